What follows belongs to an exercise in optimizing a design on an open flow for small area; a production flow would make more cautious choices.
At most, simulation tests tie the RTL to the original design; equivalence was not proved.
The runs stand in the order in which they began. Some may have run side by side, so a run need not build on the results above it, and the first need not be the original design.
Not every run is shown, and edits may drop behaviour that the tests do not exercise.
No functional check of the RTL was part of runs 3 and 4.
The clock cells of runs 7 to 11 come from the design's own scripts or RTL, not from TritonCTS.
No driver is modelled on the clock port, so clock power and skew are understated where the tree is cut down; a real chip needs a root buffer or a tree.

## flow/design.v

```verilog
module contador_ms (
    input logic clk, rst, pulse_in,
    input logic read_time,  
    output logic ready, done_tick,
    output logic [19:0] count,  
    output logic [5:0] time_ms,  
    output logic [5:0] last_time_ms  
);
typedef enum {idle, counting, done} state_type;
state_type state_reg, state_next;
logic [31:0] count_reg, count_next;
logic [31:0] time_ms_reg, time_ms_next;
logic [31:0] last_time_ms_reg, last_time_ms_next;  
  parameter logic [31:0] MS_PER_CLOCK = 50000;  
logic pulse_in_prev;  
logic edge_detected;
always_ff @(posedge clk, posedge rst) begin
    if (rst) begin
        state_reg <= idle;
        count_reg <= 0;
        time_ms_reg <= 0;
        last_time_ms_reg <= 0;
        pulse_in_prev <= 0;
    end else begin
        state_reg <= state_next;
        count_reg <= count_next;
        time_ms_reg <= time_ms_next;
        last_time_ms_reg <= last_time_ms_next;
        pulse_in_prev <= pulse_in;  
    end
end
assign edge_detected = (pulse_in && !pulse_in_prev);  
always_comb begin
    state_next = state_reg;
    ready = 1'b0;
    done_tick = 1'b0;
    count_next = count_reg;
    time_ms_next = time_ms_reg;
    last_time_ms_next = last_time_ms_reg;  
    case (state_reg)
        idle: begin
            ready = 1'b1;
            if (edge_detected) begin  
                count_next = 0;  
                state_next = counting;
            end
        end
        counting: begin
            if (!pulse_in) begin  
                state_next = done;
            end else begin
                count_next = count_reg + 1;  
            end
        end
        done: begin
            done_tick = 1'b1;
            time_ms_next = count_reg / MS_PER_CLOCK;  
            if (read_time) begin
                last_time_ms_next = time_ms_next;  
            end
            state_next = idle;  
        end
        default: state_next = idle;
    endcase
end
assign time_ms = time_ms_reg[5:0];  
assign count = count_reg;  
assign last_time_ms = last_time_ms_reg[5:0];  
endmodule
```

## flow/config.mk

```make
export PLATFORM = sky130hd
export DESIGN_NAME = contador_ms
export DESIGN_NICKNAME = contador_ms
export VERILOG_FILES = /design/flow/design.v
export SDC_FILE = /design/flow/constraint.sdc
export NUM_CORES = 4
export LEC_CHECK = 0
export CAP_MARGIN = 20
export CORE_MARGIN = 2
export CORE_UTILIZATION = 40
export SLEW_MARGIN = 20
```

## flow/run.sh

```bash
#!/bin/bash
# synth_recipe.tcl (not shown) runs the flow's synth.tcl, then flattens the netlist and writes it again
# the make line also repeats each setting of config.mk as NAME=value (left out here)
make -C /OpenROAD-flow-scripts/flow DESIGN_CONFIG=/design/flow/config.mk WORK_HOME=/design/flow/orfs CLKGATE_MAP_FILE= SYNTH_SCRIPT=/design/flow/synth_recipe.tcl finish
```

## flow/constraint.sdc

```tcl
create_clock -name core_clock -period 25.0 [get_ports {clk}]
set_input_delay 5.0000 -clock core_clock [delete_from_list [all_inputs] [get_ports {clk}]]
set_output_delay 5.0000 -clock core_clock [all_outputs]
set_load 0.01 [all_outputs]
```

==> results of run 1 <==
[final cells by class]
type / count / area [um2] / area share
flip-flops and latches: 47 / 1180 / 0.0952
well taps: 384 / 480 / 0.0389
multi-input cells: 1460 / 10000 / 0.810
clock inverters: 3 / 27.5 / 0.00223
inverters: 31 / 118 / 0.00952
repair buffers: 43 / 415 / 0.0336
clock buffers: 5 / 125 / 0.0101
[cells in the mapped netlist (10+ instances only)]
| master | instances |
|---|---|
| or2_2 | 13 |
| or3_1 | 23 |
| o21ai_1 | 21 |
| o31ai_1 | 18 |
| xor2_1 | 33 |
| o21a_1 | 13 |
| mux2i_1 | 29 |
| and2_1 | 15 |
| a21o_1 | 22 |
| o221ai_1 | 12 |
| a211o_1 | 15 |
| nand3_1 | 70 |
| o21ai_0 | 95 |
| o22ai_1 | 18 |
| nand2b_1 | 13 |
| a21oi_1 | 99 |
| nor3_1 | 50 |
| xnor2_1 | 85 |
| dfrtp_1 | 47 |
| inv_1 | 24 |
| nor3_2 | 10 |
| nand2_1 | 161 |
| o211ai_1 | 36 |
| and3_1 | 17 |
| buf_4 | 26 |
| a211oi_1 | 24 |
| nor2_1 | 173 |
| clkbuf_1 | 43 |
| nand4_1 | 24 |
| o2111ai_1 | 11 |
| nor4_1 | 16 |
| buf_2 | 27 |
| a31oi_1 | 39 |
| mux2_2 | 18 |
[cells by family after synthesis]
kind of cell | Yosys count | share of synthesized area
and+or+nand+nor | 651 | 0.284
AOI/OAI and AO/OA | 614 | 0.396
buffers and inverters | 132 | 0.0531
xor gates and xnor gates | 126 | 0.0995
muxes | 62 | 0.0610
DFF | 47 | 0.0996
adders and majority gates | 7 | 0.00636
[path summary, 6_finish.rpt]
check	startpoint	to	slack, ps	cells past startpoint
hold / removal	last_time_ms_reg[1]	last_time_ms_reg[1]	490	2
setup reg to reg	count_reg[21]	last_time_ms_reg[0]	6670	54
min in group asynchronous	rst	pulse_in_prev	5150	2
hold reg to reg	last_time_ms_reg[1]	last_time_ms_reg[1]	490	2
setup / recovery	count_reg[21]	last_time_ms_reg[0]	6670	54
max in group asynchronous	rst	count_reg[18]	19350	2
[worst max-delay path: cells and delay by family (launching register included)]
kind | cells | cell delay [ps]
xor+xnor | 2 | 390
flops | 1 | 570
mux | 4 | 1910
simple gates | 15 | 5330
compound gates | 33 | 9980
[metal layers]
| metal | vias up | track usage | routed length, um |
|---|---|---|---|
| li1 | 6218 | - | - |
| met1 | 6209 | 0.337 | 17800 |
| met2 | 387 | 0.378 | 17000 |
| met3 | 44 | 0.0145 | 1630 |
| met4 | 0 | 0.0448 | 628 |
| met5 | - | 0 | 0 |
[placed cells by master (no fill, tap or decap), types with 10 or more instances in the layout]
cell	Yosys	layout
a211o_1	15	15
a211oi_1	24	24
a21o_1	22	22
a21oi_1	99	99
a31oi_1	39	39
and2_1	15	15
and3_1	17	17
clkdlybuf4s50_1	0	37
dfrtp_1	47	47
inv_1	24	23
mux2_2	18	18
mux2i_1	29	29
nand2_1	161	161
nand2b_1	13	13
nand3_1	70	70
nand4_1	24	24
nor2_1	173	173
nor3_1	50	50
nor3_2	10	10
nor4_1	16	16
o2111ai_1	11	11
o211ai_1	36	36
o21a_1	13	13
o21ai_0	95	95
o21ai_1	21	21
o221ai_1	12	12
o22ai_1	18	18
o31ai_1	18	18
or2_2	13	13
or3_1	23	23
xnor2_1	85	85
xor2_1	33	33
[per-stage QoR]
stage                     setup slack (ps)   util
after global placement                7250  0.423
final                                 6670  0.428
after detailed placement              7030  0.423
after floorplan                      10350      -
after CTS                             6960  0.428
after global routing                  5110  0.428
==> impl_metrics.py, run 1 <==
metrics = {
    "layout": {
        "largest_register_ffs": 32,
        "layout.cells.non_filler": 1973,
        "final_nets": 1594,
        "n_antenna_cell": 0,
        "drive_gt1_frac": 0.110,
        "fill_cells": 3081,
        "fin_area_mm2": 0.0124,
        "area_growth_pct": 4.62,
    },
    "status": {
        "outcome": "complete, no violations",
    },
    "sta": {
        "skew_ps": 8.78,
        "period_needed_ps": 18330,
        "grt_setup_unrepaired": "no",
        "max_slew.worst_pin.slew_ps": 977,
        "holdWs_ps": 492,
        "fmax_mhz": 54.6,
        "setup_tns_ps": 0,
        "hold_viol": 0,
        "drv_slew": 0,
        "setup_viol": 0,
        "relSlewSlack": 0.346,
        "period_share": 0.733,
    },
    "clock_network": {
        "cts-root-buf": "clkbuf_16",
        "cts_htree_levels": 2,
        "cts_buffer_depth": 2,
        "cts_made_buffers": 5,
        "cts_resized": 0,
        "cts_tree": "built",
        "clkTransAtPathRegs_ps": 80,
        "post_cts_buffers": 0,
        "cts_hold_buf": 0,
        "worstSkewPairLatency_ps": 300,
        "clkSinkCount": 47,
    },
    "min_path": {
        "worst_hold_path_type": "reg2reg",
    },
    "placement": {
        "gp_congestion": 0.895,
        "portBuffers": 37,
        "placement.cell_area_mm2": 0.0122,
        "dp_hpwl_um": 28600,
        "dp.cells": 1965,
    },
    "route": {
        "final_antenna_net_count": 0,
        "post-route-drc-count": 0,
        "num_vias": 12900,
        "drt_pre_antenna_iters": 5,
        "avgRoutedWirePerCell_um": 18.8,
        "wirelength_um": 37000,
        "drt_iter0_markers": 1176,
        "vias_per_cell": 6.52,
    },
    "yosys": {
        "synthArstFlopShare": 1.00,
        "syn-instance-count": 1639,
        "ys_ff_latch": 47,
        "synth_area_leaders": "dfrtp_1 10%, xnor2_1 6.3%, nor2_1 5.5%",
        "synth_top_area_share": 0.0996,
        "syn_avg_cell_area_um2": 7.20,
        "synth_edf_count": 0,
        "synth_area_mm2": 0.0118,
        "synth-seq-area-share": 0.0996,
        "ys_warn_count": 1,
        "synth-main-ff-cell": "dfrtp_1",
        "synth.largest_area_cell": "dfrtp_1",
        "synth.distinct_cells": 141,
        "synth_nets": 1645,
    },
    "setup_path": {
        "crit_fanout": 18,
        "startpoint_type": "flop",
        "cp-end-kind": "flop",
        "crit_type": "reg2reg",
        "required_ps": 25170,
        "arrival_ps": 18500,
        "max_stage_delay_ps": 680,
        "slowest_stage": "nor3_1",
        "path_common_cell": "nor2_1",
    },
    "floorplanning": {
        "die_area_mm2": 0.0309,
        "dieWidth_um": 176,
        "start_util": 0.409,
        "ios": 38,
        "core_region_area_mm2": 0.0289,
        "core.rowCount": 62,
        "chipHeight_um": 176,
    },
    "global_route": {
        "grt_antenna_before_repair": 0,
        "first_global_vias": 11300,
        "grt_overflow": 0,
        "grt_max_degree": 48,
        "grt_pass1_wl_um": 60500,
        "grt_usage": 0.232,
    },
    "flow_run": {
        "maxCapViolations": 0,
    },
}
Power of run 1 is not shown: the default activity estimate is doubtful for this run.
==> run 2, diff against run 1 <==
==> flow/design.v (replaced) <==
module contador_ms (
    input logic clk, rst, pulse_in,
    input logic read_time,
    output logic ready, done_tick,
    output logic [19:0] count,
    output logic [5:0] time_ms,
    output logic [5:0] last_time_ms
);
logic rdy, dn, p;
logic [19:0] c;
logic [5:0] q, tm, lt;
logic [11:0] r;
wire cnt = !rdy && !dn;
wire start = rdy && pulse_in && !p;
wire inc = cnt && pulse_in;
wire tick = inc && (c[3:0] == 4'hf);
always_ff @(posedge clk, posedge rst) begin
    if (rst) begin
        rdy <= 1'b1; dn <= 1'b0; p <= 1'b0; c <= '0; tm <= '0; lt <= '0;
    end else begin
        p <= pulse_in;
        if (start) begin rdy <= 1'b0; c <= '0; end
        if (cnt) begin
            if (pulse_in) c <= c + 20'd1;
            else dn <= 1'b1;
        end
        if (dn) begin
            dn <= 1'b0; rdy <= 1'b1; tm <= q;
            if (read_time) lt <= q;
        end
    end
end
always_ff @(posedge clk) begin
    if (rdy) begin q <= '0; r <= '0; end
    else if (tick) begin
        if (r == 12'd3124) begin r <= '0; q <= q + 6'd1; end
        else r <= r + 12'd1;
    end
end
assign ready = rdy;
assign done_tick = dn;
assign count = c;
assign time_ms = tm;
assign last_time_ms = lt;
endmodule
==> run 2 against run 1 <==
Still clean. Global-route usage fell by 7.5 points. Clock skew fell by 1.7 ps. Maximum frequency rose to 2.6 times the previous value. Via count fell by 85%. First-iteration DRC count fell by 90%. Critical path depth fell by 49. Final area fell by 75%. Synthesized cell count fell by 85%. Area after synthesis fell by 79%. Routed wire length fell by 86%. Core utilization rose by 7.7 points. Die area fell by 78%. Largest cell class is now sequential cells.
==> impl_metrics.py, run 2 <==
metrics = {
    "route": {
        "final_antenna_net_count": 0,
        "drt_iter0_markers": 121,
        "num_vias": 1870,
        "vias_per_cell": 5.19,
        "wirelength_um": 5100,
        "post-route-drc-count": 0,
        "drt_pre_antenna_iters": 4,
        "avgRoutedWirePerCell_um": 14.2,
    },
    "floorplanning": {
        "ios": 38,
        "core_region_area_mm2": 0.00599,
        "dieWidth_um": 83.4,
        "chipHeight_um": 83.4,
        "start_util": 0.421,
        "core.rowCount": 28,
        "die_area_mm2": 0.00695,
    },
    "layout": {
        "final_common_cell": "clkdlybuf4s50_1",
        "largest_register_ffs": 20,
        "area_growth_pct": 20.1,
        "mostFrequentLayoutCells": "37 x clkdlybuf4s50_1, 34 x nand2_1, 34 x dfrtp_1",
        "n_antenna_cell": 0,
        "final_nets": 292,
        "fin_area_mm2": 0.00303,
        "drive_gt1_frac": 0.0877,
    },
    "placement": {
        "placement.cell_area_mm2": 0.00294,
        "dp_hpwl_um": 3500,
        "portBuffers": 37,
        "gp_congestion": 0.780,
        "preCtsSetupSlack_ps": 17580,
    },
    "yosys": {
        "syn-instance-count": 249,
        "ys_ff_latch": 53,
        "synth_commonest_cells": "34 x dfrtp_1, 34 x nand2_1, 18 x dfxtp_1, 15 x nor2_1, 13 x mux2i_1",
        "synthArstFlopShare": 0.660,
        "syn_avg_cell_area_um2": 10.1,
        "synth.distinct_cells": 44,
        "synth_area_mm2": 0.00252,
        "synth_top_area_share": 0.338,
        "ys_warn_count": 1,
        "synth_area_leaders": "dfrtp_1 34%, dfxtp_1 14%, mux2i_1 5.2%",
        "synth.largest_area_cell": "dfrtp_1",
        "synth-seq-area-share": 0.491,
        "synth_nets": 257,
        "synth_edf_count": 0,
        "synth-main-ff-cell": "dfrtp_1",
    },
    "sta": {
        "skew_ps": 7.06,
        "max_slew.worst_pin.slew_ps": 856,
        "relSlewSlack": 0.428,
        "worst_slack_ps": 17950,
        "fmax_mhz": 142,
        "holdWs_ps": 479,
        "period_share": 0.282,
        "period_needed_ps": 7050,
        "setup_viol": 0,
        "setup_tns_ps": 0,
        "grt_setup_unrepaired": "no",
        "hold_viol": 0,
        "drv_slew": 0,
    },
    "global_route": {
        "grt_antenna_before_repair": 0,
        "grt_usage": 0.157,
        "grt_pass1_wl_um": 8940,
        "grt_max_degree": 36,
        "first_global_vias": 1786,
        "grt_overflow": 0,
    },
    "clock_network": {
        "cts_hold_buf": 0,
        "cts-root-buf": "clkbuf_8",
        "clkSinkCount": 53,
        "cts_made_buffers": 5,
        "worstSkewPairLatency_ps": 310,
        "cts_tree": "built",
        "cts_htree_levels": 2,
        "cts_resized": 0,
        "post_cts_buffers": 0,
        "cts_buffer_depth": 2,
        "clkTransAtPathRegs_ps": 100,
    },
    "min_path": {
        "worst_hold_path_type": "reg2reg",
    },
    "setup_path": {
        "startpoint_type": "input port",
        "crit_fanout": 12,
        "arrival_ps": 7220,
        "required_ps": 25170,
        "crit_type": "in2reg",
        "cp-end-kind": "flop",
    },
    "flow_run": {
        "maxCapViolations": 0,
    },
    "status": {
        "outcome": "complete, no violations",
    },
}
## run 2: changes by cell type in the layout (fill, tap and decap cells not counted), sizes merged, moves of 32 or more
cell	change
nor2	-162
a21oi	-101
xnor2	-85
nand2	-127
o211ai	-39
o21ai	-116
xor2	-32
nand3	-60
a31oi	-42
nor3	-56
## run 2: cell families (layout without fill, tap and decap cells)
kind of cell / count (synthesis) / in the layout / share of synthesized area
buffers and inverters: 17 / 53 / 0.0328
and+or+nand+nor: 111 / 111 / 0.243
adders and majority gates: 4 / 4 / 0.0199
DFF: 53 / 53 / 0.491
muxes: 27 / 27 / 0.114
xor gates and xnor gates: 9 / 9 / 0.0313
AOI/OAI and AO/OA: 28 / 28 / 0.0675
## run 2: final cells by class
cell class	count	area [um2]
Multi-Input combinational cell	179	1200
Sequential cell	53	1240
Tap cell	75	93.8
Inverter	7	26.3
Timing Repair Buffer	38	378
Fill cell	536	2960
Clock inverter	3	22.5
Clock buffer	5	68.8
## run 2: path summary, 6_finish.rpt
kind / start / endpoint / depth (start not counted) / slack, ps
worst min-delay path: c[19] / c[19] / 1 / 480
worst max-delay path: pulse_in / r[7] / 5 / 17950
worst max register to register: dn / r[7] / 4 / 22500
worst min register to register: c[19] / c[19] / 1 / 480
min in group asynchronous: rst / c[17] / 3 / 5090
max in group asynchronous: rst / rdy / 3 / 19570
## run 2: worst max-delay path, stage by stage
cell             delay, ps
clkdlybuf4s50_1        640
and4bb_1               440
nand4_1                270
o21bai_1               750
nor2_1                 110
## run 2: through the flow
step,cells,util
finish,360,0.505
floorplan,249,-
global route,360,0.505
CTS,360,0.505
detailed placement,352,0.490
global placement,352,0.490
## run 2: layer usage
layer  vias up  routed length, um  track usage
li1        957                  -            -
met3        10                198       0.0417
met5         -                  0            0
met4         0                 90       0.0492
met2        33               2180        0.232
met1       870               2630        0.223
Power of run 2 is not shown: the default activity estimate is doubtful for this run.
==> run 3, diff against run 2 <==
==> flow/design.v (replaced) <==
module contador_ms (
    input logic clk, rst, pulse_in,
    input logic read_time,
    output logic ready, done_tick,
    output logic [19:0] count,
    output logic [5:0] time_ms,
    output logic [5:0] last_time_ms
);
logic x, y;
logic [19:0] c;
logic [5:0] q, tm, lt;
wire dn = !x && !y;
wire start = x && !y && pulse_in;
wire inc = !x && y && pulse_in;
always_ff @(posedge clk, posedge rst) begin
    if (rst) begin
        x <= 1'b1; y <= 1'b0; c <= '0; tm <= '0; lt <= '0;
    end else begin
        y <= pulse_in;
        if (!y) x <= !(x && pulse_in);
        if (start) c <= '0;
        else if (inc) c <= c + 20'd1;
        if (dn) begin
            tm <= q;
            if (read_time) lt <= q;
        end
    end
end
assign ready = x;
assign done_tick = dn;
assign count = c;
assign time_ms = tm;
assign last_time_ms = lt;
logic [15:0] r;
wire wrap = (r == 16'd33928);
always_ff @(posedge clk) begin
    if (x || wrap) r <= '0;
    else r <= {r[14:0], ~(r[15] ^ r[2])};
    if (x) q <= '0;
    else if (inc && wrap) q <= q + 6'd1;
end
endmodule
==> run 3 against run 2 <==
Final area shrank 7.5%. Still clean on timing, DRC and antenna. Sequential cell count increased by 3. Synthesized cell count shrank 17%. Die area fell by 9.2%. Critical endpoint is now done_tick. Non-clock buffer count unchanged. Via count down 11%. Routed wire length shrank 12%. Hold slack gained 20 ps. Maximum frequency rose by 0.79%.
==> impl_metrics.py, run 3 <==
metrics = {
    "layout": {
        "area_growth_pct": 23.0,
        "fill_cells": 506,
        "drive_gt1_frac": 0.103,
        "final_nets": 248,
        "largest_register_ffs": 20,
        "mostFrequentLayoutCells": "37 x clkdlybuf4s50_1, 33 x dfrtp_1, 22 x dfxtp_1",
        "final_common_cell": "clkdlybuf4s50_1",
        "n_antenna_cell": 0,
    },
    "yosys": {
        "synth_most_common_cell": "dfrtp_1",
        "synth_commonest_cells": "33 x dfrtp_1, 22 x dfxtp_1, 18 x and3_1, 16 x nand2_1, 12 x mux2_2",
        "ys_ff_latch": 56,
        "syn-instance-count": 206,
        "synth_nets": 212,
        "synth.largest_area_cell": "dfrtp_1",
        "syn_avg_cell_area_um2": 11.0,
        "synthArstFlopShare": 0.607,
        "synth-main-ff-cell": "dfrtp_1",
        "synth_edf_count": 0,
        "synth.distinct_cells": 36,
        "ys_warn_count": 1,
        "synth_area_mm2": 0.00228,
        "synth-seq-area-share": 0.568,
        "synth_area_leaders": "dfrtp_1 36%, dfxtp_1 19%, mux2_2 5.9%",
        "synth_top_area_share": 0.363,
    },
    "global_route": {
        "first_global_vias": 1598,
        "grt_usage": 0.155,
        "grt_overflow": 0,
        "grt_antenna_before_repair": 0,
        "grt_max_degree": 35,
        "grt_pass1_wl_um": 7710,
    },
    "setup_path": {
        "r2r-start": "r[9]",
        "crit_start": "x",
        "arrival_ps": 2000,
        "cp-end-kind": "output pin",
        "cp_top_family": "buffers and inverters",
        "startpoint_type": "flop",
        "reg2regPathDepth": 4,
        "max_stage_delay_ps": 660,
        "crit_chain": "nor2_1 > clkdlybuf4s50_1",
        "crit_fanout": 12,
        "crit_type": "reg2out",
        "path_buf_inv": 1,
        "cp.depth": 2,
        "slowest_stage": "clkdlybuf4s50_1",
        "required_ps": 20000,
    },
    "sta": {
        "period_share": 0.280,
        "fmax_mhz": 143,
        "drv_slew": 0,
        "hold_viol": 0,
        "period_needed_ps": 7000,
        "setup_tns_ps": 0,
        "max_slew.worst_pin.slew_ps": 833,
        "grt_setup_unrepaired": "no",
        "skew_ps": 6.04,
        "relSlewSlack": 0.443,
        "setup_viol": 0,
    },
    "clock_network": {
        "cts_htree_levels": 2,
        "post_cts_buffers": 0,
        "clkTransAtPathRegs_ps": 100,
        "cts_buffer_depth": 2,
        "cts-root-buf": "clkbuf_8",
        "cts_made_buffers": 5,
        "cts_hold_buf": 0,
        "cts_tree": "built",
        "cts_resized": 0,
        "worstSkewPairLatency_ps": 310,
        "clkSinkCount": 56,
    },
    "placement": {
        "dp_hpwl_um": 3010,
        "portBuffers": 37,
        "gp_congestion": 0.731,
    },
    "flow_run": {
        "maxCapViolations": 0,
    },
    "route": {
        "vias_per_cell": 5.27,
        "wirelength_um": 4510,
        "drt_pre_antenna_iters": 4,
        "final_antenna_net_count": 0,
        "avgRoutedWirePerCell_um": 14.3,
        "post-route-drc-count": 0,
        "drt_iter0_markers": 123,
        "num_vias": 1660,
    },
    "min_path": {
        "hold_path_depth": 1,
        "worst_hold_path_type": "reg2reg",
        "worstHoldStart": "r[14]",
    },
    "floorplanning": {
        "die_area_mm2": 0.00631,
        "core.rowCount": 27,
        "chipHeight_um": 79.4,
        "dieWidth_um": 79.4,
        "ios": 38,
        "core_region_area_mm2": 0.00551,
        "start_util": 0.413,
    },
    "status": {
        "outcome": "complete, no violations",
    },
}
==> run 3: metrics by stage <==
stage	util	hold slack, ps	setup slack (ps)	cell area [um2]	instances
after global routing	0.509	527	17850	2800	315
final	0.509	499	18000	2800	315
after floorplan	-	451	18630	2280	206
after detailed placement	0.492	474	17720	2710	307
after CTS	0.509	500	17950	2800	315
after global placement	0.492	467	17780	2710	307
==> run 3: path summary, 6_finish.rpt <==
check                           slack [ps]   endpoint
worst max-delay path                 18000  done_tick
worst min-delay path                   500      r[15]
worst max register to register       22670       q[5]
worst min register to register         500      r[15]
max in group asynchronous            19590          x
min in group asynchronous             5070      tm[1]
==> run 3: cell type report <==
class	count	area [um2]	share of cell area
Sequential cell	56	1290	0.462
Multi-Input combinational cell	135	926	0.331
Timing Repair Buffer	38	378	0.135
Tap cell	72	90.1	0.0322
Clock buffer	5	68.8	0.0246
Clock inverter	3	22.5	0.00804
Inverter	6	22.5	0.00804
==> run 3: logic make-up after synthesis <==
logic type / synth area share
AOI/OAI and AO/OA: 0.114
xor gates and xnor gates: 0.00770
adders and majority gates: 0.0110
buffers and inverters: 0.0253
DFF: 0.568
muxes: 0.0814
and+or+nand+nor: 0.192
==> run 3: worst register-to-register path, stage by stage, from the launching register on <==
cell	delay (ps)
dfxtp_1	330
nor4b_1	310
nand4_1	720
or4_1	750
a21oi_1	160
==> run 3: routing by layer <==
| metal | share of wire | global-route usage | wire length (um) |
|---|---|---|---|
| met1 | 0.51 | 0.225 | 2310 |
| met2 | 0.45 | 0.230 | 2020 |
| met3 | 0.031 | 0.0317 | 140 |
| met4 | 0.010 | 0.0534 | 46 |
| met5 | 0 | 0 | 0 |
Power of run 3 is not shown: the default activity estimate is doubtful for this run.
==> run 4, diff against run 3 <==
==> flow/flow/run.sh (new file) <==
#!/bin/bash
# Standard ORFS layout with two changes: port buffers use the smallest
# buffer (buf_1) instead of the default pick, and CTS uses no dummy loads.
set -euo pipefail
export BUFFER_PORTS_ARGS="-buffer_cell sky130_fd_sc_hd__buf_1"
export CTS_ARGS="-sink_clustering_enable -repair_clock_nets -dont_use_dummy_load"
bash standard.sh finish > standard_flow.log 2>&1
==> flow/standard.sh (new file) <==
#!/bin/bash
# synth_recipe.tcl (not shown) runs the flow's synth.tcl, then flattens the netlist and writes it again
# the make line also repeats each setting of config.mk as NAME=value (left out here)
make -C /OpenROAD-flow-scripts/flow DESIGN_CONFIG=/design/flow/config.mk WORK_HOME=/design/flow/orfs CLKGATE_MAP_FILE= SYNTH_SCRIPT=/design/flow/synth_recipe.tcl "${@:-finish}"
removed: flow/run.sh
==> run 4 against run 3 <==
Still clean. Critical path depth increased by 3. Maximum frequency rose by 6.2%. Area after synthesis is the same. First-iteration DRC count shrank 31%. Clock skew is 15 ps higher. Die area did not move. Routed wire length shrank 3.2%. Global-route usage fell by 0.76 points. Synthesized cell count did not move. Setup slack gained 410 ps. Final cell count decreased by 0.95%. Hold slack got worse by 4.1 ps. Critical path type is now in2reg.
==> impl_metrics.py, run 4 <==
metrics = {
    "status": {
        "outcome": "complete, no violations",
    },
    "clock_network": {
        "cts_made_buffers": 5,
        "post_cts_buffers": 0,
        "cts_htree_levels": 2,
        "worstSkewPairLatency_ps": 310,
        "cts_tree": "built",
        "cts_hold_buf": 0,
        "clkTransAtPathRegs_ps": 100,
        "cts-root-buf": "clkbuf_8",
        "clkSinkCount": 56,
        "cts_buffer_depth": 2,
        "cts_resized": 0,
    },
    "floorplanning": {
        "chipHeight_um": 79.4,
        "core_region_area_mm2": 0.00551,
        "core.rowCount": 27,
        "die_area_mm2": 0.00631,
        "ios": 38,
        "dieWidth_um": 79.4,
        "start_util": 0.413,
    },
    "setup_path": {
        "crit_fanout": 17,
        "max_stage_delay_ps": 740,
        "r2r-start": "r[5]",
        "cp.depth": 5,
        "cp_top_family": "simple AND/OR/NAND/NOR gates",
        "crit_chain": "buf_1 > nand3b_2 > or4_1 > or4_1 > nand2_1",
        "path_common_cell": "or4_1",
        "path_buf_inv": 1,
        "crit_start": "pulse_in",
        "cp-end-kind": "flop",
        "reg2regPathDepth": 4,
        "required_ps": 25230,
        "startpoint_type": "input port",
        "slowest_stage": "or4_1",
        "arrival_ps": 6820,
        "crit_type": "in2reg",
    },
    "yosys": {
        "synth_area_mm2": 0.00228,
        "synth_top_family_by_area": "simple AND/OR/NAND/NOR gates",
        "ys_ff_latch": 56,
        "yosys.area_share.simple": 0.192,
        "synthArstFlopShare": 0.607,
        "synth_area_leaders": "dfrtp_1 36%, dfxtp_1 19%, mux2_2 5.9%",
        "synth_edf_count": 0,
        "synth.largest_area_cell": "dfrtp_1",
        "synth_compound_area_frac": 0.114,
        "synth_xor_area_frac": 0.00770,
        "synth_nets": 212,
        "syn_avg_cell_area_um2": 11.0,
        "synth_commonest_cells": "33 x dfrtp_1, 22 x dfxtp_1, 18 x and3_1, 16 x nand2_1, 12 x mux2_2",
        "synth-seq-area-share": 0.568,
        "synth_top_area_share": 0.363,
        "synth_most_common_cell": "dfrtp_1",
        "synth-main-ff-cell": "dfrtp_1",
        "ys_warn_count": 1,
        "syn-instance-count": 206,
        "synth.distinct_cells": 36,
        "synth_fa_ha_area_frac": 0.0110,
        "synthMuxAreaShare": 0.0814,
    },
    "sta": {
        "hold_viol": 0,
        "setup_viol": 0,
        "period_share": 0.264,
        "relSlewSlack": 0.436,
        "period_needed_ps": 6590,
        "grt_setup_unrepaired": "no",
        "drv_slew": 0,
        "max_slew.worst_pin.slew_ps": 843,
        "skew_ps": 20.8,
        "fmax_mhz": 152,
        "setup_tns_ps": 0,
    },
    "layout": {
        "n_antenna_cell": 0,
        "drive_gt1_frac": 0.0917,
        "final_nets": 248,
        "fin_util": 0.462,
        "mostFrequentLayoutCells": "37 x buf_1, 33 x dfrtp_1, 22 x dfxtp_1",
        "final_common_cell": "buf_1",
        "area_growth_pct": 11.9,
        "largest_register_ffs": 20,
        "fin_area_mm2": 0.00255,
    },
    "min_path": {
        "worst_hold_path_type": "reg2reg",
        "worstHoldStart": "r[10]",
        "hold_path_depth": 1,
    },
    "route": {
        "final_antenna_net_count": 0,
        "vias_per_cell": 5.31,
        "num_vias": 1658,
        "drt_pre_antenna_iters": 4,
        "post-route-drc-count": 0,
        "drt_iter0_markers": 85,
        "avgRoutedWirePerCell_um": 14.0,
        "wirelength_um": 4360,
    },
    "flow_run": {
        "maxCapViolations": 0,
    },
    "global_route": {
        "grt_overflow": 0,
        "grt_pass1_wl_um": 7200,
        "first_global_vias": 1460,
        "grt_usage": 0.147,
        "grt_max_degree": 35,
        "grt_antenna_before_repair": 0,
    },
    "placement": {
        "dp_hpwl_um": 2920,
        "portBuffers": 37,
        "gp_congestion": 0.687,
        "placement.cell_area_mm2": 0.00248,
    },
}
run 4: cell count changes in the layout (fill, tap and decap cells not counted), sizes merged:
cell	previous run	this run
buf	1	38
clkdlybuf4s50	37	0
inv	7	6
clkinv	2	0
run 4: cell families (layout without fill, tap and decap cells):
| group | count (synthesis) | count (layout) |
|---|---|---|
| AO/OA/AOI/OAI | 39 | 39 |
| adder cells (fa/ha/maj) | 2 | 2 |
| XOR/XNOR | 2 | 2 |
| buffers and inverters | 15 | 49 |
| flip-flops | 56 | 56 |
| multiplexers | 17 | 17 |
| AND/OR/NAND/NOR | 75 | 75 |
run 4: path summary, 6_finish.rpt:
| path | to | slack [ps] |
|---|---|---|
| worst max-delay path | c[19] | 18410 |
| worst min-delay path | r[11] | 490 |
| worst max register to register | q[5] | 22650 |
| worst min register to register | r[11] | 490 |
| max in group asynchronous | x | 19910 |
| min in group asynchronous | tm[1] | 4750 |
run 4: layer usage:
metal,vias to the layer above,wire length [um],global-route usage
met1,788,2250,0.221
met2,20,1920,0.202
met3,5,131,0.0373
met5,-,0,0
met4,0,60,0.0569
li1,845,-,-
run 4: layout make-up:
cell class                 instances  area [um2]
sequential                        56        1290
inverter                           6        22.5
tap                               72        90.1
fill                             546        2960
multi-input combinational        135         926
timing repair buffer              38         146
clock buffer                       5        68.8
run 4: metrics by stage:
step	instances	hold WS (ps)	setup WS, ps
CTS	312	502	18400
finish	312	495	18410
global route	312	514	18290
detailed placement	307	474	18120
floorplan	206	451	18630
global placement	307	469	18150
Power of run 4 is not shown: the default activity estimate is doubtful for this run.
==> run 5, diff against run 4 <==
--- a/flow/design.v
+++ b/flow/design.v
@@ -32,11 +32,14 @@
 assign time_ms = tm;
 assign last_time_ms = lt;
-logic [15:0] r;
-wire wrap = (r == 16'd33928);
+localparam logic [11:0] TERM = 12'd1702;
+localparam logic [11:0] MASK = 12'd3839;
+logic [11:0] r;
+wire rterm = (r & MASK) == (TERM & MASK);
+wire reload = x || rterm;
 always_ff @(posedge clk) begin
-    if (x || wrap) r <= '0;
-    else r <= {r[14:0], ~(r[15] ^ r[2])};
+    if (reload) r <= '0;
+    else r <= {~r[10:0], ~(r[0] ^ r[11])};
     if (x) q <= '0;
-    else if (inc && wrap) q <= q + 6'd1;
+    else if (inc && (c[3:0] == 4'hf) && rterm) q <= q + 6'd1;
 end
 endmodule
==> flow/flow/run.sh (replaced) <==
#!/bin/bash
# The standard ORFS layout (standard.sh) with three changes:
# - synthesis maps the logic with an area-oriented ABC script (flow/abc_area.script);
#   everything else in synthesis is the standard script (see flow/my_synth.tcl);
# - port buffers are the smallest buffer, buf_1;
# - clock tree synthesis settings below.
set -euo pipefail
here=$(pwd)
export MY_ABC_SCRIPT=$here/flow/abc_area.script
export BUFFER_PORTS_ARGS="-buffer_cell sky130_fd_sc_hd__buf_1"
export CTS_ARGS="-sink_clustering_enable -repair_clock_nets -dont_use_dummy_load -sink_clustering_size 64 -sink_clustering_max_diameter 300 -buf_list sky130_fd_sc_hd__clkbuf_8"
sed "s#SYNTH_SCRIPT=[^ ]*#SYNTH_SCRIPT=$here/flow/my_synth.tcl#" standard.sh > my_standard.sh
bash my_standard.sh finish > flow_make.log 2>&1
==> flow/flow/abc_area.script (new file) <==
strash
&get -n
&deepsyn -T 20
&put
&get -n
&nf -a -R 1000
&put
dnsize -c
==> flow/flow/my_synth.tcl (new file) <==
proc synth {args} { yosys synth -nofsm -noshare {*}$args }
# Map with our own ABC script (area oriented); everything else is the standard synthesis.
proc abc {args} {
  set i [lsearch -exact $args -script]
  if {$i >= 0} { lset args [expr {$i + 1}] $::env(MY_ABC_SCRIPT) }
  yosys abc {*}$args
}
source $::env(SCRIPTS_DIR)/synth.tcl
# left out here: clear keep_hierarchy, flatten, clean up, hide names made inside functions, write 1_2_yosys.v
==> run 5 against run 4 <==
Still clean on timing, DRC and antenna. First-iteration DRC count fell by 31%. Area after synthesis fell by 14%. Non-clock buffer count did not move. Count of clock-buffer cells in the layout did not move. Routed wire length fell by 21%. Via count fell by 15%. Final cell count fell by 9.3%. Global-route usage fell by 0.41 points. Critical endpoint unchanged. Largest cell class unchanged.
==> impl_metrics.py, run 5 <==
metrics = {
    "sta": {
        "drv_slew": 0,
        "fmax_mhz": 127,
        "skew_ps": 8.01,
        "hold_viol": 0,
        "relSlewSlack": 0.493,
        "max_slew.worst_pin.slew_ps": 759,
        "setup_tns_ps": 0,
        "grt_setup_unrepaired": "no",
        "setup_viol": 0,
        "period_needed_ps": 7850,
        "period_share": 0.314,
    },
    "global_route": {
        "grt_usage": 0.143,
        "grt_overflow": 0,
        "grt_pass1_wl_um": 5980,
        "grt_antenna_before_repair": 0,
        "first_global_vias": 1304,
        "grt_max_degree": 35,
    },
    "layout": {
        "multiInputGateArea_um2": 721,
        "fill_cells": 464,
        "final_nets": 224,
        "seqCellArea_mm2": 0.00121,
        "largest_register_ffs": 20,
        "area_growth_pct": 15.3,
        "final_common_cell": "buf_1",
        "mostFrequentLayoutCells": "37 x buf_1, 33 x dfrtp_1, 26 x nor2_1",
        "drive_gt1_frac": 0.0324,
        "n_antenna_cell": 0,
    },
    "yosys": {
        "syn-instance-count": 173,
        "synth-main-ff-cell": "dfrtp_1",
        "synth_compound_area_frac": 0.106,
        "synth_fa_ha_area_frac": 0.0128,
        "synth-seq-area-share": 0.620,
        "synth_edf_count": 0,
        "synth_most_common_cell": "dfrtp_1",
        "synth_top_family_by_area": "simple AND/OR/NAND/NOR gates",
        "synthMuxAreaShare": 0.0742,
        "ys_warn_count": 1,
        "synthArstFlopShare": 0.654,
        "synth_commonest_cells": "33 x dfrtp_1, 26 x nor2_1, 18 x dfxtp_1, 13 x and3_1",
        "synth_area_mm2": 0.00196,
        "synth_xor_area_frac": 0.00448,
        "yosys.area_share.simple": 0.171,
        "ys_ff_latch": 52,
        "synth.distinct_cells": 26,
        "syn_avg_cell_area_um2": 11.3,
        "synth.largest_area_cell": "dfrtp_1",
        "synth_top_area_share": 0.422,
        "synth_area_leaders": "dfrtp_1 42%, dfxtp_1 18%, mux2_1 6.9%",
        "synth_nets": 179,
    },
    "floorplanning": {
        "dieWidth_um": 73.9,
        "ios": 38,
        "core.rowCount": 25,
        "start_util": 0.414,
        "core_region_area_mm2": 0.00472,
        "chipHeight_um": 73.9,
        "die_area_mm2": 0.00546,
    },
    "route": {
        "final_antenna_net_count": 0,
        "num_vias": 1411,
        "avgRoutedWirePerCell_um": 12.2,
        "drt_pre_antenna_iters": 4,
        "drt_iter0_markers": 59,
        "post-route-drc-count": 0,
        "wirelength_um": 3460,
        "vias_per_cell": 4.99,
    },
    "clock_network": {
        "clkSinkCount": 52,
        "cts_htree_levels": 2,
        "worstSkewPairLatency_ps": 290,
        "cts-root-buf": "clkbuf_8",
        "cts_made_buffers": 5,
        "post_cts_buffers": 0,
        "cts_resized": 0,
        "cts_buffer_depth": 2,
        "cts_hold_buf": 0,
        "cts_tree": "built",
        "clkTransAtPathRegs_ps": 80,
    },
    "setup_path": {
        "cp-end-kind": "flop",
        "arrival_ps": 8030,
        "path_common_cell": "and3_1",
        "max_stage_delay_ps": 660,
        "crit_chain": "buf_1 > nor3b_1 > o21ai_0 > nor3_1 > and3_1 > and4_1 > and2_0 > and3_1 > and3_1 > and3_1 > nand4_1 > a21oi_1 > a21oi_1",
        "slowest_stage": "nor3b_1",
        "startpoint_type": "input port",
        "required_ps": 25180,
        "crit_type": "in2reg",
        "crit_fanout": 7,
    },
    "placement": {
        "portBuffers": 37,
        "dp_hpwl_um": 2470,
        "gp_congestion": 0.732,
    },
    "status": {
        "outcome": "complete, no violations",
    },
    "min_path": {
        "worst_hold_path_type": "reg2reg",
    },
    "flow_run": {
        "maxCapViolations": 0,
    },
}
## run 5: final cells by class
class	instances	area share
Clock buffer	5	0.0305
Inverter	6	0.00999
Multi-Input combinational cell	115	0.320
Sequential cell	52	0.538
Tap cell	67	0.0372
Timing Repair Buffer	38	0.0649
## run 5: per-layer routing
layer,global-route usage,routed length (um),vias to the layer above
met1,0.197,1700,660
li1,-,-,715
met4,0.0687,81,0
met2,0.208,1530,27
met5,0,0,-
met3,0.0412,147,9
## run 5: critical path: cells and delay by family
family	cells	cell delay [ps]
buf+inv	1	150
compound gates	3	470
simple gates	9	2410
## run 5: final timing paths
check	to	from	depth (start not counted)	slack (ps)
worst max-delay path	c[19]	pulse_in	13	17150
worst min-delay path	r[9]	r[8]	1	380
worst max register to register	c[19]	x	13	21080
worst min register to register	r[9]	r[8]	1	380
max in group asynchronous	x	rst	3	19910
min in group asynchronous	lt[0]	rst	3	4760
## run 5: stage by stage
step / hold slack [ps] / worst slack, ps / utilization / instance area (um2) / std cells
6_report: 385 / 17150 / 0.477 / 2250 / 283
5_1_grt: 413 / 16660 / 0.477 / 2250 / 283
4_1_cts: 390 / 17140 / 0.477 / 2250 / 283
3_5_place_dp: 379 / 16830 / 0.463 / 2190 / 278
3_3_place_gp: 370 / 16890 / 0.463 / 2190 / 278
2_1_floorplan: 368 / 17430 / - / 1960 / 173
## run 5: logic make-up after synthesis
kind of cell,after synthesis
AOI/OAI and AO/OA,33
xor gates and xnor gates,1
adders and majority gates,2
buffers and inverters,6
DFF,52
muxes,13
and+or+nand+nor,66
Power of run 5 is not shown: the default activity estimate is doubtful for this run.
==> run 6, diff against run 5 <==
--- a/flow/flow/run.sh
+++ b/flow/flow/run.sh
@@ -9,5 +9,5 @@
 export MY_ABC_SCRIPT=$here/flow/abc_area.script
 export BUFFER_PORTS_ARGS="-buffer_cell sky130_fd_sc_hd__buf_1"
-export CTS_ARGS="-sink_clustering_enable -repair_clock_nets -dont_use_dummy_load -sink_clustering_size 64 -sink_clustering_max_diameter 300 -buf_list sky130_fd_sc_hd__clkbuf_8"
+export CTS_ARGS="-sink_clustering_enable -repair_clock_nets -dont_use_dummy_load"
 sed "s#SYNTH_SCRIPT=[^ ]*#SYNTH_SCRIPT=$here/flow/my_synth.tcl#" standard.sh > my_standard.sh
 bash my_standard.sh finish > flow_make.log 2>&1
==> run 6 against run 5 <==
Hold slack did not move. Setup slack stayed put. Critical path depth unchanged. Non-clock buffer count stayed put. Area after synthesis stayed put. Largest cell class unchanged. Core utilization unchanged. First-iteration DRC count unchanged. Synthesized cell count is the same. Via count unchanged. Count of clock-buffer cells in the layout is the same. Maximum frequency did not move.
==> impl_metrics.py, run 6 <==
metrics = {
    "status": {
        "outcome": "complete, no violations",
    },
    "flow_run": {
        "maxCapViolations": 0,
    },
    "global_route": {
        "grt_overflow": 0,
        "grt_pass1_wl_um": 5980,
        "first_global_vias": 1304,
        "grt_antenna_before_repair": 0,
        "grt_max_degree": 35,
        "grt_usage": 0.143,
    },
    "yosys": {
        "syn-instance-count": 173,
        "ys_ff_latch": 52,
        "synth_most_common_cell": "dfrtp_1",
        "synth_edf_count": 0,
        "synth_top_area_share": 0.422,
        "ys_warn_count": 1,
        "synth-main-ff-cell": "dfrtp_1",
        "synthArstFlopShare": 0.654,
        "synth-seq-area-share": 0.620,
        "synth_area_mm2": 0.00196,
        "synth.distinct_cells": 26,
        "syn_avg_cell_area_um2": 11.3,
        "synth_commonest_cells": "33 x dfrtp_1, 26 x nor2_1, 18 x dfxtp_1, 13 x and3_1",
        "synth_area_leaders": "dfrtp_1 42%, dfxtp_1 18%, mux2_1 6.9%",
        "synth.largest_area_cell": "dfrtp_1",
        "synth_nets": 179,
    },
    "placement": {
        "portBuffers": 37,
        "dp_hpwl_um": 2470,
        "gp_congestion": 0.732,
    },
    "layout": {
        "final_common_cell": "buf_1",
        "mostFrequentLayoutCells": "37 x buf_1, 33 x dfrtp_1, 26 x nor2_1",
        "area_growth_pct": 15.3,
        "drive_gt1_frac": 0.0324,
        "n_antenna_cell": 0,
        "largest_register_ffs": 20,
        "final_nets": 224,
    },
    "clock_network": {
        "cts-root-buf": "clkbuf_8",
        "cts_resized": 0,
        "cts_buffer_depth": 2,
        "clkTransAtPathRegs_ps": 80,
        "worstSkewPairLatency_ps": 290,
        "cts_made_buffers": 5,
        "cts_tree": "built",
        "post_cts_buffers": 0,
        "clkSinkCount": 52,
        "cts_htree_levels": 2,
        "cts_hold_buf": 0,
    },
    "floorplanning": {
        "dieWidth_um": 73.9,
        "core.rowCount": 25,
        "chipHeight_um": 73.9,
        "core_region_area_mm2": 0.00472,
        "start_util": 0.414,
        "die_area_mm2": 0.00546,
        "ios": 38,
    },
    "sta": {
        "drv_slew": 0,
        "holdWs_ps": 385,
        "setup_viol": 0,
        "hold_viol": 0,
        "period_share": 0.314,
        "skew_ps": 8.01,
        "relSlewSlack": 0.493,
        "max_slew.worst_pin.slew_ps": 759,
        "setup_tns_ps": 0,
        "grt_setup_unrepaired": "no",
        "fmax_mhz": 127,
        "period_needed_ps": 7850,
    },
    "route": {
        "drt_iter0_markers": 59,
        "wirelength_um": 3460,
        "num_vias": 1411,
        "avgRoutedWirePerCell_um": 12.2,
        "vias_per_cell": 4.99,
        "drt_pre_antenna_iters": 4,
        "final_antenna_net_count": 0,
        "post-route-drc-count": 0,
    },
    "setup_path": {
        "startpoint_type": "input port",
        "crit_fanout": 7,
        "cp-end-kind": "flop",
        "arrival_ps": 8030,
        "crit_type": "in2reg",
        "required_ps": 25180,
    },
    "min_path": {
        "worst_hold_path_type": "reg2reg",
    },
}
run 6: cell counts in the layout (fill, tap and decap cells not counted):
No cell type changed its count.
run 6: layout make-up:
cell class / instances / area (um2)
fill: 464 / 2470
tap: 67 / 83.8
sequential: 52 / 1210
multi-input combinational: 115 / 721
timing repair buffer: 38 / 146
clock buffer: 5 / 68.8
inverter: 6 / 22.5
run 6: cells by family (layout without fill, tap and decap cells):
logic type,Yosys count,in the layout,share of synthesized area
compound gates,33,33,0.106
simple gates,66,66,0.171
mux,13,13,0.0742
buf+inv,6,49,0.0115
fa+ha+maj,2,2,0.0128
flops,52,52,0.620
xor+xnor,1,1,0.00448
run 6: worst paths after layout:
path,start,endpoint,slack [ps],depth (start not counted)
min in group asynchronous,rst,lt[0],4760,3
setup / recovery,pulse_in,c[19],17150,13
hold / removal,r[8],r[9],380,1
max in group asynchronous,rst,x,19910,3
hold reg to reg,r[8],r[9],380,1
setup reg to reg,x,c[19],21080,13
run 6: through the flow:
stage	instance area (um2)	worst slack [ps]	instances	utilization
after floorplan	1960	17430	173	-
after global placement	2190	16890	278	0.463
after detailed placement	2190	16830	278	0.463
after CTS	2250	17140	283	0.477
after global routing	2250	16660	283	0.477
final	2250	17150	283	0.477
run 6: critical path, cell delays in order:
cell     delay, ps
buf_1          150
nor3b_1        660
o21ai_0        250
nor3_1         320
and3_1         260
and4_1         220
and2_0         180
and3_1         210
and3_1         200
and3_1         230
nand4_1        130
a21oi_1        170
a21oi_1         50
run 6: routing by layer:
metal  global-route usage  wire, um  vias up
li1                     -         -      715
met1                0.197      1700      660
met2                0.208      1530       27
met3               0.0412       147        9
met4               0.0687        81        0
met5                    0         0        -
Power of run 6 is not shown: the default activity estimate is doubtful for this run.
==> run 7, diff against run 6 <==
==> flow/flow/run.sh (replaced) <==
#!/bin/bash
# The standard ORFS layout (standard.sh) with these changes:
# - synthesis maps the logic with an area-oriented ABC script (flow/abc_area.script);
#   everything else in synthesis is the standard script (see flow/my_synth.tcl);
# - port buffers are the smallest buffer, buf_1;
# - the clock tree is a flat tree of a few buffers fed by the clock port
#   (flow/pre_cts.tcl, flow/manual_cts.tcl).
# Each make step's log is in orfs/logs/; make's own output goes to flow_make.log.
set -euo pipefail
here=$(pwd)
export MY_FLOW_DIR=$here/flow
export MY_ABC_SCRIPT=$here/flow/abc_area.script
export BUFFER_PORTS_ARGS="-buffer_cell sky130_fd_sc_hd__buf_1"
export PRE_CTS_TCL=$here/flow/pre_cts.tcl
sed "s#SYNTH_SCRIPT=[^ ]*#SYNTH_SCRIPT=$here/flow/my_synth.tcl#" standard.sh > my_standard.sh
bash my_standard.sh finish > flow_make.log 2>&1
==> flow/flow/abc_area.script (replaced) <==
strash
&get -n
&deepsyn -T 20
&put
&get -n
&dch -f
&nf -a -R 1000
&put
dnsize -c
==> flow/flow/manual_cts.tcl (new file) <==
# Clock tree of k buffers, each driving one group of clock sinks, all fed
# from the clock port. Groups come from a few rounds of k-means on the
# sink locations; each buffer starts at its group's centre.
proc manual_cts { master_name k } {
  set block [ord::get_db_block]
  set master [[ord::get_db] findMaster $master_name]
  set port_net [[$block findBTerm clk] getNet]
  $port_net setSigType CLOCK
  set sinks {}
  foreach it [$port_net getITerms] {
    set loc [[$it getInst] getLocation]
    lappend sinks [list $it [lindex $loc 0] [lindex $loc 1]]
  }
  set sinks [lsort -real -index 1 $sinks]
  set n [llength $sinks]
  # initial centres: spread along x
  set cx {}; set cy {}
  for {set g 0} {$g < $k} {incr g} {
    set s [lindex $sinks [expr {int(($g + 0.5) * $n / $k)}]]
    lappend cx [lindex $s 1]; lappend cy [lindex $s 2]
  }
  for {set iter 0} {$iter < 20} {incr iter} {
    set assign {}
    foreach s $sinks {
      set best 0; set bd 1e18
      for {set g 0} {$g < $k} {incr g} {
        set d [expr {abs([lindex $s 1] - [lindex $cx $g]) + abs([lindex $s 2] - [lindex $cy $g])}]
        if {$d < $bd} { set bd $d; set best $g }
      }
      lappend assign $best
    }
    set nx {}; set ny {}
    for {set g 0} {$g < $k} {incr g} {
      set sx 0; set sy 0; set m 0
      foreach s $sinks a $assign {
        if {$a == $g} { set sx [expr {$sx + [lindex $s 1]}]; set sy [expr {$sy + [lindex $s 2]}]; incr m }
      }
      if {$m > 0} { lappend nx [expr {$sx / $m}]; lappend ny [expr {$sy / $m}] } else { lappend nx [lindex $cx $g]; lappend ny [lindex $cy $g] }
    }
    set cx $nx; set cy $ny
  }
  for {set g 0} {$g < $k} {incr g} {
    set inst [odb::dbInst_create $block $master clkbuf_$g]
    set net [odb::dbNet_create $block clknet_$g]
    $net setSigType CLOCK
    set m 0
    foreach s $sinks a $assign {
      if {$a == $g} { set it [lindex $s 0]; $it disconnect; $it connect $net; incr m }
    }
    [$inst findITerm A] connect $port_net
    [$inst findITerm X] connect $net
    $inst setLocation [expr {int([lindex $cx $g])}] [expr {int([lindex $cy $g])}]
    $inst setPlacementStatus PLACED
    puts "manual_cts: clkbuf_$g ($master_name) drives $m sinks"
  }
}
==> flow/flow/pre_cts.tcl (new file) <==
# Sourced by ORFS's cts.tcl (PRE_CTS_TCL) just before clock_tree_synthesis.
# Replace clock tree synthesis with a flat tree: the clock port drives
# 3 sky130_fd_sc_hd__clkbuf_8 buffers, each driving one cluster of registers.
source $::env(MY_FLOW_DIR)/manual_cts.tcl
proc clock_tree_synthesis {args} { manual_cts sky130_fd_sc_hd__clkbuf_8 3 }
==> run 7 against run 6 <==
Hold slack improved by 8.8 ps. Core utilization decreased by 1.0 points. Routed wire length about the same. Die area decreased by 0.90%. Critical endpoint unchanged.
==> impl_metrics.py, run 7 <==
metrics = {
    "setup_path": {
        "startpoint_type": "input port",
        "crit_chain": "buf_1 > nand2_1 > or2_0 > nand3_1 > nor3_1 > and3_1 > and4_1 > and2_0 > and3_1 > and3_1 > and3_1 > nand4_1 > nand3_1 > o21ai_0",
        "path_common_cell": "and3_1",
        "arrival_ps": 7930,
        "path_buf_inv": 1,
        "required_ps": 25030,
        "cp_top_family": "simple AND/OR/NAND/NOR gates",
        "cp-end-kind": "flop",
        "max_stage_delay_ps": 670,
        "crit_fanout": 17,
        "slowest_stage": "or2_0",
        "crit_type": "in2reg",
    },
    "sta": {
        "skew_ps": 29.9,
        "relSlewSlack": 0.418,
        "holdWs_ps": 393,
        "fmax_mhz": 126,
        "max_slew.worst_pin.slew_ps": 872,
        "period_needed_ps": 7910,
        "setup_viol": 0,
        "period_share": 0.316,
        "hold_viol": 0,
        "drv_slew": 0,
        "grt_setup_unrepaired": "no",
        "setup_tns_ps": 0,
    },
    "yosys": {
        "ys_warn_count": 1,
        "syn-instance-count": 171,
        "syn_avg_cell_area_um2": 11.3,
        "synth-seq-area-share": 0.626,
        "synth.distinct_cells": 25,
        "ys_ff_latch": 52,
        "synth_area_mm2": 0.00194,
        "synth_commonest_cells": "33 x dfrtp_1, 25 x nor2_1, 18 x dfxtp_1, 12 x mux2_1, 10 x a21oi_1",
        "synth_most_common_cell": "dfrtp_1",
        "synth-main-ff-cell": "dfrtp_1",
        "synthArstFlopShare": 0.654,
        "synth_top_area_share": 0.426,
        "synth_nets": 177,
        "synth_area_leaders": "dfrtp_1 43%, dfxtp_1 19%, mux2_1 7.0%",
        "synth_edf_count": 0,
        "synth.largest_area_cell": "dfrtp_1",
    },
    "placement": {
        "portBuffers": 37,
        "dp_hpwl_um": 2470,
        "gp_congestion": 0.775,
    },
    "layout": {
        "final_common_cell": "buf_1",
        "final_nets": 220,
        "fill_cells": 473,
        "n_antenna_cell": 0,
        "seqCellArea_mm2": 0.00121,
        "area_growth_pct": 13.2,
        "mostFrequentLayoutCells": "37 x buf_1, 33 x dfrtp_1, 25 x nor2_1",
        "multiInputGateArea_um2": 706,
        "largest_register_ffs": 20,
        "drive_gt1_frac": 0.0236,
    },
    "floorplanning": {
        "core_region_area_mm2": 0.00469,
        "die_area_mm2": 0.00541,
        "core.rowCount": 25,
        "start_util": 0.413,
        "dieWidth_um": 73.6,
        "chipHeight_um": 73.6,
        "ios": 38,
    },
    "route": {
        "wirelength_met1_um": 1710,
        "wirelength_um": 3460,
        "met2_length_um": 1570,
        "num_vias": 1391,
        "drt_pre_antenna_iters": 4,
        "wl_met3_um": 113,
        "vias_per_cell": 5.23,
        "post-route-drc-count": 0,
        "final_antenna_net_count": 0,
        "routed.top_layer": "met4",
        "avgRoutedWirePerCell_um": 13.0,
        "drt_iter0_markers": 63,
    },
    "global_route": {
        "grt_usage": 0.133,
        "grt_max_degree": 35,
        "grt_overflow": 0,
        "grt_antenna_before_repair": 0,
        "first_global_vias": 1292,
        "grt_pass1_wl_um": 6000,
    },
    "clock_network": {
        "worstSkewPairLatency_ps": 170,
        "post_cts_buffers": 0,
        "cts_resized": 0,
        "cts_hold_buf": 0,
        "clkTransAtPathRegs_ps": 120,
    },
    "min_path": {
        "worst_hold_path_type": "reg2reg",
    },
    "status": {
        "outcome": "complete, no violations",
    },
    "flow_run": {
        "maxCapViolations": 0,
    },
}
==> run 7: worst paths after layout <==
check	start	endpoint	slack, ps	cells after the start
worst max-delay path	pulse_in	c[19]	17090	14
worst min-delay path	r[8]	r[9]	390	1
worst max register to register	x	c[19]	21570	13
worst min register to register	r[8]	r[9]	390	1
max in group asynchronous	rst	x	19780	3
min in group asynchronous	rst	tm[2]	4870	3
==> run 7: logic make-up after synthesis <==
group	Yosys count	share of synthesized area
buffers and inverters	5	0.00969
adder cells (fa/ha/maj)	2	0.0129
flip-flops	52	0.626
AND/OR/NAND/NOR	62	0.160
multiplexers	12	0.0698
AO/OA/AOI/OAI	37	0.117
XOR/XNOR	1	0.00452
==> run 7: metal layers <==
| layer | GRT usage | up-vias |
|---|---|---|
| li1 | - | 710 |
| met1 | 0.201 | 656 |
| met2 | 0.212 | 19 |
| met3 | 0.0110 | 6 |
| met4 | 0.0222 | 0 |
| met5 | 0 | - |
==> run 7: layout make-up <==
cell class,count,share of cell area
Sequential cell,52,0.553
Tap cell,54,0.0308
Multi-Input combinational cell,114,0.322
Timing Repair Buffer,38,0.0668
Buffer,3,0.0188
Inverter,5,0.00856
==> run 7: metrics by stage <==
stage / util / instance area [um2] / cells / setup slack, ps
after global placement: 0.458 / 2150 / 263 / 17040
after detailed placement: 0.458 / 2150 / 263 / 16900
after floorplan: - / 1940 / 171 / 17480
after CTS: 0.467 / 2190 / 266 / 16880
final: 0.467 / 2190 / 266 / 17090
after global routing: 0.467 / 2190 / 266 / 16660
Power of run 7 is not shown: the default activity estimate is doubtful for this run.
==> run 8, diff against run 7 <==
--- a/flow/flow/run.sh
+++ b/flow/flow/run.sh
@@ -3,4 +3,5 @@
 # - synthesis maps the logic with an area-oriented ABC script (flow/abc_area.script);
 #   everything else in synthesis is the standard script (see flow/my_synth.tcl);
+# - after floorplan, muxes that share a select become a22o cells (flow/swap_mux.tcl);
 # - port buffers are the smallest buffer, buf_1;
 # - the clock tree is a flat tree of a few buffers fed by the clock port
@@ -11,4 +12,5 @@
 export MY_FLOW_DIR=$here/flow
 export MY_ABC_SCRIPT=$here/flow/abc_area.script
+export POST_FLOORPLAN_TCL=$here/flow/post_floorplan.tcl
 export BUFFER_PORTS_ARGS="-buffer_cell sky130_fd_sc_hd__buf_1"
 export PRE_CTS_TCL=$here/flow/pre_cts.tcl
==> flow/flow/post_floorplan.tcl (new file) <==
# Sourced by ORFS's floorplan.tcl (POST_FLOORPLAN_TCL), before tap cells and
# the power grid: mux2_1 groups sharing a select become a22o_1 + one inverter.
source $::env(MY_FLOW_DIR)/swap_mux.tcl
swap_mux_to_a22o
==> flow/flow/swap_mux.tcl (new file) <==
# Replace each group of mux2_1 cells that share a select net by a22o_1 cells
# plus one inverter for the group: X = S&A1 | ~S&A0. Same function, less area
# once two or more muxes share the select.
proc swap_mux_to_a22o {} {
  set block [ord::get_db_block]
  set db [ord::get_db]
  set a22o [$db findMaster sky130_fd_sc_hd__a22o_1]
  set invm [$db findMaster sky130_fd_sc_hd__inv_1]
  set groups [dict create]
  foreach inst [$block getInsts] {
    if {[[$inst getMaster] getName] eq "sky130_fd_sc_hd__mux2_1"} {
      dict lappend groups [[[$inst findITerm S] getNet] getName] $inst
    }
  }
  set k 0
  dict for {sname insts} $groups {
    if {[llength $insts] < 2} { continue }
    set snet [$block findNet $sname]
    set inv [odb::dbInst_create $block $invm "muxsel_inv_$k"]
    set snn [odb::dbNet_create $block "muxsel_n_$k"]
    [$inv findITerm A] connect $snet
    [$inv findITerm Y] connect $snn
    foreach m $insts {
      set a0 [[$m findITerm A0] getNet]
      set a1 [[$m findITerm A1] getNet]
      set x [[$m findITerm X] getNet]
      set name [$m getName]
      odb::dbInst_destroy $m
      set n [odb::dbInst_create $block $a22o $name]
      [$n findITerm A1] connect $snet
      [$n findITerm A2] connect $a1
      [$n findITerm B1] connect $snn
      [$n findITerm B2] connect $a0
      [$n findITerm X] connect $x
    }
    puts "swap_mux_to_a22o: [llength $insts] muxes on select $sname"
    incr k
  }
}
--- a/flow/config.mk
+++ b/flow/config.mk
@@ -9,3 +9,4 @@
 export CORE_MARGIN = 2
 export CORE_UTILIZATION = 40
+export PLACE_DENSITY = 0.75
 export SLEW_MARGIN = 20
==> run 8 against run 7 <==
Still clean on timing, DRC and antenna. Maximum frequency increased by 1.1%. Core utilization down 0.48 points. Setup slack improved by 85 ps. Sequential cell count unchanged. First-iteration DRC count increased by 30%. Area after synthesis unchanged. Final area fell by 1.0%. Hold slack worse by 3.4 ps. Clock skew down 6.4 ps. Critical path depth did not move. Via count increased by 2.8%. Register-to-register slack improved by 70 ps. Critical endpoint unchanged. Highest routed layer unchanged.
==> impl_metrics.py, run 8 <==
metrics = {
    "yosys": {
        "synthArstFlopShare": 0.654,
        "ys_ff_latch": 52,
        "syn_avg_cell_area_um2": 11.3,
        "synth_top_area_share": 0.426,
        "synth_top_family_by_area": "simple AND/OR/NAND/NOR gates",
        "synth.distinct_cells": 25,
        "synth_compound_area_frac": 0.117,
        "synth_fa_ha_area_frac": 0.0129,
        "synth_commonest_cells": "33 x dfrtp_1, 25 x nor2_1, 18 x dfxtp_1, 12 x mux2_1, 10 x a21oi_1",
        "synth-seq-area-share": 0.626,
        "syn-instance-count": 171,
        "ys_warn_count": 1,
        "synth_xor_area_frac": 0.00452,
        "synth-main-ff-cell": "dfrtp_1",
        "synth.largest_area_cell": "dfrtp_1",
        "synth_area_mm2": 0.00194,
        "synth_most_common_cell": "dfrtp_1",
        "synth_edf_count": 0,
        "synthMuxAreaShare": 0.0698,
        "synth_area_leaders": "dfrtp_1 43%, dfxtp_1 19%, mux2_1 7.0%",
        "yosys.area_share.simple": 0.160,
        "synth_nets": 177,
    },
    "setup_path": {
        "crit_type": "in2reg",
        "slowest_stage": "or2_0",
        "startpoint_type": "input port",
        "required_ps": 25060,
        "crit_fanout": 17,
        "path_buf_inv": 1,
        "max_stage_delay_ps": 640,
        "arrival_ps": 7880,
        "crit_chain": "buf_1 > nand2_1 > or2_0 > nand3_1 > nor3_1 > and3_1 > and4_1 > and2_0 > and3_1 > and3_1 > and3_1 > nand4_1 > nand3_1 > o21ai_0",
        "path_common_cell": "and3_1",
        "cp_top_family": "simple AND/OR/NAND/NOR gates",
        "cp-end-kind": "flop",
    },
    "global_route": {
        "top_usage_layer": "met2",
        "grt_antenna_before_repair": 0,
        "grt_pass1_wl_um": 6030,
        "met2_usage": 0.219,
        "first_global_vias": 1293,
        "grt_overflow": 0,
        "use_met3": 0.00960,
        "grt_usage": 0.135,
        "grt_use_met1": 0.206,
        "grt_max_degree": 35,
    },
    "clock_network": {
        "cts_hold_buf": 0,
        "post_cts_buffers": 0,
        "worstSkewPairLatency_ps": 170,
        "cts_resized": 0,
        "clkTransAtPathRegs_ps": 110,
    },
    "layout": {
        "final_common_cell": "buf_1",
        "n_antenna_cell": 0,
        "mostFrequentLayoutCells": "37 x buf_1, 33 x dfrtp_1, 25 x nor2_1",
        "drive_gt1_frac": 0.0234,
        "final_nets": 222,
        "fin_util": 0.462,
        "area_growth_pct": 12.0,
        "largest_register_ffs": 20,
    },
    "route": {
        "vias_per_cell": 5.34,
        "num_vias": 1430,
        "post-route-drc-count": 0,
        "avgRoutedWirePerCell_um": 13.1,
        "drt_iter0_markers": 82,
        "drt_pre_antenna_iters": 4,
        "final_antenna_net_count": 0,
        "wirelength_um": 3510,
    },
    "sta": {
        "relSlewSlack": 0.454,
        "drv_slew": 0,
        "setup_tns_ps": 0,
        "fmax_mhz": 128,
        "grt_setup_unrepaired": "no",
        "period_share": 0.313,
        "hold_viol": 0,
        "setup_viol": 0,
        "skew_ps": 23.5,
        "max_slew.worst_pin.slew_ps": 819,
        "period_needed_ps": 7820,
        "holdWs_ps": 390,
    },
    "placement": {
        "dp_hpwl_um": 2590,
        "portBuffers": 37,
        "gp_congestion": 0.753,
    },
    "flow_run": {
        "maxCapViolations": 0,
    },
    "floorplanning": {
        "core_region_area_mm2": 0.00469,
        "die_area_mm2": 0.00541,
        "ios": 38,
        "chipHeight_um": 73.6,
        "dieWidth_um": 73.6,
        "start_util": 0.413,
        "core.rowCount": 25,
    },
    "min_path": {
        "worst_hold_path_type": "reg2reg",
    },
    "status": {
        "outcome": "complete, no violations",
    },
}
-- run 8: changes by cell type in the layout (fill, tap and decap cells not counted) --
cell	delta
inv_1	+2
a22o_1	+12
mux2_1	-12
-- run 8: cell families after synthesis --
| group | count (synthesis) |
|---|---|
| flip-flops | 52 |
| adder cells (fa/ha/maj) | 2 |
| XOR/XNOR | 1 |
| buffers and inverters | 5 |
| AO/OA/AOI/OAI | 37 |
| multiplexers | 12 |
| AND/OR/NAND/NOR | 62 |
-- run 8: final cells by class --
| type | count | area (um2) |
|---|---|---|
| Fill cell | 454 | 2520 |
| Sequential cell | 52 | 1210 |
| Multi-Input combinational cell | 114 | 676 |
| Timing Repair Buffer | 38 | 146 |
| Tap cell | 54 | 67.6 |
| Buffer | 3 | 41.3 |
| Inverter | 7 | 26.3 |
-- run 8: stage by stage --
stage / area [um2] / std cells / worst slack [ps]
finish: 2170 / 268 / 17180
global route: 2170 / 268 / 16770
CTS: 2170 / 268 / 17010
detailed placement: 2130 / 265 / 17010
global placement: 2130 / 265 / 17090
floorplan: 1940 / 171 / 17480
-- run 8: worst reg2reg max path, delay by kind of cell, from the launching register on --
kind	cells	cell delay, ps
simple gates	12	2730
flops	1	450
compound gates	1	90
-- run 8: per-layer routing --
metal | share of wire | vias to the layer above
met4 | 0.011 | 0
met3 | 0.045 | 5
met2 | 0.45 | 31
met1 | 0.49 | 663
met5 | 0 | -
li1 | - | 731
-- run 8: final timing paths --
check,start,to,slack [ps],depth (start not counted)
worst max-delay path,pulse_in,c[19],17180,14
worst min-delay path,r[8],r[9],390,1
worst max register to register,x,c[19],21640,13
worst min register to register,r[8],r[9],390,1
max in group asynchronous,rst,x,19790,3
min in group asynchronous,rst,c[19],4870,3
Power of run 8 is not shown: the default activity estimate is doubtful for this run.
==> run 9, diff against run 8 <==
--- a/flow/flow/run.sh
+++ b/flow/flow/run.sh
@@ -3,5 +3,6 @@
 # - synthesis maps the logic with an area-oriented ABC script (flow/abc_area.script);
 #   everything else in synthesis is the standard script (see flow/my_synth.tcl);
-# - after floorplan, muxes that share a select become a22o cells (flow/swap_mux.tcl);
+# - after floorplan, muxes that share a select become a22o cells and 1x inverters
+#   become inv_2 (flow/swap_mux.tcl);
 # - port buffers are the smallest buffer, buf_1;
 # - the clock tree is a flat tree of a few buffers fed by the clock port
==> flow/flow/post_floorplan.tcl (replaced) <==
# Sourced by ORFS's floorplan.tcl (POST_FLOORPLAN_TCL), before tap cells and
# the power grid: mux2_1 groups sharing a select become a22o_1 + one inverter,
# and 1x inverters become inv_2 (same area, twice the drive).
source $::env(MY_FLOW_DIR)/swap_mux.tcl
swap_mux_to_a22o
inverters_to_inv2
--- a/flow/flow/swap_mux.tcl
+++ b/flow/flow/swap_mux.tcl
@@ -38,2 +38,18 @@
   }
 }
+
+# inv_2 has the area of inv_1 and clkinv_1 but twice the drive: use it for
+# every such inverter, so that repair_design need not buffer their loads.
+proc inverters_to_inv2 {} {
+  set block [ord::get_db_block]
+  set inv2 [[ord::get_db] findMaster sky130_fd_sc_hd__inv_2]
+  set n 0
+  foreach inst [$block getInsts] {
+    set m [[$inst getMaster] getName]
+    if {$m eq "sky130_fd_sc_hd__inv_1" || $m eq "sky130_fd_sc_hd__clkinv_1"} {
+      $inst swapMaster $inv2
+      incr n
+    }
+  }
+  puts "inverters_to_inv2: $n inverters"
+}
==> run 9 against run 8 <==
Global-route usage is 0.65 points lower. Hold slack got worse by 0.99 ps. Maximum frequency fell by 0.22%. Register-to-register slack barely moved.
==> impl_metrics.py, run 9 <==
metrics = {
    "status": {
        "outcome": "complete, no violations",
    },
    "placement": {
        "portBuffers": 37,
        "preCtsSetupSlack_ps": 16970,
        "gp_congestion": 0.790,
        "dp_hpwl_um": 2540,
    },
    "yosys": {
        "synth-main-ff-cell": "dfrtp_1",
        "syn_avg_cell_area_um2": 11.3,
        "synth.largest_area_cell": "dfrtp_1",
        "synth_area_leaders": "dfrtp_1 43%, dfxtp_1 19%, mux2_1 7.0%",
        "synth_area_mm2": 0.00194,
        "ys_warn_count": 1,
        "syn-instance-count": 171,
        "synth_edf_count": 0,
        "ys_ff_latch": 52,
        "synth-seq-area-share": 0.626,
        "synth_top_area_share": 0.426,
        "synth_nets": 177,
        "synthArstFlopShare": 0.654,
        "synth.distinct_cells": 25,
        "synth_most_common_cell": "dfrtp_1",
        "synth_commonest_cells": "33 x dfrtp_1, 25 x nor2_1, 18 x dfxtp_1, 12 x mux2_1, 10 x a21oi_1",
    },
    "global_route": {
        "first_global_vias": 1236,
        "grt_max_degree": 35,
        "grt_antenna_before_repair": 0,
        "grt_pass1_wl_um": 5820,
        "grt_overflow": 0,
        "grt_usage": 0.128,
    },
    "min_path": {
        "worst_hold_path_type": "reg2reg",
        "worstHoldStart": "r[8]",
        "hold_path_depth": 1,
        "holdPathEnd": "r[9]",
    },
    "sta": {
        "skew_ps": 4.47,
        "period_needed_ps": 7840,
        "hold_viol": 0,
        "period_share": 0.314,
        "fmax_mhz": 128,
        "setup_viol": 0,
        "relSlewSlack": 0.419,
        "worst_slack_ps": 17160,
        "setup_tns_ps": 0,
        "max_slew.worst_pin.slew_ps": 872,
        "drv_slew": 0,
        "grt_setup_unrepaired": "no",
    },
    "setup_path": {
        "crit_start": "pulse_in",
        "reg2regPathDepth": 13,
        "cp-end-kind": "flop",
        "startpoint_type": "input port",
        "r2r-start": "x",
        "arrival_ps": 7890,
        "r2r_slack_ps": 21630,
        "r2r-end": "c[19]",
        "crit_fanout": 17,
        "crit_type": "in2reg",
        "required_ps": 25050,
    },
    "flow_run": {
        "maxCapViolations": 0,
    },
    "layout": {
        "final_nets": 221,
        "mostFrequentLayoutCells": "37 x buf_1, 33 x dfrtp_1, 25 x nor2_1",
        "drive_gt1_frac": 0.0516,
        "multiInputGateArea_um2": 676,
        "n_antenna_cell": 0,
        "fill_cells": 454,
        "largest_register_ffs": 20,
        "seqCellArea_mm2": 0.00121,
        "area_growth_pct": 11.6,
        "final_common_cell": "buf_1",
    },
    "route": {
        "num_vias": 1460,
        "avgRoutedWirePerCell_um": 13.3,
        "drt_pre_antenna_iters": 5,
        "wirelength_um": 3540,
        "vias_per_cell": 5.47,
        "final_antenna_net_count": 0,
        "drt_iter0_markers": 108,
        "post-route-drc-count": 0,
    },
    "floorplanning": {
        "dieWidth_um": 73.6,
        "core.rowCount": 25,
        "die_area_mm2": 0.00541,
        "start_util": 0.413,
        "core_region_area_mm2": 0.00469,
        "chipHeight_um": 73.6,
        "ios": 38,
    },
    "clock_network": {
        "clkTransAtPathRegs_ps": 100,
        "cts_hold_buf": 0,
        "post_cts_buffers": 0,
        "cts_resized": 0,
        "worstSkewPairLatency_ps": 160,
    },
}
run 9: cell counts after synthesis:
Identical to the previous run, type by type.
run 9: final cells by class:
| class | instances | area share |
|---|---|---|
| flip-flops and latches | 52 | 0.561 |
| well taps | 54 | 0.0313 |
| multi-input cells | 114 | 0.313 |
| repair buffers | 37 | 0.0642 |
| plain buffers | 3 | 0.0191 |
| inverters | 7 | 0.0122 |
run 9: cell families after synthesis:
group                      Yosys count  share of synthesized area
adders and majority gates            2                     0.0129
buffers and inverters                5                    0.00969
DFF                                 52                      0.626
xor gates and xnor gates             1                    0.00452
AOI/OAI and AO/OA                   37                      0.117
and+or+nand+nor                     62                      0.160
muxes                               12                     0.0698
run 9: worst max-delay path, stage by stage:
cell     delay, ps
buf_1          100
nand2_1         80
or2_0          670
nand3_1        180
nor3_1         280
and3_1         260
and4_1         210
and2_0         170
and3_1         210
and3_1         200
and3_1         220
nand4_1        120
nand3_1        100
o21ai_0         90
run 9: stage by stage:
step                hold slack, ps  instances  area, um2  utilization
global placement               371        264       2120        0.452
finish                         389        267       2160        0.461
CTS                            377        267       2160        0.461
global route                   410        267       2160        0.461
floorplan                      368        171       1940            -
detailed placement             377        264       2120        0.452
run 9: metal layers:
| layer | vias up | global-route usage | wire (um) |
|---|---|---|---|
| met3 | 3 | 0.0123 | 134 |
| met5 | - | 0 | 0 |
| met2 | 26 | 0.198 | 1580 |
| met4 | 0 | 0.0121 | 44 |
| met1 | 701 | 0.203 | 1780 |
| li1 | 730 | - | - |
run 9: how the worst max path moves through the flow:
stage / end / slack (ps) / cells after the start
final: c[19] / 17160 / 14
after CTS: c[19] / 16990 / 14
after global placement: c[19] / 17100 / 14
after global routing: c[19] / 16870 / 14
after floorplan: c[19] / 17480 / 13
after detailed placement: c[19] / 16970 / 14
Power of run 9 is not shown: the default activity estimate is doubtful for this run.
==> run 10, diff against run 9 <==
--- a/flow/design.v
+++ b/flow/design.v
@@ -8,12 +8,17 @@
 );
 logic x, y;
-logic [19:0] c;
-logic [5:0] q, tm, lt;
-wire dn = !x && !y;
-wire start = x && !y && pulse_in;
-wire inc = !x && y && pulse_in;
+logic [19:0] c;           
+logic [5:0] q;            
+logic [5:0] tm, lt;       
+wire dn    = !x && !y;                  
+wire start = x && !y && pulse_in;       
+wire inc   = !x && y && pulse_in;       
 always_ff @(posedge clk, posedge rst) begin
     if (rst) begin
-        x <= 1'b1; y <= 1'b0; c <= '0; tm <= '0; lt <= '0;
+        x <= 1'b1;
+        y <= 1'b0;
+        c <= '0;
+        tm <= '0;
+        lt <= '0;
     end else begin
         y <= pulse_in;
@@ -36,7 +41,6 @@
 logic [11:0] r;
 wire rterm = (r & MASK) == (TERM & MASK);
-wire reload = x || rterm;
 always_ff @(posedge clk) begin
-    if (reload) r <= '0;
+    if (x || rterm) r <= '0;
     else r <= {~r[10:0], ~(r[0] ^ r[11])};
     if (x) q <= '0;
==> run 10 against run 9 <==
Final cell count did not move. Synthesized cell count did not move. Hold slack stayed put. Global-route usage unchanged. Area after synthesis unchanged. Final area is the same. Core utilization unchanged.
==> impl_metrics.py, run 10 <==
metrics = {
    "yosys": {
        "synth-main-ff-cell": "dfrtp_1",
        "synth_commonest_cells": "33 x dfrtp_1, 25 x nor2_1, 18 x dfxtp_1, 12 x mux2_1, 10 x a21oi_1",
        "ys_ff_latch": 52,
        "synth_nets": 177,
        "syn_avg_cell_area_um2": 11.3,
        "synth.distinct_cells": 25,
        "synth_edf_count": 0,
        "synth_most_common_cell": "dfrtp_1",
        "synth.largest_area_cell": "dfrtp_1",
        "ys_warn_count": 1,
        "synth_top_area_share": 0.426,
        "syn-instance-count": 171,
        "synth-seq-area-share": 0.626,
        "synth_area_mm2": 0.00194,
        "synth_area_leaders": "dfrtp_1 43%, dfxtp_1 19%, mux2_1 7.0%",
        "synthArstFlopShare": 0.654,
    },
    "min_path": {
        "worst_hold_path_type": "reg2reg",
        "holdPathEnd": "r[9]",
        "worstHoldStart": "r[8]",
        "hold_path_depth": 1,
    },
    "floorplanning": {
        "die_area_mm2": 0.00541,
        "core_region_area_mm2": 0.00469,
        "chipHeight_um": 73.6,
        "dieWidth_um": 73.6,
        "start_util": 0.413,
        "core.rowCount": 25,
        "ios": 38,
    },
    "route": {
        "num_vias": 1460,
        "vias_per_cell": 5.47,
        "wirelength_um": 3540,
        "final_antenna_net_count": 0,
        "drt_iter0_markers": 108,
        "post-route-drc-count": 0,
        "drt_pre_antenna_iters": 5,
        "avgRoutedWirePerCell_um": 13.3,
    },
    "sta": {
        "setup_tns_ps": 0,
        "setup_viol": 0,
        "grt_setup_unrepaired": "no",
        "relSlewSlack": 0.419,
        "drv_slew": 0,
        "period_share": 0.314,
        "fmax_mhz": 128,
        "max_slew.worst_pin.slew_ps": 872,
        "period_needed_ps": 7840,
        "hold_viol": 0,
        "skew_ps": 4.47,
    },
    "layout": {
        "drive_gt1_frac": 0.0516,
        "multiInputGateArea_um2": 676,
        "n_antenna_cell": 0,
        "seqCellArea_mm2": 0.00121,
        "largest_register_ffs": 20,
        "final_common_cell": "buf_1",
        "final_nets": 221,
        "fill_cells": 454,
        "fin_area_mm2": 0.00216,
        "area_growth_pct": 11.6,
        "mostFrequentLayoutCells": "37 x buf_1, 33 x dfrtp_1, 25 x nor2_1",
    },
    "placement": {
        "gp_congestion": 0.790,
        "dp_hpwl_um": 2540,
        "portBuffers": 37,
        "placement.cell_area_mm2": 0.00212,
    },
    "setup_path": {
        "path_buf_inv": 1,
        "crit_chain": "buf_1 > nand2_1 > or2_0 > nand3_1 > nor3_1 > and3_1 > and4_1 > and2_0 > and3_1 > and3_1 > and3_1 > nand4_1 > nand3_1 > o21ai_0",
        "arrival_ps": 7890,
        "path_common_cell": "and3_1",
        "cp-end-kind": "flop",
        "reg2regPathDepth": 13,
        "max_stage_delay_ps": 670,
        "crit_type": "in2reg",
        "crit_fanout": 17,
        "r2r-start": "x",
        "r2r_slack_ps": 21630,
        "startpoint_type": "input port",
        "r2r-end": "c[19]",
        "required_ps": 25050,
        "slowest_stage": "or2_0",
        "cp_top_family": "simple AND/OR/NAND/NOR gates",
    },
    "clock_network": {
        "cts_hold_buf": 0,
        "clkTransAtPathRegs_ps": 100,
        "cts_resized": 0,
        "post_cts_buffers": 0,
        "worstSkewPairLatency_ps": 160,
    },
    "global_route": {
        "grt_antenna_before_repair": 0,
        "grt_overflow": 0,
        "first_global_vias": 1236,
        "grt_pass1_wl_um": 5820,
        "grt_max_degree": 35,
        "grt_usage": 0.128,
    },
    "status": {
        "outcome": "complete, no violations",
    },
    "flow_run": {
        "maxCapViolations": 0,
    },
}
==> run 10: cell counts in the layout (fill, tap and decap cells not counted) <==
No cell type changed its count.
==> run 10: worst max path at each step <==
stage / from / end / slack [ps] / depth (start not counted)
finish: pulse_in / c[19] / 17160 / 14
global route: pulse_in / c[19] / 16870 / 14
CTS: pulse_in / c[19] / 16990 / 14
detailed placement: pulse_in / c[19] / 16970 / 14
global placement: pulse_in / c[19] / 17100 / 14
floorplan: pulse_in / c[19] / 17480 / 13
==> run 10: cell families (layout without fill, tap and decap cells) <==
family	after synthesis	after routing	synth area share
multiplexers	12	0	0.0698
XOR/XNOR	1	1	0.00452
buffers and inverters	5	47	0.00969
adder cells (fa/ha/maj)	2	2	0.0129
AND/OR/NAND/NOR	62	62	0.160
flip-flops	52	52	0.626
AO/OA/AOI/OAI	37	49	0.117
==> run 10: through the flow <==
stage,utilization,setup WS [ps],hold slack (ps),std cells
global route,0.461,16870,410,267
CTS,0.461,16990,377,267
detailed placement,0.452,16970,377,264
finish,0.461,17160,389,267
floorplan,-,17480,368,171
global placement,0.452,17100,371,264
==> run 10: layout make-up <==
type	count	area share
tap	54	0.0313
sequential	52	0.561
buffer	3	0.0191
timing repair buffer	37	0.0642
multi-input combinational	114	0.313
inverter	7	0.0122
==> run 10: layer usage <==
| layer | vias up | routed length, um | global-route usage |
|---|---|---|---|
| li1 | 730 | - | - |
| met1 | 701 | 1780 | 0.203 |
| met2 | 26 | 1580 | 0.198 |
| met3 | 3 | 134 | 0.0123 |
| met4 | 0 | 44 | 0.0121 |
| met5 | - | 0 | 0 |
Power of run 10 is not shown: the default activity estimate is doubtful for this run.
==> run 11, diff against run 10 <==
--- a/flow/flow/run.sh
+++ b/flow/flow/run.sh
@@ -1,6 +1,7 @@
 #!/bin/bash
 # The standard ORFS layout (standard.sh) with these changes:
-# - synthesis maps the logic with an area-oriented ABC script (flow/abc_area.script);
-#   everything else in synthesis is the standard script (see flow/my_synth.tcl);
+# - synthesis maps the logic with an area-oriented ABC script (flow/abc_area.script),
+#   run with several random seeds, keeping the smallest result; everything else
+#   in synthesis is the standard script (see flow/my_synth.tcl);
 # - after floorplan, muxes that share a select become a22o cells and 1x inverters
 #   become inv_2 (flow/swap_mux.tcl);
@@ -13,4 +14,5 @@
 export MY_FLOW_DIR=$here/flow
 export MY_ABC_SCRIPT=$here/flow/abc_area.script
+export MY_ABC_SEEDS="1 2 3 4 5 6 7"
 export POST_FLOORPLAN_TCL=$here/flow/post_floorplan.tcl
 export BUFFER_PORTS_ARGS="-buffer_cell sky130_fd_sc_hd__buf_1"
==> flow/flow/abc_area.script (replaced) <==
strash
&get -n
&deepsyn -T 40 -S SEED
&put
&get -n
&dch -f
&nf -a -R 1000
&put
mfs3 -aeM 1000
topo
dnsize -c
==> flow/flow/my_synth.tcl (replaced) <==
proc synth {args} { yosys synth -nofsm -noshare {*}$args }
# Map the logic with our own area-oriented ABC script instead of the standard
# one, several times with different random seeds (the script's SEED), and
# keep the smallest result. Everything else is the standard synthesis.
proc abc {args} {
  global lib_args
  set i [lsearch -exact $args -script]
  set template [read [open $::env(MY_ABC_SCRIPT)]]
  yosys design -save my_pre_abc
  set best ""
  foreach seed $::env(MY_ABC_SEEDS) {
    yosys design -load my_pre_abc
    set script $::env(OBJECTS_DIR)/my_abc_seed$seed.script
    set f [open $script w]
    puts -nonewline $f [string map [list SEED $seed] $template]
    close $f
    lset args [expr {$i + 1}] $script
    yosys abc {*}$args
    set s [yosys tee -q -s result.string stat {*}$lib_args]
    regexp {Chip area for module[^:]*:\s*([0-9.]+)} $s -> area
    puts "my abc: seed $seed area $area"
    if {$best eq "" || $area < $best} {
      set best $area
      yosys design -save my_best_abc
    }
  }
  yosys design -load my_best_abc
  puts "my abc: kept area $best"
}
source $::env(SCRIPTS_DIR)/synth.tcl
# left out here: clear keep_hierarchy, flatten, clean up, hide names made inside functions, write 1_2_yosys.v
==> run 11 against run 10 <==
Maximum frequency is 0.37% higher. Routed wire length grew 0.28%. Die area down 0.61%. Via count stayed put. Area after synthesis down 0.65%. Largest cell class unchanged.
==> impl_metrics.py, run 11 <==
metrics = {
    "yosys": {
        "synth_edf_count": 0,
        "syn-instance-count": 170,
        "synth.largest_area_cell": "dfrtp_1",
        "synth-main-ff-cell": "dfrtp_1",
        "synth_area_mm2": 0.00192,
        "synthArstFlopShare": 0.654,
        "synth_nets": 176,
        "synth-seq-area-share": 0.630,
        "synth_commonest_cells": "33 x dfrtp_1, 22 x nor2_1, 18 x dfxtp_1, 13 x a21oi_1, 13 x and3_1",
        "syn_avg_cell_area_um2": 11.3,
        "synth_most_common_cell": "dfrtp_1",
        "synth_area_leaders": "dfrtp_1 43%, dfxtp_1 19%, mux2_1 7.0%",
        "ys_ff_latch": 52,
        "synth.distinct_cells": 24,
        "synth_top_area_share": 0.429,
        "ys_warn_count": 1,
    },
    "route": {
        "drt_pre_antenna_iters": 4,
        "final_antenna_net_count": 0,
        "drt_iter0_markers": 57,
        "wirelength_um": 3550,
        "post-route-drc-count": 0,
        "num_vias": 1460,
        "vias_per_cell": 5.49,
        "avgRoutedWirePerCell_um": 13.3,
    },
    "flow_run": {
        "maxCapViolations": 0,
    },
    "layout": {
        "drive_gt1_frac": 0.0519,
        "mostFrequentLayoutCells": "37 x buf_1, 33 x dfrtp_1, 22 x nor2_1",
        "layout.cells.non_filler": 266,
        "fin_area_mm2": 0.00215,
        "largest_register_ffs": 20,
        "final_nets": 220,
        "area_growth_pct": 11.7,
        "n_antenna_cell": 0,
        "fin_util": 0.458,
        "final_common_cell": "buf_1",
        "fill_cells": 465,
    },
    "setup_path": {
        "arrival_ps": 7860,
        "cp-end-kind": "flop",
        "required_ps": 25050,
        "crit_type": "in2reg",
        "startpoint_type": "input port",
        "crit_fanout": 14,
    },
    "floorplanning": {
        "core_region_area_mm2": 0.00469,
        "ios": 38,
        "start_util": 0.410,
        "die_area_mm2": 0.00538,
        "core.rowCount": 25,
        "dieWidth_um": 73.4,
        "chipHeight_um": 73.4,
    },
    "placement": {
        "placement.cell_area_mm2": 0.00211,
        "gp_congestion": 0.728,
        "portBuffers": 37,
        "dp_hpwl_um": 2590,
        "dp.cells": 263,
    },
    "sta": {
        "period_needed_ps": 7810,
        "drv_slew": 0,
        "period_share": 0.312,
        "skew_ps": 11.1,
        "hold_viol": 0,
        "setup_viol": 0,
        "grt_setup_unrepaired": "no",
        "fmax_mhz": 128,
        "max_slew.worst_pin.slew_ps": 690,
        "relSlewSlack": 0.540,
        "setup_tns_ps": 0,
    },
    "global_route": {
        "grt_use_met1": 0.188,
        "grt_usage": 0.129,
        "grt_overflow": 0,
        "met2_usage": 0.219,
        "use_met3": 0.0137,
        "top_usage_layer": "met2",
        "grt_max_degree": 35,
        "grt_pass1_wl_um": 5740,
        "first_global_vias": 1259,
        "grt_antenna_before_repair": 0,
    },
    "clock_network": {
        "cts_resized": 0,
        "cts_hold_buf": 0,
        "worstSkewPairLatency_ps": 160,
        "post_cts_buffers": 0,
        "clkTransAtPathRegs_ps": 100,
    },
    "min_path": {
        "worst_hold_path_type": "reg2reg",
    },
    "status": {
        "outcome": "complete, no violations",
    },
}
==> run 11: cell count changes in the layout (fill, tap and decap cells not counted), moves of 2 or more <==
cell	previous run	this run
a22oi_1	9	7
a31oi_1	7	5
and3_1	9	13
a21oi_1	10	13
nor3_1	7	12
nor2_1	25	22
==> run 11: area by class of cell <==
| type | count | area (um2) | area share |
|---|---|---|---|
| sequential | 52 | 1210 | 0.564 |
| timing repair buffer | 37 | 139 | 0.0646 |
| multi-input combinational | 113 | 663 | 0.308 |
| buffer | 3 | 41.3 | 0.0192 |
| tap | 54 | 67.6 | 0.0314 |
| inverter | 7 | 26.3 | 0.0122 |
==> run 11: final timing paths <==
| path | startpoint | end | slack, ps | depth (start not counted) |
|---|---|---|---|---|
| hold / removal | r[8] | r[9] | 400 | 1 |
| setup / recovery | pulse_in | c[19] | 17190 | 14 |
| setup reg to reg | x | c[19] | 21400 | 13 |
| hold reg to reg | r[8] | r[9] | 400 | 1 |
| min in group asynchronous | rst | c[1] | 4910 | 2 |
| max in group asynchronous | rst | c[5] | 19640 | 2 |
==> run 11: cell families (layout without fill, tap and decap cells) <==
logic type | after synthesis | after routing | share of synthesized area
multiplexers | 12 | 0 | 0.0702
AO/OA/AOI/OAI | 35 | 47 | 0.109
XOR/XNOR | 1 | 1 | 0.00455
flip-flops | 52 | 52 | 0.630
AND/OR/NAND/NOR | 63 | 63 | 0.164
buffers and inverters | 5 | 47 | 0.00975
adder cells (fa/ha/maj) | 2 | 2 | 0.0130
==> run 11: critical path, stage by stage <==
cell and delay (ps):
buf_1 120, nand3b_1 410, inv_2 290, o21ai_0 160
nor3_1 300, and3_1 230, and3_1 200, and3_1 200
and3_1 200, and3_1 210, and3_1 230, nand4_1 130
nand3_1 100, o21ai_0 90
==> run 11: through the flow <==
stage	hold slack (ps)	setup slack (ps)
global route	402	16870
global placement	371	17120
detailed placement	375	17010
finish	397	17190
floorplan	368	17540
CTS	377	17010
==> run 11: routing by layer <==
metal / wire length (um) / share of wire
met2: 1560 / 0.44
met5: 0 / 0
met3: 168 / 0.047
met1: 1810 / 0.51
met4: 14 / 0.0039
Power of run 11 is not shown: the default activity estimate is doubtful for this run.

==> separate check: timing with driven ports <==
No port has a modelled driver above. Below, the same layouts with a new extraction and two added sets of constraints. Step 1, drivers: a clkbuf_16 drives clk and a buf_2 each remaining input, both assumed. Step 2 moves the port delays by t, midway between the first and last clock arrival at a register: inputs arrive t later, outputs are due t later. That takes back most of the time a late clock gives input paths. Three values: ideal, step 1, step 2; two values: the first two.
run | shift t [ns] | slack for setup (ns) | worst hold slack (ns) | cell pins on the clock port's net
run 1 | 0.335 | 6.669 / 6.669 / 6.669 | 0.492 / 0.492 / 0.492 | 1
run 2 | 0.335 | 17.947 / 17.944 / 17.609 | 0.479 / 0.479 / 0.479 | 1
run 3 | 0.330 | 18.002 / 17.975 / 17.733 | 0.499 / 0.499 / 0.499 | 1
run 4 | 0.327 | 18.411 / 18.418 / 18.091 | 0.495 / 0.495 / 0.495 | 1
run 5 | 0.314 | 17.154 / 17.158 / 16.844 | 0.385 / 0.385 / 0.385 | 1
run 6 | 0.314 | 17.154 / 17.158 / 16.844 | 0.385 / 0.385 / 0.385 | 1
run 7 | 0.207 | 17.094 / 17.106 / 16.899 | 0.393 / 0.393 / 0.393 | 3
run 8 | 0.202 | 17.179 / 17.205 / 17.003 | 0.390 / 0.390 / 0.390 | 3
run 9 | 0.201 | 17.161 / 17.189 / 16.988 | 0.389 / 0.389 / 0.389 | 3
run 10 | 0.201 | 17.161 / 17.189 / 16.988 | 0.389 / 0.389 / 0.389 | 3
run 11 | 0.198 | 17.190 / 17.206 / 17.008 | 0.397 / 0.397 / 0.397 | 3
After both steps every run listed still meets setup and hold. For run 2, which loses most, drivers alone change the setup slack by -0.003 ns; drivers and shift together by -0.338 ns.
